Source: an optimization exercise on an open RTL-to-GDS flow (aim: small area). Production flows keep margins and buffers that such runs may drop.
Function was checked by simulation only, so behaviour that the tests miss may differ from the original.
The runs stand in the order in which they began. Some may have run side by side, so a run need not build on the results above it, and the first need not be the original design.
Not every run is shown, and edits may drop behaviour that the tests do not exercise.
Power figures rest on the tool's default switching activity, not on a simulated workload.

==> flow/design.v <==
module RegFile(  
   input clk,
   input reset,
   input [3:0] A1,
   input [3:0] A2,
   input [3:0] A3,    
   input [31:0] WD3,  
   input RegWrite,    
   input [31:0] PCPlus8,    
   output [31:0] RD1,    
   output [31:0] RD2    
   );
   reg[31:0] R[15:0]; 
   integer i;
   always @ (posedge clk or posedge reset)
   begin   
         if (reset) 
         begin
            for (i=0; i<16 ;i=i+1)
            begin
				R[i] <= 32'b0;
            end
         end
         else 
         begin         
            if(RegWrite == 1'b1) begin  
               R[A3] <= WD3;
            end
            R[15] <= PCPlus8;
         end
   end
   assign RD1 = R[A1];
   assign RD2 = R[A2];
endmodule
==> flow/run.sh <==
#!/bin/bash
# synth_recipe.tcl (not shown) runs the flow's synth.tcl, then flattens the netlist and writes it again
# the make line also repeats each setting of config.mk as NAME=value (left out here)
make -C /OpenROAD-flow-scripts/flow DESIGN_CONFIG=/design/flow/config.mk WORK_HOME=/design/flow/orfs CLKGATE_MAP_FILE= SYNTH_SCRIPT=/design/flow/synth_recipe.tcl finish
==> flow/config.mk <==
export PLATFORM = sky130hd
export DESIGN_NAME = RegFile
export DESIGN_NICKNAME = RegFile
export VERILOG_FILES = /design/flow/design.v
export SDC_FILE = /design/flow/constraint.sdc
export NUM_CORES = 4
export LEC_CHECK = 0
export CAP_MARGIN = 20
export CORE_MARGIN = 2
export CORE_UTILIZATION = 50
export SLEW_MARGIN = 20
==> flow/constraint.sdc <==
create_clock -name core_clock -period 6.0 [get_ports {clk}]
set_input_delay 1.2000 -clock core_clock [delete_from_list [all_inputs] [get_ports {clk}]]
set_output_delay 1.2000 -clock core_clock [all_outputs]
set_load 0.01 [all_outputs]
==> results of run 1 <==
[cells in the mapped netlist, types with 3 or more instances]
cell type                     n
sky130_fd_sc_hd__nor3b_1      3
sky130_fd_sc_hd__nor2b_1     47
sky130_fd_sc_hd__o32ai_1     12
sky130_fd_sc_hd__and2_1       6
sky130_fd_sc_hd__buf_1        5
sky130_fd_sc_hd__a211oi_1     3
sky130_fd_sc_hd__a32oi_1      9
sky130_fd_sc_hd__inv_1       26
sky130_fd_sc_hd__a22o_1      83
sky130_fd_sc_hd__o221ai_1    25
sky130_fd_sc_hd__buf_2      106
sky130_fd_sc_hd__clkbuf_1    92
sky130_fd_sc_hd__a2111oi_0   11
sky130_fd_sc_hd__nand3b_1     6
sky130_fd_sc_hd__mux2_2     496
sky130_fd_sc_hd__o22ai_1     75
sky130_fd_sc_hd__a22oi_1    136
sky130_fd_sc_hd__nor2_1     102
sky130_fd_sc_hd__o21ai_0     41
sky130_fd_sc_hd__and2b_1      8
sky130_fd_sc_hd__a222oi_1    32
sky130_fd_sc_hd__nor3_1       8
sky130_fd_sc_hd__mux2i_1     94
sky130_fd_sc_hd__nand2_1     82
sky130_fd_sc_hd__a31oi_1     49
sky130_fd_sc_hd__buf_6        9
sky130_fd_sc_hd__nand3_1      7
sky130_fd_sc_hd__a221oi_1    19
sky130_fd_sc_hd__o32a_1       4
sky130_fd_sc_hd__buf_4       17
sky130_fd_sc_hd__a211o_1      3
sky130_fd_sc_hd__nor3_2       3
sky130_fd_sc_hd__a21oi_1     90
sky130_fd_sc_hd__a32o_1       4
sky130_fd_sc_hd__o2bb2ai_1    6
sky130_fd_sc_hd__dfrtp_1    512
sky130_fd_sc_hd__o22a_1       9
sky130_fd_sc_hd__nor2_2       3
sky130_fd_sc_hd__or3_1        5
sky130_fd_sc_hd__mux2_1      43
sky130_fd_sc_hd__and3_1       9
sky130_fd_sc_hd__nand2b_1    11
[cell type report]
| class | count | area share (%) |
|---|---|---|
| Sequential cell | 512 | 41.17 |
| Clock inverter | 22 | 0.6996 |
| Inverter | 27 | 0.3377 |
| Timing Repair Buffer | 248 | 7.357 |
| Multi-Input combinational cell | 1563 | 42.40 |
| Tap cell | 696 | 2.798 |
| Clock buffer | 82 | 5.239 |
[power breakdown]
part	internal (mW)	switching, mW	leakage [nW]
clock	2.05	1.47	0.926
combinational	1.22	1.05	5.77
sequential	4.23	0.627	6.26
total	7.49	3.14	13.0
[logic make-up (layout without fill, tap and decap cells)]
| logic type | after synthesis | after routing | synth area share (%) |
|---|---|---|---|
| flip-flops | 512 | 512 | 47.30 |
| AND/OR/NAND/NOR | 315 | 315 | 5.816 |
| buffers and inverters | 257 | 379 | 4.541 |
| multiplexers | 633 | 633 | 25.88 |
| AO/OA/AOI/OAI | 615 | 615 | 16.46 |
[stage by stage]
| step | setup WS [ns] | utilization (%) | hold slack (ns) | power, mW |
|---|---|---|---|---|
| floorplan | -2.152 | - | 0.4739 | 6.240 |
| global placement | 0.6604 | 54.50 | 0.4939 | 7.045 |
| detailed placement | 0.5781 | 54.50 | 0.4999 | 7.128 |
| CTS | 0.5753 | 57.94 | 0.5134 | 10.64 |
| global route | 0.5332 | 57.95 | 0.5281 | 11.06 |
| finish | 0.4583 | 57.95 | 0.5134 | 10.63 |
[how the worst max path moves through the flow]
stage	startpoint	end	slack [ns]
global route	A2[1]	RD2[5]	0.53
global placement	A2[3]	RD2[5]	0.66
finish	A2[3]	RD2[5]	0.46
floorplan	reset	R[0][0]$_DFFE_PP0P_	-2.15
detailed placement	A2[1]	RD2[5]	0.58
CTS	A2[1]	RD2[5]	0.58
[layer usage]
| metal | wire length (um) | global-route usage [%] | vias to the layer above |
|---|---|---|---|
| met3 | 9506 | 7.111 | 344 |
| met4 | 5794 | 18.66 | 2 |
| met5 | 12 | 0 | - |
| li1 | - | - | 9029 |
| met2 | 45550 | 56.26 | 1274 |
| met1 | 40810 | 48.22 | 11190 |
==> load_flow_metrics.sql, run 1 <==
INSERT INTO impl_metrics (metric_group, metric, value, unit) VALUES
('layout', 'finalNetCount', '2488', ''),
('global_routing', 'grt_pass1_vias', '22300', ''),
('layout', 'design_area', '0.03112', 'mm2'),
('route', 'drt-total-wl', '101700', 'um'),
('worst_setup_path', 'reg2reg_depth', '1', ''),
('hold_path', 'hp-start', 'R[5][2]$_DFFE_PP0P_', ''),
('flow_run', 'max_cap_violations', '0', ''),
('layout', 'multi_input_area', '0.01320', 'mm2'),
('synthesis', 'synth-async-reset-ratio', '100.0', '%'),
('synthesis', 'ys_types', '59', ''),
('worst_setup_path', 'crit_path_max_incr_delay', '0.85', 'ns'),
('clock_network', 'clock-root-buffer', 'sky130_fd_sc_hd__clkbuf_16', ''),
('global_routing', 'grt_max_degree', '137', ''),
('worst_setup_path', 'endpoint_kind', 'primary output', ''),
('clock_network', 'post_cts_hold_buffer_count', '0', ''),
('sta', 'worst_clock_skew', '0', 'ns'),
('clock_network', 'cts_inserted_buffers', '57', ''),
('die', 'initial_core_util', '50.43', '%'),
('hold_path', 'hold_depth', '1', ''),
('power_and_ir_drop', 'power.static_leakage', '12.96', 'nW'),
('synthesis', 'synthesis.area_per_instance', '11.62', 'um2'),
('sta', 'transition_time_at_the_pin_with_the_least_slew_margin', '1.151', 'ns'),
('sta', 'unrepaired_setup_endpoints_after_global_routing', 'no', ''),
('hold_path', 'holdPathEnd', 'R[5][2]$_DFFE_PP0P_', ''),
('clock_network', 'clock_tree.htree_level_count', '2', ''),
('clock_network', 'clock_pin_transition_on_the_worst_setup_and_hold_timing_paths', '0.06', 'ns'),
('sta', 'fin_setup_tns', '0', 'ns'),
('placed_design', 'dpl.hpwl', '63610', 'um'),
('worst_setup_path', 'critical_path.top_delay_family', 'buffers and inverters', ''),
('synthesis', 'seq_area_frac_synth', '47.30', '%'),
('route', 'post-route-drc-count', '0', ''),
('route', 'dr_pass1_iterations', '8', ''),
('sta', 'max_slew_margin', '23.11', '%'),
('die', 'die-width', '236.8', 'um'),
('layout', 'final_common_cell', 'sky130_fd_sc_hd__dfrtp_1', ''),
('layout', 'register_with_the_most_flip_flops', 'R', ''),
('route', 'routedWlPerCell', '32.28', 'um'),
('sta', 'finalSetupViolations', '0', ''),
('synthesis', 'post_synth_main_area_contributors', 'sky130_fd_sc_hd__dfrtp_1 (47%), sky130_fd_sc_hd__mux2_2 (21%), sky130_fd_sc_hd__a22oi_1 (3.8%), sky130_fd_sc_hd__mux2i_1 (3.5%), sky130_fd_sc_hd__a22o_1 (2.7%)', ''),
('clock_network', 'cts_tree', 'done', ''),
('status', 'status', 'no timing/DRC/antenna violations', ''),
('sta', 'final_period_minus_worst_setup_slack', '5.542', 'ns'),
('power_and_ir_drop', 'power.ir.vdd_worst', '246.8', 'uV'),
('worst_setup_path', 'buffering_stage_count_on_the_worst_path_with_inverters_included', '4', ''),
('layout', 'antennaDiodeCount', '0', ''),
('worst_setup_path', 'rr_startpoint', 'R[11][28]$_DFFE_PP0P_', ''),
('layout', 'register_area', '0.01281', 'mm2'),
('power_and_ir_drop', 'power-per-cell-area', '341.7', 'mW/mm2'),
('global_routing', 'grt_antenna_before_repair', '1', ''),
('worst_setup_path', 'required', '4.80', 'ns'),
('clock_network', 'clkSinkCount', '512', ''),
('layout', 'final_cell_mix', 'sky130_fd_sc_hd__dfrtp_1 (512), sky130_fd_sc_hd__mux2_2 (496), sky130_fd_sc_hd__a22oi_1 (136)', ''),
('worst_setup_path', 'cp_max_fo', '16', ''),
('global_routing', 'gr-usage-all-layers', '36.16', '%'),
('worst_setup_path', 'worstPathCellList', 'buf_2 -> buf_4 -> and2_1 -> buf_4 -> a222oi_1 -> a31oi_1 -> clkdlybuf4s50_1', ''),
('layout', 'final.fill_count', '4506', ''),
('placed_design', 'dpl_cell_area', '0.02927', 'mm2'),
('route', 'vias_per_cell', '6.932', ''),
('worst_setup_path', 'cp_slowest_cell', 'sky130_fd_sc_hd__and2_1', ''),
('worst_setup_path', 'worst_ep_arrival_time', '4.34', 'ns'),
('global_routing', 'globalRouteOverflowTotal', '0', ''),
('worst_setup_path', 'reg2reg_capture_point', 'R[11][28]$_DFFE_PP0P_', ''),
('layout', 'area_growth', '14.89', '%'),
('layout', 'stdcell_count', '3150', ''),
('worst_setup_path', 'cp-start-kind', 'input port', ''),
('worst_setup_path', 'critical_path_class', 'in -> out', ''),
('layout', 'drive_above_1_share', '30.28', '%'),
('clock_network', 'clk_latency', '0.61', 'ns'),
('sta', 'report.final.slew_viol_count', '0', ''),
('hold_path', 'hold_path.class', 'reg -> reg', ''),
('route', 'drt.antenna.violating_nets', '0', '');
==> run 2, diff against run 1 <==
==> flow/design.v (replaced) <==
module RegFile(  
   input clk,
   input reset,
   input [3:0] A1,
   input [3:0] A2,
   input [3:0] A3,    
   input [31:0] WD3,  
   input RegWrite,    
   input [31:0] PCPlus8,    
   output [31:0] RD1,    
   output [31:0] RD2    
   );
   reg [31:0] R [0:15];
   reg [15:0] v;
   integer i;
   always @(posedge clk) begin
      for (i = 0; i < 15; i = i + 1)
         if (RegWrite && A3 == i) R[i] <= WD3;
      R[15] <= PCPlus8;
   end
   always @(posedge clk or posedge reset) begin
      if (reset)
         v <= 16'b0;
      else begin
         for (i = 0; i < 15; i = i + 1)
            if (RegWrite && A3 == i) v[i] <= 1'b1;
         v[15] <= 1'b1;
      end
   end
   wire [15:0] s1, s2;
   genvar g, b;
   generate
      for (g = 0; g < 16; g = g + 1) begin : dec
         assign s1[g] = v[g] & (A1 == g);
         assign s2[g] = v[g] & (A2 == g);
      end
   endgenerate
   generate
      for (b = 0; b < 32; b = b + 1) begin : bits
         wire [15:0] col;
         for (g = 0; g < 16; g = g + 1) begin : c
            assign col[g] = R[g][b];
         end
         RegFile_rbit u1 (.s(s1), .d(col), .y(RD1[b]));
         RegFile_rbit u2 (.s(s2), .d(col), .y(RD2[b]));
      end
   endgenerate
endmodule
module RegFile_rbit(
   input [15:0] s,
   input [15:0] d,
   output y
   );
   wire [4:0] x;
   wire n, m;
   genvar k;
   generate
      for (k = 0; k < 5; k = k + 1) begin : grp
         RegFile_aoi222 u (.a(s[3*k]), .b(d[3*k]), .c(s[3*k+1]), .d(d[3*k+1]),
                           .e(s[3*k+2]), .f(d[3*k+2]), .y(x[k]));
      end
   endgenerate
   RegFile_nand3 n0 (.a(x[0]), .b(x[1]), .c(x[2]), .y(n));
   RegFile_nand2 n1 (.a(x[3]), .b(x[4]), .y(m));
   RegFile_ao211 o0 (.a(s[15]), .b(d[15]), .c(n), .d(m), .y(y));
endmodule
module RegFile_aoi222(input a, input b, input c, input d, input e, input f, output y);
   assign y = ~((a & b) | (c & d) | (e & f));
endmodule
module RegFile_nand3(input a, input b, input c, output y);
   assign y = ~(a & b & c);
endmodule
module RegFile_nand2(input a, input b, output y);
   assign y = ~(a & b);
endmodule
module RegFile_ao211(input a, input b, input c, input d, output y);
   assign y = (a & b) | c | d;
endmodule
--- a/flow/config.mk
+++ b/flow/config.mk
@@ -7,5 +7,6 @@
 export LEC_CHECK = 0
 export CAP_MARGIN = 20
 export CORE_MARGIN = 2
-export CORE_UTILIZATION = 50
+export CORE_UTILIZATION = 70
 export SLEW_MARGIN = 20
+export SYNTH_HIERARCHICAL = 1
==> run 2 against run 1 <==
First-iteration DRC count up 67%. Area after synthesis fell by 25%. Sequential power decreased by 14%. Via count decreased by 30%. Die area fell by 46%. Sequential cell count increased by 16. Largest cell class is now sequential cells. Still clean. Sequential share of layout area is 22 points higher. Combinational power down 68%. Register-to-register slack improved by 0.08 ns. Clock skew did not move. Final area decreased by 21%.
==> load_flow_metrics.sql, run 2 <==
INSERT INTO impl_metrics (metric_group, metric, value, unit) VALUES
('status', 'status', 'no timing/DRC/antenna violations', ''),
('route', 'vias_per_cell', '8.545', ''),
('synthesis', 'synth-adder-area-share', '0', '%'),
('die', 'design.portCount', '143', ''),
('route', 'post-route-drc-count', '0', ''),
('route', 'routedWlPerCell', '36.06', 'um'),
('sta', 'report.final.slew_viol_count', '0', ''),
('synthesis', 'ys_types', '25', ''),
('clock_network', 'clock-root-buffer', 'sky130_fd_sc_hd__clkbuf_16', ''),
('synthesis', 'xor_and_xnor_area_share_after_synthesis', '0', '%'),
('synthesis', 'synth.top_cells.by_count', 'sky130_fd_sc_hd__edfxtp_1 (480), sky130_fd_sc_hd__a222oi_1 (320), sky130_fd_sc_hd__nand2_1 (68)', ''),
('route', 'dr_pass1_iterations', '12', ''),
('sta', 'max_slew_margin', '23.80', '%'),
('die', 'floorplan.die_area', '0.03045', 'mm2'),
('route', 'vias', '15370', ''),
('layout', 'final.fill_count', '1293', ''),
('layout', 'multi_input_area', '0.005004', 'mm2'),
('synthesis', 'synthesis.area_per_instance', '17.93', 'um2'),
('sta', 'fin_worst_hold_slack', '0.5269', 'ns'),
('hold_path', 'hp-start', 'v[2]$_DFFE_PP0P_', ''),
('route', 'drt.antenna.violating_nets', '0', ''),
('worst_setup_path', 'reg2reg_depth', '1', ''),
('clock_network', 'cts_buffer_depth', '3', ''),
('global_routing', 'grt_antenna_before_repair', '0', ''),
('clock_network', 'clock_tree.htree_level_count', '2', ''),
('sta', 'final_period_minus_worst_setup_slack', '5.495', 'ns'),
('placed_design', 'place_congestion', '0.8533', ''),
('layout', 'register_with_the_most_flip_flops', 'R', ''),
('synthesis', 'synth_most_common_cell', 'sky130_fd_sc_hd__edfxtp_1', ''),
('global_routing', 'globalRouteOverflowTotal', '0', ''),
('synthesis', 'synthSimpleGateAreaFrac', '4.778', '%'),
('flow_run', 'max_cap_violations', '0', ''),
('power_and_ir_drop', 'power.ir.vdd_worst', '313.4', 'uV'),
('sta', 'fmax', '182.0', 'MHz'),
('worst_setup_path', 'cp-start-kind', 'input port', ''),
('global_routing', 'grt_first_pass_wirelength', '94400', 'um'),
('clock_network', 'clk_latency', '0.56', 'ns'),
('layout', 'register_area', '0.01545', 'mm2'),
('hold_path', 'holdPathEnd', 'v[2]$_DFFE_PP0P_', ''),
('synthesis', 'yosys_register_bits', '528', ''),
('sta', 'finalHoldViolations', '0', ''),
('global_routing', 'grt_pass1_vias', '15810', ''),
('power_and_ir_drop', 'design_power_total', '8.054', 'mW'),
('sta', 'unrepaired_setup_endpoints_after_global_routing', 'no', ''),
('synthesis', 'synthDominantCellAreaShare', '70.84', '%'),
('die', 'die_h', '174.5', 'um'),
('sta', 'transition_time_at_the_pin_with_the_least_slew_margin', '1.143', 'ns'),
('global_routing', 'gr-usage-all-layers', '42.04', '%'),
('power_and_ir_drop', 'power-per-cell-area', '329.2', 'mW/mm2'),
('clock_network', 'clkSinkCount', '528', ''),
('die', 'initial_core_util', '71.08', '%'),
('worst_setup_path', 'critical_path_class', 'in -> out', ''),
('synthesis', 'synth_edf_count', '480', ''),
('die', 'floorplan.core_area', '0.02863', 'mm2'),
('synthesis', 'synthesis.yosys.warnings', '8', ''),
('clock_network', 'cts_tree', 'done', ''),
('clock_network', 'clock_pin_transition_on_the_worst_setup_and_hold_timing_paths', '0.07', 'ns'),
('synthesis', 'synth.cell_area', '0.02035', 'mm2'),
('sta', 'worst_clock_skew', '0', 'ns'),
('worst_setup_path', 'reg2reg_capture_point', 'v[12]$_DFFE_PP0P_', ''),
('hold_path', 'hold_depth', '1', ''),
('placed_design', 'dpl.hpwl', '34440', 'um'),
('power_and_ir_drop', 'power.static_leakage', '8.468', 'nW'),
('worst_setup_path', 'r2r_slack', '5.22', 'ns'),
('synthesis', 'yosysTopAreaCell', 'sky130_fd_sc_hd__edfxtp_1', ''),
('layout', 'largest_reg_flops', '512', ''),
('placed_design', 'port_buffers', '142', ''),
('die', 'die-width', '174.5', 'um'),
('worst_setup_path', 'rr_startpoint', 'v[12]$_DFFE_PP0P_', ''),
('synthesis', 'dominant_combinational_cell_family_by_area_after_synthesis', 'compound AO/OA/AOI/OAI gates', ''),
('synthesis', 'synth_mux_area_share', '0', '%'),
('sta', 'finalSetupViolations', '0', ''),
('worst_setup_path', 'endpoint_kind', 'primary output', ''),
('layout', 'drive_above_1_share', '9.894', '%'),
('synthesis', 'synth-async-reset-ratio', '3.030', '%'),
('layout', 'final_common_cell', 'sky130_fd_sc_hd__edfxtp_1', ''),
('sta', 'setup_slack_of_the_critical_path_after_layout', '0.5048', 'ns'),
('route', 'drt-total-wl', '64880', 'um'),
('global_routing', 'grt_max_degree', '33', ''),
('die', 'placement_rows', '62', ''),
('clock_network', 'postCtsSetupBuffers', '0', ''),
('synthesis', 'synthFlopType', 'sky130_fd_sc_hd__edfxtp_1', ''),
('clock_network', 'cts_resized', '0', ''),
('layout', 'final_cell_mix', 'sky130_fd_sc_hd__edfxtp_1 (480), sky130_fd_sc_hd__a222oi_1 (320), sky130_fd_sc_hd__clkdlybuf4s50_1 (142)', ''),
('clock_network', 'cts_inserted_buffers', '50', ''),
('sta', 'finalCritPeriodShare', '91.59', '%'),
('synthesis', 'synth_fp_nets', '1214', ''),
('worst_setup_path', 'cp_max_fo', '17', ''),
('placed_design', 'placement.setup.worst_slack', '0.6769', 'ns'),
('worst_setup_path', 'critical_path.startpoint', 'A2[3]', ''),
('layout', 'area_growth', '20.24', '%'),
('clock_network', 'post_cts_hold_buffer_count', '0', ''),
('synthesis', 'seq_area_frac_synth', '75.96', '%'),
('layout', 'finalNetCount', '1452', ''),
('synthesis', 'post_synth_main_area_contributors', 'sky130_fd_sc_hd__edfxtp_1 (71%), sky130_fd_sc_hd__a222oi_1 (16%), sky130_fd_sc_hd__dfxtp_1 (3.1%), sky130_fd_sc_hd__a211o_1 (2.8%), sky130_fd_sc_hd__dfrtp_1 (2.0%)', ''),
('worst_setup_path', 'worst_ep_arrival_time', '4.30', 'ns'),
('synthesis', 'postSynthCellCount', '1135', ''),
('hold_path', 'hold_path.class', 'reg -> reg', ''),
('worst_setup_path', 'required', '4.80', 'ns'),
('route', 'initialDrtViolationCount', '4042', ''),
('sta', 'fin_setup_tns', '0', 'ns'),
('layout', 'reg.largest.list', 'R: 512 flops, v: 16 flops', ''),
('layout', 'antennaDiodeCount', '0', ''),
('synthesis', 'synth-compound-area-share', '19.13', '%');
-- run 2: cells by family (layout without fill, tap and decap cells) --
kind of cell,Yosys count,count (layout)
flip-flops,528,528
AND/OR/NAND/NOR,201,201
other,1,1
AO/OA/AOI/OAI,399,399
buffers and inverters,6,286
-- run 2: worst max path at each step --
stage / end / slack, ns / depth (start not counted)
after floorplan: RD2[0] / 0.27 / 5
after global placement: RD2[7] / 0.77 / 8
after detailed placement: RD2[7] / 0.68 / 8
after CTS: RD2[7] / 0.66 / 8
after global routing: RD2[22] / 0.51 / 8
final: RD2[17] / 0.50 / 8
-- run 2: power breakdown --
| part | switching, mW | internal (mW) | total [mW] |
|---|---|---|---|
| Sequential | 0.0624 | 4.11 | 4.18 |
| Clock | 1.32 | 1.83 | 3.15 |
| Combinational | 0.395 | 0.333 | 0.728 |
-- run 2: through the flow --
stage	cell area [um2]	utilization [%]	cells
finish	24460	85.46	1799
global route	24460	85.46	1799
CTS	24460	85.46	1799
floorplan	20350	-	1135
detailed placement	22840	79.79	1705
global placement	22810	79.69	1704
-- run 2: Yosys stat by module, one instance, submodules excluded, excerpt --
module	flip-flops and latches	cells inside	times used	cell area, um2
RegFile_aoi222	0	1	320	10.01
RegFile_ao211	0	1	64	8.758
RegFile_nand2	0	1	64	3.754
RegFile_nand3	0	1	64	5.005
RegFile	528	623	1	16020
-- run 2: layout make-up --
type,count,share of cell area [%]
repair buffers,191,7.754
clock buffers,79,5.943
flip-flops and latches,528,63.17
well taps,384,1.964
inverters,1,0.01534
clock inverters,15,0.6956
multi-input cells,601,20.45
-- run 2: per-layer routing --
metal  part of all wire (%)  up-vias  global-route usage [%]  routed length (um)
met2                     46     1821                   65.48               29800
li1                       -     5962                       -                   -
met3                     18      351                   12.45               11450
met4                    5.9        0                   21.60                3845
met5                      0        -                       0                   0
met1                     30     7239                   54.49               19780
-- run 2: worst max-delay path, cell delays in order --
cell and delay, ns:
sky130_fd_sc_hd__clkdlybuf4s50_1 0.67, sky130_fd_sc_hd__nor2b_1 0.29, sky130_fd_sc_hd__and3_1 0.92, sky130_fd_sc_hd__buf_12 0.28
sky130_fd_sc_hd__a222oi_1 0.12, sky130_fd_sc_hd__nand2_1 0.13, sky130_fd_sc_hd__a211o_1 0.13, sky130_fd_sc_hd__clkdlybuf4s50_1 0.53
==> run 3, diff against run 2 <==
==> flow/flow/run.sh (new file) <==
#!/bin/bash
# Own layout flow: the standard ORFS flow, with
#  - one buf_1 buffer per input and output port (the standard flow picks a
#    larger delay buffer),
#  - clock tree synthesis with clkbuf_8 leaf clusters and no dummy loads.
# Every ORFS step writes its full log under orfs/logs/; make's own output goes
# to standard.log in the work folder.
set -euo pipefail
bash standard.sh \
  "BUFFER_PORTS_ARGS=-buffer_cell sky130_fd_sc_hd__buf_1" \
  "CTS_ARGS=-sink_clustering_enable -repair_clock_nets -dont_use_dummy_load -sink_clustering_size 20 -sink_clustering_max_diameter 40 -buf_list {sky130_fd_sc_hd__clkbuf_8}" \
  finish > standard.log 2>&1
==> flow/standard.sh (new file) <==
#!/bin/bash
# synth_recipe.tcl (not shown) runs the flow's synth.tcl, then flattens the netlist and writes it again
# the make line also repeats each setting of config.mk as NAME=value (left out here)
make -C /OpenROAD-flow-scripts/flow DESIGN_CONFIG=/design/flow/config.mk WORK_HOME=/design/flow/orfs CLKGATE_MAP_FILE= SYNTH_SCRIPT=/design/flow/synth_recipe.tcl "${@:-finish}"
--- a/flow/config.mk
+++ b/flow/config.mk
@@ -7,6 +7,6 @@
 export LEC_CHECK = 0
 export CAP_MARGIN = 20
 export CORE_MARGIN = 2
-export CORE_UTILIZATION = 70
+export CORE_UTILIZATION = 60
 export SLEW_MARGIN = 20
 export SYNTH_HIERARCHICAL = 1
removed: flow/run.sh
==> run 3 against run 2 <==
Synthesized cell count is the same. Via count shrank 5.6%. Sequential share of layout area grew 4.7 points. Final cell count grew 1.7%. Still clean. Final area shrank 6.9%. Clock skew is the same. Wire length shrank 4.9%. Sequential power is essentially flat.
==> load_flow_metrics.sql, run 3 <==
INSERT INTO impl_metrics (metric_group, metric, value, unit) VALUES
('clock_network', 'clock_pin_transition_on_the_worst_setup_and_hold_timing_paths', '0.07', 'ns'),
('sta', 'report.final.slew_viol_count', '0', ''),
('global_routing', 'grt.busiest_layer', 'met2', ''),
('sta', 'fmax', '205.4', 'MHz'),
('placed_design', 'dpl_cell_area', '0.02194', 'mm2'),
('worst_setup_path', 'worst_ep_arrival_time', '3.67', 'ns'),
('placed_design', 'place_congestion', '0.8249', ''),
('global_routing', 'gr-usage-met2', '55.85', '%'),
('layout', 'finalNetCount', '1462', ''),
('sta', 'fin_setup_tns', '0', 'ns'),
('sta', 'transition_time_at_the_pin_with_the_least_slew_margin', '1.140', 'ns'),
('layout', 'area_growth', '11.93', '%'),
('route', 'post-route-drc-count', '0', ''),
('sta', 'fin_worst_hold_slack', '0.5183', 'ns'),
('synthesis', 'ys_types', '25', ''),
('synthesis', 'seq_area_frac_synth', '75.96', '%'),
('synthesis', 'synth_edf_count', '480', ''),
('synthesis', 'synthFlopType', 'sky130_fd_sc_hd__edfxtp_1', ''),
('route', 'routedWlPerCell', '33.71', 'um'),
('worst_setup_path', 'required', '4.80', 'ns'),
('sta', 'finalHoldViolations', '0', ''),
('worst_setup_path', 'critical_path_class', 'in -> out', ''),
('global_routing', 'grt_first_pass_wirelength', '90070', 'um'),
('layout', 'largest_reg_flops', '512', ''),
('sta', 'setup_slack_of_the_critical_path_after_layout', '1.132', 'ns'),
('layout', 'postLayoutCoreUtil', '68.08', '%'),
('clock_network', 'clkSinkCount', '528', ''),
('layout', 'register_with_the_most_flip_flops', 'R', ''),
('global_routing', 'global_route.usage.met3', '7.898', '%'),
('power_and_ir_drop', 'power.ir.vdd_worst', '258.2', 'uV'),
('clock_network', 'clock-root-buffer', 'sky130_fd_sc_hd__clkbuf_8', ''),
('layout', 'reg.largest.list', 'R: 512 flops, v: 16 flops', ''),
('die', 'design.portCount', '143', ''),
('worst_setup_path', 'rr_startpoint', 'v[12]$_DFFE_PP0P_', ''),
('worst_setup_path', 'reg2reg_depth', '1', ''),
('layout', 'drive_above_1_share', '9.703', '%'),
('clock_network', 'cts_tree', 'done', ''),
('route', 'vias', '14520', ''),
('status', 'status', 'no timing/DRC/antenna violations', ''),
('placed_design', 'placement.setup.worst_slack', '1.249', 'ns'),
('layout', 'design_area', '0.02277', 'mm2'),
('synthesis', 'yosysTopAreaCell', 'sky130_fd_sc_hd__edfxtp_1', ''),
('synthesis', 'yosys_register_bits', '528', ''),
('sta', 'final_period_minus_worst_setup_slack', '4.869', 'ns'),
('clock_network', 'cts_buffer_depth', '3', ''),
('die', 'placement_rows', '67', ''),
('worst_setup_path', 'cp-start-kind', 'input port', ''),
('synthesis', 'synth_most_common_cell', 'sky130_fd_sc_hd__edfxtp_1', ''),
('global_routing', 'globalRouteOverflowTotal', '0', ''),
('synthesis', 'synth-async-reset-ratio', '3.030', '%'),
('power_and_ir_drop', 'design_power_total', '6.761', 'mW'),
('sta', 'finalSetupViolations', '0', ''),
('clock_network', 'post_cts_hold_buffer_count', '0', ''),
('global_routing', 'grt_antenna_before_repair', '1', ''),
('layout', 'final_common_cell', 'sky130_fd_sc_hd__edfxtp_1', ''),
('clock_network', 'cts_resized', '0', ''),
('worst_setup_path', 'reg2reg_capture_point', 'v[12]$_DFFE_PP0P_', ''),
('sta', 'finalCritPeriodShare', '81.14', '%'),
('worst_setup_path', 'r2r_slack', '5.23', 'ns'),
('power_and_ir_drop', 'power.static_leakage', '7.714', 'nW'),
('synthesis', 'post_synth_main_area_contributors', 'sky130_fd_sc_hd__edfxtp_1 (71%), sky130_fd_sc_hd__a222oi_1 (16%), sky130_fd_sc_hd__dfxtp_1 (3.1%), sky130_fd_sc_hd__a211o_1 (2.8%), sky130_fd_sc_hd__dfrtp_1 (2.0%)', ''),
('flow_run', 'max_cap_violations', '0', ''),
('die', 'initial_core_util', '60.83', '%'),
('die', 'floorplan.core_area', '0.03345', 'mm2'),
('global_routing', 'grt_use_met1', '46.27', '%'),
('route', 'initialDrtViolationCount', '3187', ''),
('sta', 'max_slew_margin', '23.99', '%'),
('synthesis', 'synthesis.area_per_instance', '17.93', 'um2'),
('route', 'drt-total-wl', '61690', 'um'),
('placed_design', 'port_buffers', '142', ''),
('sta', 'worst_clock_skew', '0', 'ns'),
('route', 'vias_per_cell', '7.932', ''),
('hold_path', 'hold_path.class', 'reg -> reg', ''),
('route', 'drt.antenna.violating_nets', '0', ''),
('layout', 'stdcell_count', '1830', ''),
('die', 'floorplan.die_area', '0.03540', 'mm2'),
('hold_path', 'hp-start', 'v[7]$_DFFE_PP0P_', ''),
('power_and_ir_drop', 'power-per-cell-area', '296.9', 'mW/mm2'),
('synthesis', 'synth.cell_area', '0.02035', 'mm2'),
('clock_network', 'clock_tree.htree_level_count', '2', ''),
('clock_network', 'clk_latency', '0.63', 'ns'),
('route', 'dr_pass1_iterations', '12', ''),
('sta', 'unrepaired_setup_endpoints_after_global_routing', 'no', ''),
('synthesis', 'postSynthCellCount', '1135', ''),
('die', 'die-width', '188.1', 'um'),
('hold_path', 'holdPathEnd', 'v[7]$_DFFE_PP0P_', ''),
('synthesis', 'synthDominantCellAreaShare', '70.84', '%'),
('placed_design', 'dpl.hpwl', '33430', 'um'),
('global_routing', 'grt_max_degree', '33', ''),
('layout', 'final_cell_mix', 'sky130_fd_sc_hd__edfxtp_1 (480), sky130_fd_sc_hd__a222oi_1 (320), sky130_fd_sc_hd__buf_1 (142)', ''),
('placed_design', 'cell_total_after_placement', '1769', ''),
('synthesis', 'synthesis.yosys.warnings', '8', ''),
('global_routing', 'gr-usage-all-layers', '34.84', '%'),
('clock_network', 'cts_inserted_buffers', '60', ''),
('layout', 'final.fill_count', '2292', ''),
('die', 'die_h', '188.1', 'um'),
('global_routing', 'grt_pass1_vias', '14710', ''),
('hold_path', 'hold_depth', '1', ''),
('synthesis', 'synth.top_cells.by_count', 'sky130_fd_sc_hd__edfxtp_1 (480), sky130_fd_sc_hd__a222oi_1 (320), sky130_fd_sc_hd__nand2_1 (68)', ''),
('clock_network', 'postCtsSetupBuffers', '0', ''),
('synthesis', 'synth_fp_nets', '1214', ''),
('worst_setup_path', 'cp_max_fo', '18', ''),
('worst_setup_path', 'endpoint_kind', 'primary output', '');
==> run 3: cell counts after synthesis <==
Identical to the previous run, type by type.
==> run 3: cell type report <==
cell class	instances	area [um2]	area share (%)
multi-input combinational	601	5005	21.98
clock buffer	60	825.8	3.626
timing repair buffer	191	920.9	4.044
antenna	1	2.502	0.01099
inverter	1	3.754	0.01648
sequential	528	15450	67.86
tap	448	560.5	2.461
==> run 3: per-module statistics from Yosys (local to each module, per instance), excerpt <==
module | copies in the design | area (um2) | cells inside | flip-flops and latches
RegFile | 1 | 16020 | 623 | 528
RegFile_ao211 | 64 | 8.758 | 1 | 0
RegFile_aoi222 | 320 | 10.01 | 1 | 0
RegFile_nand2 | 64 | 3.754 | 1 | 0
RegFile_nand3 | 64 | 5.005 | 1 | 0
==> run 3: how the worst max path moves through the flow <==
stage | slack (ns) | start | endpoint
finish | 1.13 | A2[1] | RD2[23]
global route | 1.07 | A2[1] | RD2[10]
CTS | 1.23 | A2[1] | RD2[23]
detailed placement | 1.25 | A2[1] | RD2[23]
global placement | 1.29 | A2[1] | RD2[14]
floorplan | 0.27 | A2[1] | RD2[0]
==> run 3: metal layers <==
layer  vias to the layer above  wire, um
met1                      7197     21850
met3                       190      8467
met5                         -         0
met4                         0      2316
met2                      1210     29060
li1                       5919         -
==> run 3: cell families after synthesis <==
group / synth area share (%)
and+or+nand+nor: 4.778
AOI/OAI and AO/OA: 19.13
DFF: 75.96
buffers and inverters: 0.1168
other: 0.01843
==> run 3: power by group <==
| group | total [mW] | switching (mW) | internal, mW |
|---|---|---|---|
| Clock | 2.02 | 1.14 | 0.880 |
| Sequential | 4.16 | 0.0530 | 4.11 |
| Combinational | 0.576 | 0.373 | 0.203 |
| Total | 6.76 | 1.57 | 5.19 |
==> run 3: critical path, stage by stage <==
cell and delay (ns):
sky130_fd_sc_hd__buf_1 0.31, sky130_fd_sc_hd__nor2_1 0.14, sky130_fd_sc_hd__and4_1 0.60, sky130_fd_sc_hd__buf_4 0.42
sky130_fd_sc_hd__a222oi_1 0.47, sky130_fd_sc_hd__nand2_1 0.10, sky130_fd_sc_hd__a211o_1 0.27, sky130_fd_sc_hd__buf_1 0.13
==> run 4, diff against run 3 <==
--- a/flow/flow/run.sh
+++ b/flow/flow/run.sh
@@ -8,5 +8,5 @@
 set -euo pipefail
 bash standard.sh \
   "BUFFER_PORTS_ARGS=-buffer_cell sky130_fd_sc_hd__buf_1" \
-  "CTS_ARGS=-sink_clustering_enable -repair_clock_nets -dont_use_dummy_load -sink_clustering_size 20 -sink_clustering_max_diameter 40 -buf_list {sky130_fd_sc_hd__clkbuf_8}" \
+  "CTS_ARGS=-sink_clustering_enable -repair_clock_nets -dont_use_dummy_load -sink_clustering_size 24 -sink_clustering_max_diameter 45 -buf_list {sky130_fd_sc_hd__clkbuf_8}" \
   finish > standard.log 2>&1
--- a/flow/config.mk
+++ b/flow/config.mk
@@ -7,6 +7,6 @@
 export LEC_CHECK = 0
 export CAP_MARGIN = 20
 export CORE_MARGIN = 2
-export CORE_UTILIZATION = 60
+export CORE_UTILIZATION = 70
 export SLEW_MARGIN = 20
 export SYNTH_HIERARCHICAL = 1
==> run 4 against run 3 <==
Still clean. Die area is 14% lower. Sequential share of layout area rose by 1.0 points. Clock skew stayed put. Critical endpoint is now RD1[22]. Largest cell class unchanged.
==> load_flow_metrics.sql, run 4 <==
INSERT INTO impl_metrics (metric_group, metric, value, unit) VALUES
('route', 'routedWlPerCell', '35.65', 'um'),
('die', 'design.portCount', '143', ''),
('synthesis', 'synthesis.yosys.warnings', '8', ''),
('synthesis', 'yosysTopAreaCell', 'sky130_fd_sc_hd__edfxtp_1', ''),
('worst_setup_path', 'required', '4.80', 'ns'),
('die', 'floorplan.die_area', '0.03045', 'mm2'),
('die', 'initial_core_util', '71.08', '%'),
('hold_path', 'hold_path.class', 'reg -> reg', ''),
('synthesis', 'ys_types', '25', ''),
('worst_setup_path', 'critical_path_class', 'in -> out', ''),
('synthesis', 'synth-async-reset-ratio', '3.030', '%'),
('layout', 'final_common_cell', 'sky130_fd_sc_hd__edfxtp_1', ''),
('status', 'status', 'no timing/DRC/antenna violations', ''),
('global_routing', 'grt_max_degree', '33', ''),
('layout', 'final_cell_mix', 'sky130_fd_sc_hd__edfxtp_1 (480), sky130_fd_sc_hd__a222oi_1 (320), sky130_fd_sc_hd__buf_1 (142)', ''),
('sta', 'report.final.slew_viol_count', '0', ''),
('power_and_ir_drop', 'clockPowerShare', '26.8', '%'),
('layout', 'largest_reg_flops', '512', ''),
('placed_design', 'placement.setup.worst_slack', '1.300', 'ns'),
('layout', 'multi_input_area', '0.005005', 'mm2'),
('clock_network', 'clock_tree.htree_level_count', '2', ''),
('clock_network', 'cts_buffer_depth', '3', ''),
('global_routing', 'gr-usage-met2', '62.68', '%'),
('route', 'post-route-drc-count', '0', ''),
('layout', 'final.fill_count', '1607', ''),
('clock_network', 'postCtsSetupBuffers', '0', ''),
('synthesis', 'synthesis.area_per_instance', '17.93', 'um2'),
('clock_network', 'cts_resized', '0', ''),
('worst_setup_path', 'cp-start-kind', 'input port', ''),
('synthesis', 'synthFlopType', 'sky130_fd_sc_hd__edfxtp_1', ''),
('sta', 'max_slew_margin', '19.30', '%'),
('worst_setup_path', 'cp_max_fo', '17', ''),
('global_routing', 'grt_pass1_vias', '14920', ''),
('synthesis', 'postSynthCellCount', '1135', ''),
('layout', 'register_area', '0.01545', 'mm2'),
('global_routing', 'grt_antenna_before_repair', '1', ''),
('power_and_ir_drop', 'switching_power', '1.513', 'mW'),
('synthesis', 'seq_area_frac_synth', '75.96', '%'),
('power_and_ir_drop', 'sw_frac_of_total', '23.30', '%'),
('die', 'die_h', '174.5', 'um'),
('layout', 'drive_above_1_share', '8.511', '%'),
('global_routing', 'grt.busiest_layer', 'met2', ''),
('sta', 'unrepaired_setup_endpoints_after_global_routing', 'no', ''),
('placed_design', 'port_buffers', '142', ''),
('clock_network', 'clk_latency', '0.59', 'ns'),
('route', 'drt.antenna.violating_nets', '0', ''),
('clock_network', 'cts_tree', 'done', ''),
('sta', 'fmax', '205.9', 'MHz'),
('flow_run', 'max_cap_violations', '0', ''),
('route', 'dr_pass1_iterations', '15', ''),
('worst_setup_path', 'endpoint_kind', 'primary output', ''),
('placed_design', 'place_congestion', '0.8813', ''),
('power_and_ir_drop', 'power_frac_comb', '9.0', '%'),
('synthesis', 'synth.cell_area', '0.02035', 'mm2'),
('die', 'floorplan.core_area', '0.02863', 'mm2'),
('placed_design', 'dpl.hpwl', '33390', 'um'),
('global_routing', 'global_route.usage.met3', '10.35', '%'),
('synthesis', 'synth_edf_count', '480', ''),
('synthesis', 'yosys_register_bits', '528', ''),
('layout', 'finalNetCount', '1444', ''),
('clock_network', 'clkSinkCount', '528', ''),
('route', 'vias_per_cell', '8.556', ''),
('global_routing', 'globalRouteOverflowTotal', '0', ''),
('power_and_ir_drop', 'power-per-cell-area', '289.3', 'mW/mm2'),
('sta', 'finalCritPeriodShare', '80.95', '%'),
('global_routing', 'grt_first_pass_wirelength', '89840', 'um'),
('clock_network', 'cts_inserted_buffers', '45', ''),
('sta', 'setup_slack_of_the_critical_path_after_layout', '1.143', 'ns'),
('synthesis', 'synthDominantCellAreaShare', '70.84', '%'),
('layout', 'area_growth', '10.30', '%'),
('route', 'initialDrtViolationCount', '3777', ''),
('global_routing', 'gr-usage-all-layers', '40.40', '%'),
('die', 'die-width', '174.5', 'um'),
('clock_network', 'clock_pin_transition_on_the_worst_setup_and_hold_timing_paths', '0.06', 'ns'),
('global_routing', 'grt_use_met1', '54.50', '%'),
('power_and_ir_drop', 'power.internal', '4.980', 'mW'),
('sta', 'fin_setup_tns', '0', 'ns'),
('sta', 'worst_clock_skew', '0', 'ns'),
('worst_setup_path', 'worst_ep_arrival_time', '3.66', 'ns'),
('power_and_ir_drop', 'power.static_leakage', '7.584', 'nW'),
('synthesis', 'post_synth_main_area_contributors', 'sky130_fd_sc_hd__edfxtp_1 (71%), sky130_fd_sc_hd__a222oi_1 (16%), sky130_fd_sc_hd__dfxtp_1 (3.1%), sky130_fd_sc_hd__a211o_1 (2.8%), sky130_fd_sc_hd__dfrtp_1 (2.0%)', ''),
('sta', 'transition_time_at_the_pin_with_the_least_slew_margin', '1.211', 'ns'),
('sta', 'final_period_minus_worst_setup_slack', '4.857', 'ns'),
('sta', 'finalHoldViolations', '0', ''),
('synthesis', 'synth_fp_nets', '1214', ''),
('clock_network', 'clock-root-buffer', 'sky130_fd_sc_hd__clkbuf_8', ''),
('die', 'placement_rows', '62', ''),
('route', 'vias', '14950', ''),
('clock_network', 'post_cts_hold_buffer_count', '0', ''),
('route', 'drt-total-wl', '62270', 'um'),
('layout', 'stdcell_count', '1747', ''),
('synthesis', 'synth_most_common_cell', 'sky130_fd_sc_hd__edfxtp_1', ''),
('layout', 'reg.largest.list', 'R: 512 flops, v: 16 flops', ''),
('layout', 'antennaDiodeCount', '0', ''),
('layout', 'register_with_the_most_flip_flops', 'R', ''),
('synthesis', 'synth.top_cells.by_count', 'sky130_fd_sc_hd__edfxtp_1 (480), sky130_fd_sc_hd__a222oi_1 (320), sky130_fd_sc_hd__nand2_1 (68)', ''),
('placed_design', 'cell_total_after_placement', '1702', ''),
('power_and_ir_drop', 'power.ir.vdd_worst', '222.0', 'uV'),
('power_and_ir_drop', 'seqPwrFrac', '64.2', '%'),
('sta', 'finalSetupViolations', '0', '');
run 4: cell counts after synthesis:
No cell type changed its count.
run 4: cells by family (layout without fill, tap and decap cells):
logic type | Yosys count | in the layout | synth area share, %
flops | 528 | 528 | 75.96
compound gates | 399 | 399 | 19.13
other cells | 1 | 1 | 0.01843
simple gates | 201 | 201 | 4.778
buf+inv | 6 | 234 | 0.1168
run 4: critical path: stages:
cell and delay [ns]:
sky130_fd_sc_hd__buf_1 0.12, sky130_fd_sc_hd__nor2b_1 0.26, sky130_fd_sc_hd__and3_1 1.01, sky130_fd_sc_hd__buf_4 0.49
sky130_fd_sc_hd__a222oi_1 0.18, sky130_fd_sc_hd__nand2_1 0.11, sky130_fd_sc_hd__a211o_1 0.11, sky130_fd_sc_hd__buf_1 0.16
run 4: cell type report:
type / count / area share, %
Tap cell: 384 / 2.141
Timing Repair Buffer: 188 / 3.914
Sequential cell: 528 / 68.87
Multi-Input combinational cell: 601 / 22.30
Clock buffer: 45 / 2.760
Inverter: 1 / 0.01673
run 4: final timing paths:
check | slack (ns) | startpoint | end | cells after the start
min in group asynchronous | 0.66 | reset | v[0]$_DFFE_PP0P_ | 2
worst min-delay path | 0.52 | v[3]$_DFFE_PP0P_ | v[3]$_DFFE_PP0P_ | 1
worst max register to register | 5.25 | v[12]$_DFFE_PP0P_ | v[12]$_DFFE_PP0P_ | 1
worst max-delay path | 1.14 | A1[0] | RD1[22] | 8
worst min register to register | 0.52 | v[3]$_DFFE_PP0P_ | v[3]$_DFFE_PP0P_ | 1
max in group asynchronous | 4.90 | reset | v[10]$_DFFE_PP0P_ | 2
run 4: modules after synthesis, one instance, submodules excluded, excerpt:
module,cells inside,times used,flip-flops and latches,area [um2]
RegFile_aoi222,1,320,0,10.01
RegFile_nand3,1,64,0,5.005
RegFile,623,1,528,16020
RegFile_ao211,1,64,0,8.758
RegFile_nand2,1,64,0,3.754
run 4: power by group through the flow:
stage	logic [mW]	clock network, mW	registers [mW]
floorplan	0.313	0	4.22
global placement	0.551	0	4.24
detailed placement	0.562	0	4.24
CTS	0.566	1.73	4.16
global route	0.610	1.87	4.17
finish	0.585	1.74	4.17
run 4: through the flow:
stage	power, mW	area, um2	util (%)	hold WS, ns
floorplan	4.536	20350	-	0.4484
finish	6.493	22440	78.40	0.5181
global route	6.649	22440	78.40	0.5326
global placement	4.787	21820	76.23	0.4894
detailed placement	4.806	21820	76.23	0.4950
CTS	6.462	22440	78.40	0.5126
run 4: per-layer routing:
layer / part of all wire (%) / wire length (um) / vias up
met5: 0.018 / 11 / -
li1: - / - / 5880
met4: 4.7 / 2898 / 2
met1: 33 / 20350 / 7151
met2: 46 / 28360 / 1670
met3: 17 / 10650 / 245
==> run 5, diff against run 4 <==
--- a/flow/flow/run.sh
+++ b/flow/flow/run.sh
@@ -8,5 +8,5 @@
 set -euo pipefail
 bash standard.sh \
   "BUFFER_PORTS_ARGS=-buffer_cell sky130_fd_sc_hd__buf_1" \
-  "CTS_ARGS=-sink_clustering_enable -repair_clock_nets -dont_use_dummy_load -sink_clustering_size 24 -sink_clustering_max_diameter 45 -buf_list {sky130_fd_sc_hd__clkbuf_8}" \
+  "CTS_ARGS=-sink_clustering_enable -repair_clock_nets -dont_use_dummy_load -sink_clustering_size 24 -sink_clustering_max_diameter 40 -buf_list {sky130_fd_sc_hd__clkbuf_8}" \
   finish > standard.log 2>&1
--- a/flow/config.mk
+++ b/flow/config.mk
@@ -7,6 +7,6 @@
 export LEC_CHECK = 0
 export CAP_MARGIN = 20
 export CORE_MARGIN = 2
-export CORE_UTILIZATION = 70
+export CORE_UTILIZATION = 75
 export SLEW_MARGIN = 20
 export SYNTH_HIERARCHICAL = 1
==> run 5 against run 4 <==
Sequential share of layout area down 0.12 points. Worst hold slack lost 0.014 ns. Sequential power is essentially flat. Sequential cell count unchanged. Largest cell class unchanged. Largest power group unchanged. Combinational power hardly changed. Final area increased by 0.17%. Final cell count is 2.1% lower.
==> load_flow_metrics.sql, run 5 <==
INSERT INTO impl_metrics (metric_group, metric, value, unit) VALUES
('route', 'drt-total-wl', '60400', 'um'),
('worst_setup_path', 'critical_path.startpoint', 'A1[3]', ''),
('synthesis', 'synth.cell_area', '0.02035', 'mm2'),
('layout', 'multi_input_area', '0.005006', 'mm2'),
('clock_network', 'cts_inserted_buffers', '48', ''),
('worst_setup_path', 'required', '4.80', 'ns'),
('route', 'initialDrtViolationCount', '3853', ''),
('sta', 'finalCritPeriodShare', '80.38', '%'),
('synthesis', 'synthFlopType', 'sky130_fd_sc_hd__edfxtp_1', ''),
('hold_path', 'hold_path.class', 'reg -> reg', ''),
('worst_setup_path', 'endpoint_kind', 'primary output', ''),
('synthesis', 'synth.top_cells.by_count', 'sky130_fd_sc_hd__edfxtp_1 (480), sky130_fd_sc_hd__a222oi_1 (320), sky130_fd_sc_hd__nand2_1 (68)', ''),
('synthesis', 'postSynthCellCount', '1135', ''),
('layout', 'register_area', '0.01545', 'mm2'),
('global_routing', 'grt_first_pass_wirelength', '87570', 'um'),
('clock_network', 'clk_latency', '0.61', 'ns'),
('hold_path', 'hp-start', 'v[3]$_DFFE_PP0P_', ''),
('sta', 'setup_slack_of_the_critical_path_after_layout', '1.177', 'ns'),
('sta', 'finalHoldViolations', '0', ''),
('die', 'floorplan.die_area', '0.02846', 'mm2'),
('die', 'initial_core_util', '75.92', '%'),
('worst_setup_path', 'reg2reg_capture_point', 'v[12]$_DFFE_PP0P_', ''),
('worst_setup_path', 'cp_max_fo', '17', ''),
('synthesis', 'seq_area_frac_synth', '75.96', '%'),
('synthesis', 'synth_edf_count', '480', ''),
('layout', 'largest_reg_flops', '512', ''),
('clock_network', 'clock_pin_transition_on_the_worst_setup_and_hold_timing_paths', '0.07', 'ns'),
('clock_network', 'cts_tree', 'done', ''),
('sta', 'transition_time_at_the_pin_with_the_least_slew_margin', '1.160', 'ns'),
('clock_network', 'cts_buffer_depth', '3', ''),
('layout', 'postLayoutCoreUtil', '83.88', '%'),
('synthesis', 'yosysTopAreaCell', 'sky130_fd_sc_hd__edfxtp_1', ''),
('sta', 'final_period_minus_worst_setup_slack', '4.823', 'ns'),
('die', 'placement_rows', '60', ''),
('synthesis', 'synth-async-reset-ratio', '3.030', '%'),
('clock_network', 'clock-root-buffer', 'sky130_fd_sc_hd__clkbuf_8', ''),
('worst_setup_path', 'worst_ep_arrival_time', '3.62', 'ns'),
('synthesis', 'synthesis.yosys.warnings', '8', ''),
('clock_network', 'postCtsSetupBuffers', '0', ''),
('layout', 'antennaDiodeCount', '0', ''),
('global_routing', 'grt_max_degree', '33', ''),
('global_routing', 'globalRouteOverflowTotal', '0', ''),
('layout', 'reg.largest.list', 'R: 512 flops, v: 16 flops', ''),
('die', 'die-width', '168.7', 'um'),
('placed_design', 'place_congestion', '0.8429', ''),
('clock_network', 'cts_resized', '0', ''),
('synthesis', 'synthesis.area_per_instance', '17.93', 'um2'),
('sta', 'fmax', '207.4', 'MHz'),
('route', 'vias_per_cell', '8.739', ''),
('hold_path', 'hold_depth', '1', ''),
('placed_design', 'port_buffers', '142', ''),
('layout', 'final_cell_mix', 'sky130_fd_sc_hd__edfxtp_1 (480), sky130_fd_sc_hd__a222oi_1 (320), sky130_fd_sc_hd__buf_1 (142)', ''),
('sta', 'max_slew_margin', '22.65', '%'),
('layout', 'drive_above_1_share', '9.051', '%'),
('global_routing', 'grt_antenna_before_repair', '0', ''),
('power_and_ir_drop', 'design_power_total', '6.546', 'mW'),
('flow_run', 'max_cap_violations', '0', ''),
('power_and_ir_drop', 'power.static_leakage', '7.633', 'nW'),
('die', 'design.portCount', '143', ''),
('global_routing', 'grt_pass1_vias', '14860', ''),
('power_and_ir_drop', 'power.ir.vdd_worst', '274.4', 'uV'),
('placed_design', 'dpl.hpwl', '32820', 'um'),
('synthesis', 'synthDominantCellAreaShare', '70.84', '%'),
('die', 'floorplan.core_area', '0.02680', 'mm2'),
('layout', 'final.fill_count', '1303', ''),
('sta', 'unrepaired_setup_endpoints_after_global_routing', 'no', ''),
('synthesis', 'synth_fp_nets', '1214', ''),
('route', 'routedWlPerCell', '35.30', 'um'),
('route', 'drt.antenna.violating_nets', '0', ''),
('sta', 'finalSetupViolations', '0', ''),
('clock_network', 'clock_tree.htree_level_count', '2', ''),
('die', 'die_h', '168.7', 'um'),
('sta', 'worst_clock_skew', '0', 'ns'),
('sta', 'fin_setup_tns', '0', 'ns'),
('clock_network', 'post_cts_hold_buffer_count', '0', ''),
('global_routing', 'gr-usage-all-layers', '42.36', '%'),
('hold_path', 'holdPathEnd', 'v[3]$_DFFE_PP0P_', ''),
('worst_setup_path', 'critical_path_class', 'in -> out', ''),
('synthesis', 'yosys_register_bits', '528', ''),
('synthesis', 'synth_most_common_cell', 'sky130_fd_sc_hd__edfxtp_1', ''),
('worst_setup_path', 'reg2reg_depth', '1', ''),
('worst_setup_path', 'cp-start-kind', 'input port', ''),
('sta', 'report.final.slew_viol_count', '0', ''),
('synthesis', 'ys_types', '25', ''),
('layout', 'finalNetCount', '1451', ''),
('layout', 'final_common_cell', 'sky130_fd_sc_hd__edfxtp_1', ''),
('status', 'status', 'no timing/DRC/antenna violations', ''),
('clock_network', 'clkSinkCount', '528', ''),
('worst_setup_path', 'rr_startpoint', 'v[12]$_DFFE_PP0P_', ''),
('route', 'dr_pass1_iterations', '13', ''),
('route', 'vias', '14950', ''),
('synthesis', 'post_synth_main_area_contributors', 'sky130_fd_sc_hd__edfxtp_1 (71%), sky130_fd_sc_hd__a222oi_1 (16%), sky130_fd_sc_hd__dfxtp_1 (3.1%), sky130_fd_sc_hd__a211o_1 (2.8%), sky130_fd_sc_hd__dfrtp_1 (2.0%)', ''),
('route', 'post-route-drc-count', '0', ''),
('placed_design', 'placement.setup.worst_slack', '1.082', 'ns'),
('worst_setup_path', 'r2r_slack', '5.26', 'ns'),
('layout', 'register_with_the_most_flip_flops', 'R', ''),
('power_and_ir_drop', 'power-per-cell-area', '291.2', 'mW/mm2'),
('layout', 'area_growth', '10.49', '%');
[run 5: cell types whose count changed in the layout (fill, tap and decap cells not counted)]
cell,before,now
sky130_fd_sc_hd__buf_4,46,49
sky130_fd_sc_hd__clkbuf_8,45,48
sky130_fd_sc_hd__and4_1,4,3
sky130_fd_sc_hd__and4_2,0,1
sky130_fd_sc_hd__buf_16,0,1
[run 5: per-module statistics from Yosys, one instance, submodules excluded, a selection]
module / cells inside / flip-flops and latches / times used
RegFile_ao211: 1 / 0 / 64
RegFile: 623 / 528 / 1
RegFile_aoi222: 1 / 0 / 320
RegFile_nand3: 1 / 0 / 64
RegFile_nand2: 1 / 0 / 64
[run 5: layout make-up]
class / instances / area share, %
Clock buffer: 48 / 2.939
Inverter: 1 / 0.01670
Multi-Input combinational cell: 601 / 22.27
Sequential cell: 528 / 68.75
Tap cell: 341 / 1.898
Timing Repair Buffer: 192 / 4.130
[run 5: worst max-delay path by stage]
stage | slack, ns | cells after the start | to
after CTS | 1.08 | 8 | RD2[19]
final | 1.18 | 8 | RD1[17]
after detailed placement | 1.08 | 8 | RD2[19]
after global routing | 1.08 | 8 | RD1[17]
after global placement | 1.20 | 8 | RD2[28]
after floorplan | 0.27 | 5 | RD2[0]
[run 5: routing by layer]
layer / global-route usage (%) / part of all wire, %
met2: 65.75 / 46
met5: 0 / 0
met4: 22.00 / 5.2
met3: 14.22 / 18
met1: 54.18 / 31
[run 5: logic make-up after synthesis]
| family | Yosys count | share of synthesized area [%] |
|---|---|---|
| buffers and inverters | 6 | 0.1168 |
| AOI/OAI and AO/OA | 399 | 19.13 |
| DFF | 528 | 75.96 |
| and+or+nand+nor | 201 | 4.778 |
| other | 1 | 0.01843 |
[run 5: critical path, stage by stage]
cell and delay [ns]:
sky130_fd_sc_hd__buf_1 0.13, sky130_fd_sc_hd__nor2b_1 0.29, sky130_fd_sc_hd__and3_1 0.98, sky130_fd_sc_hd__buf_4 0.46, sky130_fd_sc_hd__a222oi_1 0.15, sky130_fd_sc_hd__nand2_1 0.09, sky130_fd_sc_hd__a211o_1 0.11, sky130_fd_sc_hd__buf_1 0.19
[run 5: metrics by stage]
| stage | cells | instance area, um2 | hold WS (ns) |
|---|---|---|---|
| 6_report | 1711 | 22480 | 0.5037 |
| 5_1_grt | 1711 | 22480 | 0.5297 |
| 4_1_cts | 1710 | 22450 | 0.4983 |
| 3_5_place_dp | 1662 | 21790 | 0.4799 |
| 3_3_place_gp | 1662 | 21790 | 0.4694 |
| 2_1_floorplan | 1135 | 20350 | 0.4484 |
[run 5: report_power, final]
part | switching [mW] | total, mW | internal [mW] | leakage, nW
Clock | 1.08 | 1.80 | 0.712 | 0.345
Sequential | 0.0565 | 4.17 | 4.11 | 4.77
Combinational | 0.382 | 0.585 | 0.203 | 2.52
==> run 6, diff against run 5 <==
--- a/flow/design.v
+++ b/flow/design.v
@@ -13,22 +13,31 @@
    reg [31:0] R [0:15];
    reg [15:0] v;
    integer i;
+   wire [3:0] wlo, whi;
+   wire [14:0] we;
+   genvar g, b;
+   generate
+      for (g = 0; g < 4; g = g + 1) begin : wpre
+         assign wlo[g] = (A3[1:0] == g);
+         assign whi[g] = RegWrite & (A3[3:2] == g);
+      end
+      for (g = 0; g < 15; g = g + 1) begin : wdec
+         RegFile_and2 u (.a(wlo[g % 4]), .b(whi[g / 4]), .y(we[g]));
+      end
+   endgenerate
    always @(posedge clk) begin
       for (i = 0; i < 15; i = i + 1)
-         if (RegWrite && A3 == i) R[i] <= WD3;
+         if (we[i]) R[i] <= WD3;
       R[15] <= PCPlus8;
    end
    always @(posedge clk or posedge reset) begin
       if (reset)
          v <= 16'b0;
       else begin
-         for (i = 0; i < 15; i = i + 1)
-            if (RegWrite && A3 == i) v[i] <= 1'b1;
-         v[15] <= 1'b1;
+         v <= {1'b1, v[14:0] | we};
       end
    end
    wire [15:0] s1, s2;
-   genvar g, b;
    generate
       for (g = 0; g < 16; g = g + 1) begin : dec
          assign s1[g] = v[g] & (A1 == g);
@@ -70,6 +79,9 @@
 module RegFile_nand3(input a, input b, input c, output y);
    assign y = ~(a & b & c);
 endmodule
+module RegFile_and2(input a, input b, output y);
+   assign y = a & b;
+endmodule
 module RegFile_nand2(input a, input b, output y);
    assign y = ~(a & b);
 endmodule
==> flow/flow/run.sh (replaced) <==
#!/bin/bash
# Own layout flow: the standard ORFS flow, with
#  - one buf_1 buffer per input and output port (the standard flow picks a
#    larger delay buffer),
#  - the drivers of high-fanout nets upsized before global placement
#    (flow/upsize.tcl), in place of the buffers repair would add,
#  - clock tree synthesis with clkbuf_8 leaf clusters and no dummy loads.
# Every ORFS step writes its full log under orfs/logs/; make's own output goes
# to standard.log in the work folder.
set -euo pipefail
bash standard.sh \
  "BUFFER_PORTS_ARGS=-buffer_cell sky130_fd_sc_hd__buf_1" \
  "PRE_GLOBAL_PLACE_TCL=$PWD/flow/upsize.tcl" \
  "CTS_ARGS=-sink_clustering_enable -repair_clock_nets -dont_use_dummy_load -sink_clustering_size 24 -sink_clustering_max_diameter 42 -buf_list {sky130_fd_sc_hd__clkbuf_8}" \
  finish > standard.log 2>&1
==> flow/flow/upsize.tcl (new file) <==
# Sourced before global placement (PRE_GLOBAL_PLACE_TCL). Upsizes the small
# logic gates that drive the design's high-fanout nets (the read selects and
# the write enables), so that repair does not add a buffer after each of them.
# Gates driving flip-flop enables get the _4 size, the others the _2 size.
set block [ord::get_db_block]
set db [ord::get_db]
set n_up 0
foreach net [$block getNets] {
  if {[$net getSigType] ne "SIGNAL"} { continue }
  set fo 0
  set drv ""
  set ff 0
  foreach it [$net getITerms] {
    if {[$it isInputSignal]} {
      incr fo
      if {[string match "*edfxtp*" [[[$it getInst] getMaster] getName]]} { set ff 1 }
    } elseif {[$it isOutputSignal]} { set drv [$it getInst] }
  }
  if {$fo < 20 || $drv eq ""} { continue }
  set m [[$drv getMaster] getName]
  if {![regexp {^(sky130_fd_sc_hd__[a-z0-9]+)_1$} $m -> base]} { continue }
  if {[string match "*df*" $base] || [string match "*buf*" $base]} { continue }
  set new ""
  foreach s [expr {$ff ? {4 2} : {2 4}}] {
    if {[$db findMaster ${base}_$s] ne "NULL"} { set new ${base}_$s; break }
  }
  if {$new eq ""} { continue }
  puts "upsize [$drv getName] $m -> $new (fanout $fo)"
  replace_cell [$drv getName] $new
  incr n_up
}
puts "upsized $n_up drivers"
--- a/flow/config.mk
+++ b/flow/config.mk
@@ -7,6 +7,6 @@
 export LEC_CHECK = 0
 export CAP_MARGIN = 20
 export CORE_MARGIN = 2
-export CORE_UTILIZATION = 75
+export CORE_UTILIZATION = 70
 export SLEW_MARGIN = 20
 export SYNTH_HIERARCHICAL = 1
==> run 6 against run 5 <==
Sequential cell count unchanged. Clock power barely moved. Global-route usage down 1.7 points. Total power shrank 0.23%. Clock skew unchanged. Core utilization fell by 6.1 points. Critical endpoint is now RD2[28]. Highest routed layer unchanged.
==> load_flow_metrics.sql, run 6 <==
INSERT INTO impl_metrics (metric_group, metric, value, unit) VALUES
('status', 'status', 'no timing/DRC/antenna violations', ''),
('clock_network', 'cts_buffer_depth', '3', ''),
('route', 'vias_per_cell', '8.697', ''),
('synthesis', 'synth-compound-area-share', '18.46', '%'),
('sta', 'finalCritPeriodShare', '83.98', '%'),
('synthesis', 'synthesis.area_per_instance', '17.93', 'um2'),
('sta', 'worst_clock_skew', '0', 'ns'),
('sta', 'report.final.slew_viol_count', '0', ''),
('worst_setup_path', 'r2r_slack', '5.18', 'ns'),
('clock_network', 'clock-root-buffer', 'sky130_fd_sc_hd__clkbuf_8', ''),
('global_routing', 'grt_first_pass_wirelength', '89690', 'um'),
('clock_network', 'post_cts_hold_buffer_count', '0', ''),
('die', 'initial_core_util', '71.03', '%'),
('synthesis', 'synth.top_cells.by_count', 'sky130_fd_sc_hd__edfxtp_1 (480), sky130_fd_sc_hd__a222oi_1 (320), sky130_fd_sc_hd__nand2_1 (72)', ''),
('worst_setup_path', 'endpoint_kind', 'primary output', ''),
('layout', 'final.fill_count', '1634', ''),
('worst_setup_path', 'required', '4.80', 'ns'),
('synthesis', 'synth_fp_nets', '1216', ''),
('sta', 'finalHoldViolations', '0', ''),
('sta', 'fmax', '198.5', 'MHz'),
('synthesis', 'post_synth_main_area_contributors', 'sky130_fd_sc_hd__edfxtp_1 (71%), sky130_fd_sc_hd__a222oi_1 (16%), sky130_fd_sc_hd__dfxtp_1 (3.1%), sky130_fd_sc_hd__a211o_1 (2.7%), sky130_fd_sc_hd__dfrtp_1 (2.0%)', ''),
('route', 'vias', '14950', ''),
('synthesis', 'dominant_combinational_cell_family_by_area_after_synthesis', 'compound AO/OA/AOI/OAI gates', ''),
('sta', 'unrepaired_setup_endpoints_after_global_routing', 'no', ''),
('clock_network', 'clock_pin_transition_on_the_worst_setup_and_hold_timing_paths', '0.05', 'ns'),
('sta', 'transition_time_at_the_pin_with_the_least_slew_margin', '1.221', 'ns'),
('layout', 'reg.largest.list', 'R: 512 flops, v: 16 flops', ''),
('synthesis', 'synthDominantCellAreaShare', '70.70', '%'),
('global_routing', 'gr-usage-all-layers', '40.66', '%'),
('placed_design', 'place_congestion', '0.8317', ''),
('die', 'design.portCount', '143', ''),
('worst_setup_path', 'cp-start-kind', 'input port', ''),
('layout', 'register_with_the_most_flip_flops', 'R', ''),
('clock_network', 'postCtsSetupBuffers', '0', ''),
('route', 'post-route-drc-count', '0', ''),
('worst_setup_path', 'cp_slowest_cell', 'sky130_fd_sc_hd__nor3_4', ''),
('synthesis', 'xor_and_xnor_area_share_after_synthesis', '0', '%'),
('worst_setup_path', 'worstPathCellList', 'buf_1 -> nand2b_1 -> nor3_4 -> buf_4 -> a222oi_1 -> nand2_1 -> a211o_1 -> buf_1', ''),
('synthesis', 'synthFlopType', 'sky130_fd_sc_hd__edfxtp_1', ''),
('die', 'floorplan.core_area', '0.02870', 'mm2'),
('synthesis', 'synth-adder-area-share', '0', '%'),
('placed_design', 'dpl.hpwl', '31260', 'um'),
('hold_path', 'hold_path.class', 'reg -> reg', ''),
('sta', 'final_period_minus_worst_setup_slack', '5.039', 'ns'),
('route', 'initialDrtViolationCount', '4006', ''),
('synthesis', 'synth_mux_area_share', '0', '%'),
('power_and_ir_drop', 'power.ir.vdd_worst', '223.6', 'uV'),
('global_routing', 'grt_pass1_vias', '14390', ''),
('worst_setup_path', 'cp_max_fo', '18', ''),
('placed_design', 'port_buffers', '142', ''),
('clock_network', 'cts_resized', '0', ''),
('layout', 'largest_reg_flops', '512', ''),
('clock_network', 'clkSinkCount', '528', ''),
('layout', 'antennaDiodeCount', '0', ''),
('global_routing', 'globalRouteOverflowTotal', '0', ''),
('clock_network', 'cts_inserted_buffers', '47', ''),
('clock_network', 'clk_latency', '0.58', 'ns'),
('global_routing', 'grt_max_degree', '34', ''),
('power_and_ir_drop', 'power-per-cell-area', '292.6', 'mW/mm2'),
('synthesis', 'synth-async-reset-ratio', '3.030', '%'),
('placed_design', 'dpl_cell_area', '0.02164', 'mm2'),
('sta', 'finalSetupViolations', '0', ''),
('clock_network', 'clock_tree.htree_level_count', '2', ''),
('route', 'drt.antenna.violating_nets', '0', ''),
('die', 'floorplan.die_area', '0.03051', 'mm2'),
('die', 'die_h', '174.7', 'um'),
('synthesis', 'synth_edf_count', '480', ''),
('synthesis', 'seq_area_frac_synth', '75.81', '%'),
('layout', 'finalNetCount', '1416', ''),
('synthesis', 'yosysTopAreaCell', 'sky130_fd_sc_hd__edfxtp_1', ''),
('flow_run', 'max_cap_violations', '0', ''),
('power_and_ir_drop', 'power.static_leakage', '7.503', 'nW'),
('worst_setup_path', 'worst_ep_arrival_time', '3.84', 'ns'),
('synthesis', 'synth.cell_area', '0.02039', 'mm2'),
('layout', 'final_common_cell', 'sky130_fd_sc_hd__edfxtp_1', ''),
('route', 'drt-total-wl', '62860', 'um'),
('worst_setup_path', 'critical_path.top_delay_family', 'simple AND/OR/NAND/NOR gates', ''),
('synthesis', 'postSynthCellCount', '1137', ''),
('synthesis', 'yosys_register_bits', '528', ''),
('worst_setup_path', 'crit_path_max_incr_delay', '0.83', 'ns'),
('layout', 'design_area', '0.02232', 'mm2'),
('route', 'dr_pass1_iterations', '11', ''),
('route', 'routedWlPerCell', '36.56', 'um'),
('synthesis', 'synthesis.yosys.warnings', '8', ''),
('worst_setup_path', 'timing.critical_path.mode_cell', 'sky130_fd_sc_hd__buf_1', ''),
('worst_setup_path', 'critical_path_class', 'in -> out', ''),
('sta', 'fin_setup_tns', '0', 'ns'),
('layout', 'area_growth', '9.488', '%'),
('sta', 'max_slew_margin', '18.59', '%'),
('layout', 'drive_above_1_share', '9.139', '%'),
('layout', 'final_cell_mix', 'sky130_fd_sc_hd__edfxtp_1 (480), sky130_fd_sc_hd__a222oi_1 (320), sky130_fd_sc_hd__buf_1 (142)', ''),
('die', 'die-width', '174.7', 'um'),
('worst_setup_path', 'buffering_stage_count_on_the_worst_path_with_inverters_included', '3', ''),
('clock_network', 'cts_tree', 'done', ''),
('die', 'placement_rows', '62', ''),
('synthesis', 'ys_types', '25', ''),
('global_routing', 'grt_antenna_before_repair', '0', ''),
('synthesis', 'synth_most_common_cell', 'sky130_fd_sc_hd__edfxtp_1', ''),
('synthesis', 'synthSimpleGateAreaFrac', '5.591', '%');
-- run 6: cell count changes in the layout (fill, tap and decap cells not counted), moves of 4 or more --
cell                       previous run  this run
sky130_fd_sc_hd__and3_1              23         1
sky130_fd_sc_hd__nand2_1             68        72
sky130_fd_sc_hd__or2_2                1        15
sky130_fd_sc_hd__o21bai_1            11         0
sky130_fd_sc_hd__and3_2               1        11
sky130_fd_sc_hd__nor2_4              16         2
sky130_fd_sc_hd__o21bai_2             4         0
sky130_fd_sc_hd__buf_4               49        11
sky130_fd_sc_hd__and2_4               0        15
sky130_fd_sc_hd__nor3_4               0         4
sky130_fd_sc_hd__and4_2               1         7
-- run 6: worst paths after layout --
check                               start              to  depth (start not counted)
setup reg to reg           v[9]$_DFF_PP0_  v[9]$_DFF_PP0_                          1
max in group asynchronous           reset  v[1]$_DFF_PP0_                          2
hold reg to reg            v[4]$_DFF_PP0_  v[4]$_DFF_PP0_                          1
setup / recovery                    A2[0]         RD2[28]                          8
hold / removal             v[4]$_DFF_PP0_  v[4]$_DFF_PP0_                          1
min in group asynchronous           reset  v[3]$_DFF_PP0_                          2
-- run 6: area by class of cell --
type	instances	area, um2	share of cell area (%)
well taps	384	480.5	2.152
clock buffers	47	646.9	2.898
multi-input cells	604	5089	22.80
flip-flops and latches	528	15450	69.24
inverters	2	7.507	0.03363
repair buffers	154	643.1	2.881
-- run 6: logic make-up after synthesis --
family / after synthesis
flip-flops: 528
AO/OA/AOI/OAI: 384
AND/OR/NAND/NOR: 219
buffers and inverters: 5
other: 1
-- run 6: power by group --
part           leakage [nW]  switching (mW)  total (mW)  internal, mW
Clock                 0.338            1.09        1.79         0.699
Sequential             4.77          0.0534        4.16          4.11
Combinational          2.39           0.379       0.579         0.200
-- run 6: Yosys stat by module, one instance, submodules excluded, excerpt --
module | area (um2) | times used | flip-flops and latches | cells inside
RegFile | 15970 | 1 | 528 | 610
RegFile_ao211 | 8.758 | 64 | 0 | 1
RegFile_nand3 | 5.005 | 64 | 0 | 1
RegFile_aoi222 | 10.01 | 320 | 0 | 1
RegFile_nand2 | 3.754 | 64 | 0 | 1
RegFile_and2 | 6.256 | 15 | 0 | 1
-- run 6: routing by layer --
layer / share of wire (%) / track usage, % / vias up / routed length [um]
met3: 19 / 11.64 / 261 / 11750
met5: 0 / 0 / - / 0
met2: 45 / 61.17 / 1765 / 28090
li1: - / - / 5820 / -
met1: 32 / 55.77 / 7104 / 20000
met4: 4.8 / 19.62 / 0 / 3012
-- run 6: per-stage QoR --
step / power [mW] / std cells / worst slack, ns / util, % / hold WS, ns
global placement: 4.779 / 1671 / 1.138 / 75.41 / 0.4633
floorplan: 4.534 / 1137 / 0.2476 / - / 0.4425
CTS: 6.490 / 1718 / 1.054 / 77.66 / 0.4821
detailed placement: 4.798 / 1671 / 1.056 / 75.41 / 0.4675
global route: 6.660 / 1719 / 0.9038 / 77.77 / 0.5076
finish: 6.531 / 1719 / 0.9612 / 77.77 / 0.4833
==> run 7, diff against run 6 <==
--- a/flow/design.v
+++ b/flow/design.v
@@ -38,10 +38,17 @@
       end
    end
    wire [15:0] s1, s2;
+   wire [3:0] r1lo, r1hi, r2lo, r2hi;
    generate
+      for (g = 0; g < 4; g = g + 1) begin : rpre
+         assign r1lo[g] = (A1[1:0] == g);
+         assign r1hi[g] = (A1[3:2] == g);
+         assign r2lo[g] = (A2[1:0] == g);
+         assign r2hi[g] = (A2[3:2] == g);
+      end
       for (g = 0; g < 16; g = g + 1) begin : dec
-         assign s1[g] = v[g] & (A1 == g);
-         assign s2[g] = v[g] & (A2 == g);
+         RegFile_and3 u1 (.a(r1lo[g % 4]), .b(r1hi[g / 4]), .c(v[g]), .y(s1[g]));
+         RegFile_and3 u2 (.a(r2lo[g % 4]), .b(r2hi[g / 4]), .c(v[g]), .y(s2[g]));
       end
    endgenerate
    generate
@@ -79,6 +86,9 @@
 module RegFile_nand3(input a, input b, input c, output y);
    assign y = ~(a & b & c);
 endmodule
+module RegFile_and3(input a, input b, input c, output y);
+   assign y = a & b & c;
+endmodule
 module RegFile_and2(input a, input b, output y);
    assign y = a & b;
 endmodule
--- a/flow/flow/run.sh
+++ b/flow/flow/run.sh
@@ -11,5 +11,5 @@
 bash standard.sh \
   "BUFFER_PORTS_ARGS=-buffer_cell sky130_fd_sc_hd__buf_1" \
   "PRE_GLOBAL_PLACE_TCL=$PWD/flow/upsize.tcl" \
-  "CTS_ARGS=-sink_clustering_enable -repair_clock_nets -dont_use_dummy_load -sink_clustering_size 24 -sink_clustering_max_diameter 42 -buf_list {sky130_fd_sc_hd__clkbuf_8}" \
+  "CTS_ARGS=-sink_clustering_enable -repair_clock_nets -dont_use_dummy_load -sink_clustering_size 24 -sink_clustering_max_diameter 45 -buf_list {sky130_fd_sc_hd__clkbuf_8}" \
   finish > standard.log 2>&1
==> run 7 against run 6 <==
Wire length is 4.1% lower. Non-clock buffer count is 12 lower. Sequential cell count stayed put. Final area is 1.3% lower. Via count is 1.4% lower. Critical path depth is 1 lower. Maximum frequency is 10% higher.
==> load_flow_metrics.sql, run 7 <==
INSERT INTO impl_metrics (metric_group, metric, value, unit) VALUES
('die', 'die_h', '174.5', 'um'),
('synthesis', 'synth_mux_area_share', '0', '%'),
('synthesis', 'yosysTopAreaCell', 'sky130_fd_sc_hd__edfxtp_1', ''),
('clock_network', 'cts_tree', 'done', ''),
('synthesis', 'seq_area_frac_synth', '75.95', '%'),
('layout', 'design_area', '0.02203', 'mm2'),
('placed_design', 'cell_total_after_placement', '1654', ''),
('worst_setup_path', 'cp-start-kind', 'input port', ''),
('layout', 'reg.largest.list', 'R: 512 flops, v: 16 flops', ''),
('synthesis', 'synthFlopType', 'sky130_fd_sc_hd__edfxtp_1', ''),
('route', 'drt.antenna.violating_nets', '0', ''),
('global_routing', 'grt_antenna_before_repair', '1', ''),
('synthesis', 'post_synth_main_area_contributors', 'sky130_fd_sc_hd__edfxtp_1 (71%), sky130_fd_sc_hd__a222oi_1 (16%), sky130_fd_sc_hd__dfxtp_1 (3.1%), sky130_fd_sc_hd__a211o_1 (2.8%), sky130_fd_sc_hd__dfrtp_1 (2.0%)', ''),
('global_routing', 'grt_first_pass_wirelength', '86950', 'um'),
('clock_network', 'post_cts_hold_buffer_count', '0', ''),
('worst_setup_path', 'endpoint_kind', 'primary output', ''),
('die', 'floorplan.core_area', '0.02870', 'mm2'),
('clock_network', 'cts_buffer_depth', '3', ''),
('placed_design', 'place_congestion', '0.8156', ''),
('layout', 'register_with_the_most_flip_flops', 'R', ''),
('worst_setup_path', 'cp_max_fo', '32', ''),
('die', 'initial_core_util', '70.90', '%'),
('flow_run', 'max_cap_violations', '0', ''),
('global_routing', 'grt_max_degree', '34', ''),
('synthesis', 'synth_most_common_cell', 'sky130_fd_sc_hd__edfxtp_1', ''),
('global_routing', 'grt_pass1_vias', '14420', ''),
('sta', 'final_period_minus_worst_setup_slack', '4.562', 'ns'),
('synthesis', 'synth-compound-area-share', '18.49', '%'),
('global_routing', 'globalRouteOverflowTotal', '0', ''),
('clock_network', 'clock_pin_transition_on_the_worst_setup_and_hold_timing_paths', '0.06', 'ns'),
('layout', 'postLayoutCoreUtil', '76.77', '%'),
('clock_network', 'clock_tree.htree_level_count', '2', ''),
('sta', 'fin_setup_tns', '0', 'ns'),
('sta', 'fmax', '219.2', 'MHz'),
('route', 'post-route-drc-count', '0', ''),
('synthesis', 'dominant_combinational_cell_family_by_area_after_synthesis', 'compound AO/OA/AOI/OAI gates', ''),
('synthesis', 'postSynthCellCount', '1128', ''),
('synthesis', 'ys_types', '17', ''),
('synthesis', 'synthSimpleGateAreaFrac', '5.521', '%'),
('layout', 'register_area', '0.01545', 'mm2'),
('power_and_ir_drop', 'power.ir.vdd_worst', '232.2', 'uV'),
('synthesis', 'synth_edf_count', '480', ''),
('clock_network', 'postCtsSetupBuffers', '0', ''),
('layout', 'finalNetCount', '1394', ''),
('sta', 'finalHoldViolations', '0', ''),
('power_and_ir_drop', 'design_power_total', '6.411', 'mW'),
('synthesis', 'synth.top_cells.by_count', 'sky130_fd_sc_hd__edfxtp_1 (480), sky130_fd_sc_hd__a222oi_1 (320), sky130_fd_sc_hd__a211o_1 (64), sky130_fd_sc_hd__nand2_1 (64), sky130_fd_sc_hd__nand3_1 (64)', ''),
('die', 'floorplan.die_area', '0.03045', 'mm2'),
('global_routing', 'gr-usage-all-layers', '38.95', '%'),
('synthesis', 'yosys_register_bits', '528', ''),
('layout', 'final_cell_mix', 'sky130_fd_sc_hd__edfxtp_1 (480), sky130_fd_sc_hd__a222oi_1 (320), sky130_fd_sc_hd__buf_1 (142)', ''),
('power_and_ir_drop', 'power-per-cell-area', '291.0', 'mW/mm2'),
('synthesis', 'synth.cell_area', '0.02035', 'mm2'),
('sta', 'report.final.slew_viol_count', '0', ''),
('sta', 'worst_clock_skew', '0', 'ns'),
('layout', 'final_common_cell', 'sky130_fd_sc_hd__edfxtp_1', ''),
('placed_design', 'port_buffers', '142', ''),
('route', 'vias_per_cell', '8.681', ''),
('synthesis', 'synth-async-reset-ratio', '3.030', '%'),
('layout', 'area_growth', '8.282', '%'),
('sta', 'max_slew_margin', '21.15', '%'),
('sta', 'finalSetupViolations', '0', ''),
('power_and_ir_drop', 'power.static_leakage', '7.418', 'nW'),
('die', 'placement_rows', '62', ''),
('die', 'die-width', '174.5', 'um'),
('synthesis', 'synthesis.yosys.warnings', '8', ''),
('route', 'drt-total-wl', '60260', 'um'),
('route', 'dr_pass1_iterations', '12', ''),
('status', 'status', 'no timing/DRC/antenna violations', ''),
('clock_network', 'cts_resized', '0', ''),
('clock_network', 'clk_latency', '0.57', 'ns'),
('sta', 'finalCritPeriodShare', '76.03', '%'),
('die', 'design.portCount', '143', ''),
('route', 'routedWlPerCell', '35.49', 'um'),
('synthesis', 'xor_and_xnor_area_share_after_synthesis', '0', '%'),
('worst_setup_path', 'worst_ep_arrival_time', '3.36', 'ns'),
('synthesis', 'synth_fp_nets', '1207', ''),
('sta', 'unrepaired_setup_endpoints_after_global_routing', 'no', ''),
('synthesis', 'synth-adder-area-share', '0', '%'),
('route', 'vias', '14740', ''),
('synthesis', 'synthDominantCellAreaShare', '70.83', '%'),
('layout', 'stdcell_count', '1698', ''),
('layout', 'largest_reg_flops', '512', ''),
('layout', 'final.fill_count', '1641', ''),
('clock_network', 'clock-root-buffer', 'sky130_fd_sc_hd__clkbuf_8', ''),
('placed_design', 'dpl.hpwl', '29520', 'um'),
('worst_setup_path', 'critical_path_class', 'in -> out', ''),
('hold_path', 'hold_path.class', 'reg -> reg', ''),
('route', 'initialDrtViolationCount', '3364', ''),
('synthesis', 'synthesis.area_per_instance', '18.04', 'um2'),
('clock_network', 'cts_inserted_buffers', '43', ''),
('placed_design', 'dpl_cell_area', '0.02144', 'mm2'),
('layout', 'multi_input_area', '0.004969', 'mm2'),
('clock_network', 'clkSinkCount', '528', ''),
('sta', 'transition_time_at_the_pin_with_the_least_slew_margin', '1.183', 'ns'),
('worst_setup_path', 'required', '4.80', 'ns'),
('layout', 'drive_above_1_share', '7.997', '%');
-- run 7: cell types whose count changed after synthesis, sizes merged, moves of 7 or more --
cell	change
and2b	+10
and3	+21
and4	-7
nand2	-8
nor2b	-8
-- run 7: area by class of cell --
class	count	area share, %
timing repair buffer	142	2.419
tap	384	2.180
inverter	1	0.01703
multi-input combinational	599	22.55
clock buffer	43	2.686
sequential	528	70.14
antenna	1	0.01136
-- run 7: kinds of logic after synthesis --
logic type / after synthesis
and+or+nand+nor: 214
other: 1
AOI/OAI and AO/OA: 384
buffers and inverters: 1
DFF: 528
-- run 7: modules after synthesis (local to each module, per instance), excerpt --
module          copies in the design  flops+latches  cell area, um2
RegFile_and3                      32              0           6.256
RegFile_nand3                     64              0           5.005
RegFile_aoi222                   320              0           10.01
RegFile                            1            528           15730
RegFile_ao211                     64              0           8.758
RegFile_and2                      15              0           6.256
RegFile_nand2                     64              0           3.754
-- run 7: final timing paths --
check	from	endpoint	slack, ns	cells after the start
setup / recovery	A1[0]	RD1[19]	1.44	7
hold / removal	v[8]$_DFF_PP0_	v[8]$_DFF_PP0_	0.49	1
setup reg to reg	v[7]$_DFF_PP0_	v[7]$_DFF_PP0_	5.26	1
hold reg to reg	v[8]$_DFF_PP0_	v[8]$_DFF_PP0_	0.49	1
max in group asynchronous	reset	v[15]$_DFF_PP0_	4.88	2
min in group asynchronous	reset	v[3]$_DFF_PP0_	0.66	2
-- run 7: power breakdown --
part | switching, mW | internal (mW) | leakage (nW)
registers | 0.0509 | 4.11 | 4.77
clock network | 1.05 | 0.642 | 0.309
logic | 0.369 | 0.191 | 2.34
-- run 7: metal layers --
metal / part of all wire [%] / vias up / track usage, %
li1: - / 5760 / -
met1: 33 / 7089 / 53.76
met2: 45 / 1669 / 59.54
met3: 18 / 223 / 11.44
met4: 4.0 / 0 / 15.59
met5: 0 / - / 0
-- run 7: metrics by stage --
step	hold WS [ns]	setup slack [ns]
after floorplan	0.4394	2.207
after CTS	0.4796	1.541
final	0.4888	1.438
after detailed placement	0.4601	1.542
after global placement	0.4581	1.577
after global routing	0.4958	1.430
-- run 7: worst max-delay path, cell delays in order --
cell                       delay (ns)
sky130_fd_sc_hd__buf_1           0.12
sky130_fd_sc_hd__and2b_2         0.26
sky130_fd_sc_hd__and3_2          0.56
sky130_fd_sc_hd__a222oi_1        0.60
sky130_fd_sc_hd__nand3_1         0.21
sky130_fd_sc_hd__a211o_1         0.26
sky130_fd_sc_hd__buf_1           0.13

## what the ideal ports hide
Ports are ideal in the flow. The routed layouts listed here were re-timed in OpenROAD.
Step 1: set_driving_cell puts a clkbuf_16 on clk and a buf_2 on each other input, an assumption about the parent block.
Step 2, shift: input delay + t, output delay - t, t = (earliest + latest rising clock arrival at the registers) / 2. This alone moves slack from input paths to output paths.
Three values: no drivers, after step 1, after step 2; two values: the first two.
| run | shift t [ns] | setup slack, ns | clock arrival spread, ns | worst slew at a driven data input, ns | pins driven straight from the clock port |
|---|---|---|---|---|---|
| run 1 | 0.675 | 0.458 / 0.433 / 0.433 | 0.021 / 0.021 | 0.08 | 1 |
| run 2 | 0.610 | 0.505 / 0.482 / 0.482 | 0.018 / 0.018 | 0.06 | 1 |
| run 3 | 0.687 | 1.132 / 1.110 / 1.110 | 0.064 / 0.064 | 0.06 | 1 |
| run 4 | 0.629 | 1.143 / 1.116 / 1.116 | 0.063 / 0.063 | 0.06 | 1 |
| run 5 | 0.636 | 1.177 / 1.154 / 1.154 | 0.067 / 0.066 | 0.05 | 1 |
| run 6 | 0.633 | 0.961 / 0.939 / 0.939 | 0.083 / 0.083 | 0.06 | 1 |
| run 7 | 0.619 | 1.438 / 1.412 / 1.412 | 0.085 / 0.085 | 0.05 | 1 |
After both steps setup and hold are still met in every run listed. The setup slack of run 4, which loses most, moves by -0.027 ns with the drivers and by -0.027 ns with both steps.
